This is an optimization exercise on Yosys and OpenROAD, whose aim is small area, not a production implementation. Where RTL was checked, it was by simulation tests only, not by an equivalence proof against the original. The runs stand in the order in which they began. Some may have run side by side, so a run need not build on the results above it, and the first need not be the original design. Some runs may be left out. An edit can pass the tests and still lose a function that they never use. The RTL of runs 1 to 4 was laid out without a check of its function. Power is estimated from default activity; no workload was simulated.

==> flow/design.v <==
module baud_rate_generator #(
    parameter CLK_FREQ = 100_000_000,    
    parameter BAUD_SELECTOR = 2'b00          
) (
    input  wire        clk,             
    input  wire        reset,           
    output wire        tick_16x         
);
    localparam DIV_9600   = (CLK_FREQ / (9600   * 16)) - 1;
    localparam DIV_19200  = (CLK_FREQ / (19200  * 16)) - 1;
    localparam DIV_57600  = (CLK_FREQ / (57600  * 16)) - 1;
    localparam DIV_115200 = (CLK_FREQ / (115200 * 16)) - 1;
    reg [$clog2(DIV_9600)-1:0] counter_reg;   
    reg [$clog2(DIV_9600)-1:0] divisor_reg;   
    reg [1:0]                  baud_selector_d; 
    always @(*) begin
        case (BAUD_SELECTOR)
            2'b00:  divisor_reg = DIV_9600;
            2'b01:  divisor_reg = DIV_19200;
            2'b10:  divisor_reg = DIV_57600;
            2'b11:  divisor_reg = DIV_115200;
            default: divisor_reg = DIV_9600;  
        endcase
    end
    always @(posedge clk or posedge reset) begin
        if (reset) begin
            counter_reg     <= 0;
            baud_selector_d <= 2'b0;
        end else begin
            if (BAUD_SELECTOR != baud_selector_d) begin
                baud_selector_d <= BAUD_SELECTOR;
                counter_reg     <= 0; 
            end
            else if (counter_reg == divisor_reg) begin
                counter_reg <= 0;
            end else begin
                counter_reg <= counter_reg + 1;
            end
        end
    end
    assign tick_16x = (counter_reg == divisor_reg);
endmodule
module register #(
    parameter WIDTH = 8  
) (
    input wire clk,
    input wire reset, 
    input wire load_en,
    input wire [WIDTH-1:0] data_in, 
    output reg [WIDTH-1:0] data_out 
);
always @(posedge clk or posedge reset) begin
    if (reset) data_out <= {WIDTH{1'b0}};       
    else if (load_en)  data_out <= data_in;     
end
endmodule
module uart_rx #(
) (
    input  wire                   clk,
    input  wire                   reset,
    input  wire                   serial_in,
    input  wire                   tick_16x,
    output reg                    data_ready_pulse,
    output wire                   error_frame,
    output wire [7:0]   data_out
);
    reg serial_in_r1, serial_in_r2;
    always @(posedge clk or posedge reset) begin
        if (reset) begin
            serial_in_r1 <= 1'b1;
            serial_in_r2 <= 1'b1;
        end else begin
            serial_in_r1 <= serial_in;
            serial_in_r2 <= serial_in_r1;
        end
    end
    wire falling_edge = ~serial_in_r1 & serial_in_r2;
    localparam [2:0] S_IDLE      = 3'd0;  
    localparam [2:0] S_START_BIT = 3'd1;  
    localparam [2:0] S_DATA_BITS = 3'd2;  
    localparam [2:0] S_STOP_BIT  = 3'd3;  
    localparam [2:0] S_DONE      = 3'd4;  
    reg [2:0]                   state_reg, next_state;
    reg [7:0]                   bit_index_reg, next_bit_index;
    reg [3:0]                   tick_count_reg, next_tick_count;
    reg [7:0]                   data_buffer_reg, next_data_buffer;
    reg [7:0]                   data_out_reg, next_data_out;
    reg                         error_frame_reg, next_error_frame;
    always @(posedge clk or posedge reset) begin
        if (reset) begin
            state_reg       <= S_IDLE;
            bit_index_reg   <= 0;
            tick_count_reg  <= 0;
            data_buffer_reg <= 0;
            data_out_reg    <= 0;
            error_frame_reg <= 1'b0;
        end else begin
            state_reg       <= next_state;
            bit_index_reg   <= next_bit_index;
            tick_count_reg  <= next_tick_count;
            data_buffer_reg <= next_data_buffer;
            data_out_reg    <= next_data_out;
            error_frame_reg <= next_error_frame;
        end
    end
    always @(*) begin
        next_state       = state_reg;
        next_bit_index   = bit_index_reg;
        next_tick_count  = tick_count_reg;
        next_data_buffer = data_buffer_reg;
        next_data_out    = data_out_reg;
        next_error_frame = error_frame_reg;
        data_ready_pulse        = 1'b0;  
        case (state_reg)
            S_IDLE: begin
                if (falling_edge) begin
                    next_state       = S_START_BIT;
                    next_tick_count  = 0;
                    next_error_frame = 1'b0;  
                end
            end
            S_START_BIT: begin
                if (tick_16x) begin
                    if (tick_count_reg == 7) begin  
                        next_tick_count = 0;
                        if (serial_in_r2 == 1'b0) begin  
                            next_state      = S_DATA_BITS;
                            next_tick_count = 0;
                            next_bit_index  = 0;
                        end else begin  
                            next_state = S_IDLE;
                        end
                    end else begin
                        next_tick_count = tick_count_reg + 1;
                    end
                end
            end
            S_DATA_BITS: begin
                if (tick_16x) begin
                    if (tick_count_reg == 15) begin  
                        next_tick_count  = 0;
                        next_data_buffer = {serial_in_r2, data_buffer_reg[7:1]};
                        if (bit_index_reg == 7) begin  
                            next_state = S_STOP_BIT;
                        end else begin
                            next_bit_index = bit_index_reg + 1;
                        end
                    end else begin
                        next_tick_count = tick_count_reg + 1;
                    end
                end
            end
            S_STOP_BIT: begin
                if (tick_16x) begin
                    if (tick_count_reg == 15) begin  
                        if (serial_in_r2 == 1'b1) begin  
                            next_data_out = data_buffer_reg;  
                            next_error_frame = 1'b0;
                        end else begin
                            next_error_frame = 1'b1;         
                        end
                        next_state = S_DONE;  
                    end else begin
                        next_tick_count = tick_count_reg + 1;
                    end
                end
            end
            S_DONE: begin
                data_ready_pulse  = 1'b1;  
                next_state = S_IDLE;  
            end
            default: begin
                next_state = S_IDLE;
            end
        endcase
    end
    assign data_out    = data_out_reg;
    assign error_frame = error_frame_reg;
endmodule
module uart_tx (
    input  wire        clk,             
    input  wire        reset,           
    input  wire        tick_16x,        
    input  wire [7:0]  data_in,         
    input  wire        start,           
    output reg         serial_out,      
    output wire        busy             
);
    localparam S_IDLE      = 2'd0;  
    localparam S_START_BIT = 2'd1;  
    localparam S_DATA_BITS = 2'd2;  
    localparam S_STOP_BIT  = 2'd3;  
    reg [1:0] state_reg;
    reg [3:0] tick_counter_reg; 
    reg [2:0] bit_index_reg;    
    reg [7:0] data_buffer_reg;  
    always @(posedge clk or posedge reset) begin
        if (reset) begin
            state_reg        <= S_IDLE;
            tick_counter_reg <= 4'd0;
            bit_index_reg    <= 3'd0;
            serial_out       <= 1'b1;  
        end else begin
            case (state_reg)
                S_IDLE: begin 
                    serial_out <= 1'b1;
                    if (start) begin
                        data_buffer_reg  <= data_in;  
                        tick_counter_reg <= 4'd0;
                        serial_out       <= 1'b0;   
                        state_reg        <= S_START_BIT;
                    end
                end
                S_START_BIT: begin
                    if (tick_16x) begin
                        if (tick_counter_reg == 15) begin  
                            tick_counter_reg <= 4'd0;
                            bit_index_reg    <= 3'd0;
                            serial_out       <= data_buffer_reg[0];  
                            state_reg        <= S_DATA_BITS;
                        end else begin
                            tick_counter_reg <= tick_counter_reg + 1;
                        end
                    end
                end
                S_DATA_BITS: begin
                    if (tick_16x) begin
                        if (tick_counter_reg == 15) begin  
                            tick_counter_reg <= 4'd0;
                            if (bit_index_reg == 7) begin  
                                serial_out <= 1'b1; 
                                state_reg  <= S_STOP_BIT;
                            end else begin  
                                bit_index_reg <= bit_index_reg + 1;
                                serial_out    <= data_buffer_reg[bit_index_reg + 1];
                            end
                        end else begin
                            tick_counter_reg <= tick_counter_reg + 1;
                        end
                    end
                end
                S_STOP_BIT: begin
                    if (tick_16x) begin
                        if (tick_counter_reg == 15) begin
                            state_reg <= S_IDLE;
                        end else begin
                            tick_counter_reg <= tick_counter_reg + 1;
                        end
                    end
                end
                default: begin
                    state_reg <= S_IDLE;
                end
            endcase
        end
    end
    assign busy = (state_reg != S_IDLE);  
endmodule
module rx_controller (
    input  wire        clk,
    input  wire        reset,
    input  wire        data_ready_pulse,  
    input  wire [7:0]  data_in,           
    output wire [21:0] alu_data_out,        
    output wire        reg_load_pulse,      
    output wire [2:0]  current_ctrl_state,      
    output wire        display_cmd_pulse    
);
    localparam CMD_CONFIG  = 8'hCD;
    localparam CMD_DISPLAY = 8'hD1;
    localparam [2:0] S_IDLE    = 3'd0;
    localparam [2:0] S_WAIT_A  = 3'd1;
    localparam [2:0] S_WAIT_B  = 3'd2;
    localparam [2:0] S_WAIT_OP = 3'd3;
    localparam [2:0] S_DONE    = 3'd4; 
    reg [2:0] state_reg, next_state;
    reg [7:0] op_a_reg;
    reg [7:0] op_b_reg;
    reg [7:0] op_code_reg;
    reg [21:0] alu_data_out_reg;
    reg display_cmd_pulse_comb;
    always @(posedge clk or posedge reset) begin
        if (reset) begin
            state_reg        <= S_IDLE;
            op_a_reg         <= 8'd0;
            op_b_reg         <= 8'd0;
            op_code_reg      <= 8'd0;
            alu_data_out_reg <= 22'd0;
        end else begin
            state_reg <= next_state;
            if (data_ready_pulse) begin
                case (state_reg)
                    S_WAIT_A:  op_a_reg    <= data_in;
                    S_WAIT_B:  op_b_reg    <= data_in;
                    S_WAIT_OP: op_code_reg <= data_in; 
                endcase
            end
            if (next_state == S_DONE) begin
                 alu_data_out_reg <= {data_in[5:0], op_b_reg, op_a_reg};
            end
        end
    end
    always @(*) begin
        next_state             = state_reg;
        display_cmd_pulse_comb = 1'b0;
        case (state_reg)
            S_IDLE: begin
                if (data_ready_pulse) begin
                    if (data_in == CMD_CONFIG) begin
                        next_state = S_WAIT_A;
                    end 
                    else if (data_in == CMD_DISPLAY) begin
                        display_cmd_pulse_comb = 1'b1;
                        next_state = S_IDLE;  
                    end
                end
            end
            S_WAIT_A: begin
                if (data_ready_pulse) next_state = S_WAIT_B;
            end
            S_WAIT_B: begin
                if (data_ready_pulse) next_state = S_WAIT_OP;
            end
            S_WAIT_OP: begin
                if (data_ready_pulse) next_state = S_DONE;
            end
            S_DONE: begin
                next_state = S_IDLE;
            end
            default: begin
                next_state = S_IDLE;
            end
        endcase
    end
    assign alu_data_out      = alu_data_out_reg;
    assign reg_load_pulse    = (state_reg == S_DONE);
    assign display_cmd_pulse = display_cmd_pulse_comb;
    assign current_ctrl_state = state_reg;
endmodule
module tx_controller (
    input  wire        clk,
    input  wire        reset,
    input  wire        display_cmd_pulse,    
    input  wire [7:0]  alu_result,
    input  wire        alu_zero_flag,
    input  wire        alu_overflow_flag,
    input  wire        tx_busy,              
    output wire [7:0]  tx_data_out,        
    output wire        tx_start_pulse,        
    output wire [2:0]  tx_current_state
);
    localparam [2:0] S_IDLE              = 3'd0;  
    localparam [2:0] S_CAPTURE_DATA      = 3'd1;  
    localparam [2:0] S_SEND_RESULT       = 3'd2;  
    localparam [2:0] S_WAIT_RESULT_SENT  = 3'd3;  
    localparam [2:0] S_SEND_FLAGS        = 3'd4;  
    localparam [2:0] S_WAIT_FLAGS_SENT   = 3'd5;  
    reg [2:0] state_reg, next_state;
    reg [7:0] result_reg;
    reg [7:0] flags_reg;
    always @(posedge clk or posedge reset) begin
        if (reset) begin
            state_reg  <= S_IDLE;
            result_reg <= 8'd0;
            flags_reg  <= 8'd0;
        end else begin
            state_reg <= next_state;
            if (next_state == S_CAPTURE_DATA) begin
                result_reg <= alu_result;
                flags_reg  <= {6'b0, alu_overflow_flag, alu_zero_flag};
            end
        end
    end
    always @(*) begin
        next_state = state_reg;
        case (state_reg)
            S_IDLE: begin
                if (display_cmd_pulse && !tx_busy) begin
                    next_state = S_CAPTURE_DATA;
                end
            end
            S_CAPTURE_DATA: begin
                next_state = S_SEND_RESULT;
            end
            S_SEND_RESULT: begin
                next_state = S_WAIT_RESULT_SENT;
            end
            S_WAIT_RESULT_SENT: begin
                if (!tx_busy) begin
                    next_state = S_SEND_FLAGS;
                end
            end
            S_SEND_FLAGS: begin
                next_state = S_WAIT_FLAGS_SENT;
            end
            S_WAIT_FLAGS_SENT: begin
                if (!tx_busy) begin
                    next_state = S_IDLE;
                end
            end
            default: begin
                next_state = S_IDLE;
            end
        endcase
    end
    assign tx_start_pulse = (state_reg == S_SEND_RESULT) || (state_reg == S_SEND_FLAGS);
    assign tx_data_out = (state_reg == S_SEND_RESULT) ? result_reg : flags_reg;
    assign tx_current_state = state_reg;
endmodule
module simple_alu #(
    parameter DATA_WIDTH = 8
) (
    input  wire [DATA_WIDTH-1:0] A,
    input  wire [DATA_WIDTH-1:0] B,
    input  wire [5:0] Op,
    output reg signed [DATA_WIDTH-1:0] Result, 
    output reg Overflow,
    output reg Zero
);
localparam OP_ADD = 6'b100000;
localparam OP_SUB = 6'b100010;
localparam OP_AND = 6'b100100;
localparam OP_OR  = 6'b100101;
localparam OP_XOR = 6'b100110;
localparam OP_SRA = 6'b000011;
localparam OP_SRL = 6'b000010;
localparam OP_NOR = 6'b100111;
reg [DATA_WIDTH:0] sum_result;
wire a_sign, b_sign, res_sign;      
assign a_sign = A[DATA_WIDTH-1];
assign b_sign = B[DATA_WIDTH-1];
assign res_sign = Result[DATA_WIDTH-1];
always @(*) begin
    Result = {DATA_WIDTH{1'b0}};   
    Overflow = 1'b0;
    Zero = 1'b0;
    case (Op)
        OP_ADD: begin
            sum_result = {1'b0, A} + {1'b0, B};
            Result = sum_result[DATA_WIDTH-1:0];
            Overflow = (a_sign == 1'b0 && b_sign == 1'b0 && res_sign == 1'b1) || 
                       (a_sign == 1'b1 && b_sign == 1'b1 && res_sign == 1'b0);
        end
        OP_SUB: begin
            sum_result = {1'b0, A} - {1'b0, B};
            Result = sum_result[DATA_WIDTH-1:0];
            Overflow = (a_sign == 1'b0 && b_sign == 1'b1 && res_sign == 1'b1) || 
                       (a_sign == 1'b1 && b_sign == 1'b0 && res_sign == 1'b0);
        end
        OP_AND: Result = A & B;
        OP_OR:  Result = A | B;
        OP_XOR: Result = A ^ B;
        OP_NOR: Result = ~(A | B);
        OP_SRL: Result = A >> 1;  
        OP_SRA: Result = $signed(A) >>> 1;  
        default: Result = {DATA_WIDTH{1'b0}};  
    endcase
    if (Result == {DATA_WIDTH{1'b0}}) Zero = 1'b1;
    else Zero = 1'b0;
end
endmodule
module uart_controller #(
    parameter BAUD_SELECTOR = 2'b00
)
 (
    input  wire        clk,
    input  wire        reset,
    input  wire        serial_in,
    output wire        serial_out,
    input  wire [7:0]  alu_result,
    input  wire        alu_zero_flag,
    input  wire        alu_overflow_flag,
    output wire [21:0] alu_data_out,
    output wire        reg_load_pulse,
    output wire [2:0]  rx_current_state,
    output wire [2:0]  tx_current_state
);
    wire tick_16x;
    wire       rx_data_ready_pulse;
    wire [7:0] rx_data_out;
    wire       rx_error_frame;
    wire       tx_start_pulse;
    wire [7:0] tx_data_out;
    wire       tx_busy;
    wire display_cmd_pulse;
    baud_rate_generator #(
        .CLK_FREQ(1_843_200),   
        .BAUD_SELECTOR(BAUD_SELECTOR)
    ) i_baud_gen (
        .clk(clk),
        .reset(reset),
        .tick_16x(tick_16x)
    );
    uart_rx i_uart_rx (
        .clk(clk),
        .reset(reset),
        .serial_in(serial_in),
        .tick_16x(tick_16x),
        .data_ready_pulse(rx_data_ready_pulse),
        .error_frame(rx_error_frame),
        .data_out(rx_data_out)
    );
    rx_controller i_rx_controller (
        .clk(clk),
        .reset(reset),
        .data_ready_pulse(rx_data_ready_pulse),
        .data_in(rx_data_out),
        .alu_data_out(alu_data_out),
        .reg_load_pulse(reg_load_pulse),
        .display_cmd_pulse(display_cmd_pulse),
        .current_ctrl_state(rx_current_state)
    );
    tx_controller i_tx_controller (
        .clk(clk),
        .reset(reset),
        .display_cmd_pulse(display_cmd_pulse),
        .alu_result(alu_result),
        .alu_zero_flag(alu_zero_flag),
        .alu_overflow_flag(alu_overflow_flag),
        .tx_busy(tx_busy),
        .tx_data_out(tx_data_out),
        .tx_start_pulse(tx_start_pulse),
        .tx_current_state(tx_current_state)
    );
    uart_tx i_uart_tx (
        .clk(clk),
        .reset(reset),
        .tick_16x(tick_16x),
        .data_in(tx_data_out),
        .start(tx_start_pulse),
        .serial_out(serial_out),
        .busy(tx_busy)
    );
endmodule
module uart_top (
    input  wire        CLK100MHZ,      
    input  wire        RST,     
    input  wire        RX_IN,          
    output wire        TX_OUT,         
    output wire [7:0]  LED             
);
wire [21:0] reg_alu_data_in;
wire        reg_alu_load_pulse;
wire [21:0] alu_config_bus;
wire [7:0] alu_in_a;
wire [7:0] alu_in_b;
wire [5:0] alu_in_op;
wire [7:0] alu_result_out;
wire       alu_zero_out;
wire       alu_overflow_out;
wire [2:0] rx_current_state;
wire [2:0] tx_current_state;
assign alu_in_op = alu_config_bus[21:16];
assign alu_in_b  = alu_config_bus[15:8];
assign alu_in_a  = alu_config_bus[7:0];
uart_controller #(
    .BAUD_SELECTOR(2'b00)
)i_uart_ctrl 
(
    .clk(CLK100MHZ),
    .reset(RST),
    .serial_in(RX_IN),
    .serial_out(TX_OUT),
    .alu_result(alu_result_out),
    .alu_zero_flag(alu_zero_out),
    .alu_overflow_flag(alu_overflow_out),
    .alu_data_out(reg_alu_data_in),
    .reg_load_pulse(reg_alu_load_pulse),
    .rx_current_state(rx_current_state),
    .tx_current_state(tx_current_state)
);
register #(
    .WIDTH(22)
) i_alu_register (
    .clk(CLK100MHZ),
    .reset(RST),
    .load_en(reg_alu_load_pulse),
    .data_in(reg_alu_data_in),
    .data_out(alu_config_bus)
);
simple_alu #(
    .DATA_WIDTH(8)
) i_simple_alu (
    .A(alu_in_a),
    .B(alu_in_b),
    .Op(alu_in_op),
    .Result(alu_result_out),
    .Overflow(alu_overflow_out),
    .Zero(alu_zero_out)
);
assign LED[2:0] = rx_current_state;
assign LED[3]   = 1'b1;
assign LED[6:4] = tx_current_state;
assign LED[7]   = 1'b1;
endmodule
==> flow/run.sh <==
#!/bin/bash
# synth_recipe.tcl (not shown) runs the flow's synth.tcl, then flattens the netlist and writes it again
# the make line also repeats each setting of config.mk as NAME=value (left out here)
make -C /OpenROAD-flow-scripts/flow DESIGN_CONFIG=/design/flow/config.mk WORK_HOME=/design/flow/orfs CLKGATE_MAP_FILE= SYNTH_SCRIPT=/design/flow/synth_recipe.tcl finish
==> flow/config.mk <==
export PLATFORM = sky130hd
export DESIGN_NAME = uart_top
export DESIGN_NICKNAME = uart_top
export VERILOG_FILES = /design/flow/design.v
export SDC_FILE = /design/flow/constraint.sdc
export NUM_CORES = 4
export LEC_CHECK = 0
export CAP_MARGIN = 20
export CORE_MARGIN = 2
export CORE_UTILIZATION = 40
export SLEW_MARGIN = 20
==> flow/constraint.sdc <==
create_clock -name core_clock -period 10.0 [get_ports {CLK100MHZ}]
set_input_delay 2.0000 -clock core_clock [delete_from_list [all_inputs] [get_ports {CLK100MHZ}]]
set_output_delay 2.0000 -clock core_clock [all_outputs]
set_load 0.01 [all_outputs]
==> results of run 1 <==
-- per-layer routing --
| layer | global-route usage (%) | up-vias | share of wire, % |
|---|---|---|---|
| li1 | - | 2219 | - |
| met1 | 21.14 | 2311 | 46 |
| met2 | 26.42 | 67 | 49 |
| met3 | 4.617 | 21 | 3.2 |
| met4 | 6.374 | 0 | 2.0 |
| met5 | 0 | - | 0 |
-- area by class of cell --
class	instances	share of cell area (%)
Clock buffer	19	5.807
Clock inverter	13	2.919
Inverter	26	1.315
Multi-Input combinational cell	432	42.44
Sequential cell	131	42.59
Tap cell	220	3.529
Timing Repair Buffer	11	1.396
-- worst paths after layout --
| check | to | slack [ns] | depth (start not counted) |
|---|---|---|---|
| worst max-delay path | i_uart_ctrl.i_tx_controller.flags_reg[0] | 6.02 | 11 |
| worst min-delay path | i_uart_ctrl.i_uart_rx.serial_in_r2 | 0.37 | 0 |
| worst max register to register | i_uart_ctrl.i_tx_controller.flags_reg[0] | 6.02 | 11 |
| worst min register to register | i_uart_ctrl.i_uart_rx.serial_in_r2 | 0.37 | 0 |
| max in group asynchronous | i_uart_ctrl.i_rx_controller.op_a_reg[2] | 6.88 | 3 |
| min in group asynchronous | i_uart_ctrl.i_tx_controller.result_reg[4] | 2.03 | 2 |
-- stage by stage --
stage / worst slack [ns] / instances / power [µW]
global route: 5.811 / 852 / 1416
detailed placement: 6.036 / 820 / 658.2
CTS: 6.118 / 852 / 1373
global placement: 6.090 / 820 / 654.7
floorplan: 4.734 / 611 / 645.2
finish: 6.015 / 852 / 1358
-- report_power, final --
group	leakage (µW)	switching (µW)	internal, µW
registers	0.00179	20.7	549
logic	0.00145	43.6	34.4
clock network	0.000329	230	480
-- worst max-delay path, cell delays in order, from the launching register on --
cell and delay (ns):
sky130_fd_sc_hd__dfrtp_1 0.44, sky130_fd_sc_hd__or4b_1 0.76, sky130_fd_sc_hd__nor2_8 0.21, sky130_fd_sc_hd__mux2_2 0.39, sky130_fd_sc_hd__fa_1 0.50, sky130_fd_sc_hd__or2_2 0.10
sky130_fd_sc_hd__a21oi_1 0.05, sky130_fd_sc_hd__a2111oi_0 0.75, sky130_fd_sc_hd__nand2_1 0.13, sky130_fd_sc_hd__nor4_1 0.24, sky130_fd_sc_hd__o2111a_1 0.23, sky130_fd_sc_hd__a22o_1 0.12
-- placed cells by master, fill, tap and decap left out, types with 15 or more instances in the layout --
cell,n
sky130_fd_sc_hd__a21oi_1,15
sky130_fd_sc_hd__mux2_2,72
sky130_fd_sc_hd__ha_1,37
sky130_fd_sc_hd__dfrtp_1,120
sky130_fd_sc_hd__clkbuf_16,17
sky130_fd_sc_hd__o21ai_0,44
sky130_fd_sc_hd__nand2_1,57
sky130_fd_sc_hd__xnor2_1,16
sky130_fd_sc_hd__nor2_1,32
sky130_fd_sc_hd__inv_1,24
-- cell families (layout without fill, tap and decap cells) --
logic type,after synthesis,after routing,synth area share [%]
xor+xnor,20,20,2.679
simple gates,179,179,14.06
fa+ha+maj,38,38,7.084
compound gates,112,112,10.77
mux,81,81,13.64
buf+inv,48,69,2.991
flops,131,131,48.72
other cells,1,2,0.05500
==> run notes, run 1 <==
Synthesis
The post-synthesis cell area is 6818 µm². The number of flops mapped to enable cells by yosys is 8. In this run the biggest area consumer among cell types represents 44.04% of the synthesized area. A synthesized cell averages 11.18 µm². By count the netlist is led by sky130_fd_sc_hd__dfrtp_1, sky130_fd_sc_hd__mux2_2, sky130_fd_sc_hd__nand2_1, sky130_fd_sc_hd__o21ai_0, sky130_fd_sc_hd__ha_1. Synthesis produced a netlist whose cell count is 610. Summing the sequential cell areas from Yosys gives 48.72% of the chip area. The most frequently used cell type in the post-synthesis netlist is sky130_fd_sc_hd__dfrtp_1. The number of storage elements in the synthesis netlist is 131. The leading area contributor after synthesis is sky130_fd_sc_hd__dfrtp_1.

The most used flip-flop cell after synthesis is sky130_fd_sc_hd__dfrtp_1. The number of different library cells used by synthesis comes to 74. Ranked by total cell area, the synthesized netlist is headed by sky130_fd_sc_hd__dfrtp_1, sky130_fd_sc_hd__mux2_2, sky130_fd_sc_hd__ha_1, sky130_fd_sc_hd__edfxtp_1, sky130_fd_sc_hd__o21ai_0.

The share of async-settable or async-resettable flops after synthesis is 93.89%. The count of warnings emitted by yosys is 7.

Clock network
The CTS tree is done. In this run the post-CTS setup repair buffer count came out at 0. The clock tree root driver cell is sky130_fd_sc_hd__clkbuf_16.

The number of hold buffers added after CTS is 0. For this design, the sink count on the clock tree is 131. In this run the deepest clock path goes through 2 buffers.

The clock latency on the worst-skew pair is 0.42 ns. The count of cells resized by post-cts repair is 0. The post-CTS clock slew at the launch and capture registers of the worst setup and hold paths is 0.06 ns. The total number of H-tree levels is 4. The number of clock buffers added by TritonCTS is 17.

Min path
The startpoint of the tightest hold check path is i_uart_ctrl.i_uart_rx.serial_in_r1. The worst hold path class is flop to flop.

Timing
Setup violations remaining at the end of the flow were counted as 0. Measured against its own limit, the worst slew margin works out to 28.89%. The worst-case hold slack is 0.3665 ns.

The transition time of the tightest slew-check pin is 1.052 ns. The share of the clock period used by the worst path after layout is 39.85%. Setup repair after global routing left no endpoint under its margin.

The clock period could shrink to 3.985 ns. The timing-limited maximum frequency is 251.0 MHz. The final-report max-slew violation count came to 0.

The post-route setup TNS is 0 ns. The worst clock skew is 0.005924 ns. The hold violation count in the final report is 0.

Global routing
Across every metal layer, demand over resource in global routing totals 16.43%. The residual overflow from global routing is 0. The wire length of the first global-routing pass is 23.49 mm. The number of antenna violations at the first check in global routing is 0.

The via count of the first global-routing pass was 4734. The pin count of the biggest net entering global routing is 84.

Layout
The antenna diode instance count is 0. The fraction of final layout cells sized beyond drive strength 1 is 20.25%. The finished cells cover 7800 µm². In the final layout, flip-flops and latches occupy 3322 µm². The area added between synthesis and finish is 14.41%. Cells fill 46.87% of the core in the end. The fill cell total of the finished layout is 1476.

The total area of multi-input combinational cells is 3311 µm². After the last flow step, the layout net total stands at 660.

Floorplanning
The die covers 18110 µm². The height of the die is 134.6 µm. The number of cell rows is 47.

Pin placement for this block handled 12 I/O pins. The starting utilization of the core area is 40.97%. The floorplan step set the die width to 134.6 µm.

The area of the core is 16640 µm².

Routing
The first-pass iteration count of the detailed router is 4. In this run the remaining antenna-violating nets after routing total 0. The violation count after the first detailed-routing iteration is 236.

After detailed routing, the average wire length per cell comes to 15.75 µm. The residual DRC count is 0. The final routed wirelength across all metal layers is 13.42 mm.

The final route contains 4618 vias. Dividing the detail-routed via count by the number of cells gives 5.420.

Job
Max-cap violations in this run came to 0.

Placed design
Summed over all nets, the half-perimeter wirelength after detailed placement is 9.460 mm. Buffers placed on the I/O ports in this run total 9. The routability-driven placement congestion ratio is 0.8370. The post-place instance area is 7106 µm².

Setup path
The required time of the worst setup path is 10.36 ns. In this run the critical register-to-register path is launched from i_alu_register.data_out[19]. STA classifies the critical path startpoint as a flop. For the worst setup path, the data arrival time is 4.34 ns. The worst setup path category is flop to flop. The most critical setup path has its startpoint at i_alu_register.data_out[19]. In this run the worst path has a maximum fanout of 7. STA classifies the critical path endpoint as a flop.

Pwr
The leakage dissipation is 0.003564 µW. Power spread over the standard cell area amounts to 174.1 nW/µm². VDD sags by at most 0.0001251 V.

Outcome
The flow ran to the end and the layout has no timing, DRC or antenna violations.
==> run 2, diff against run 1 <==
==> flow/design.v (replaced) <==
module uart_top (
    input  wire       CLK100MHZ,
    input  wire       RST,
    input  wire       RX_IN,
    output wire       TX_OUT,
    output wire [7:0] LED
);
    wire clk = CLK100MHZ;
    reg [3:0] bc;
    wire tick = (bc == 4'd11);
    always @(posedge clk or posedge RST)
        if (RST) bc <= 4'd0;
        else     bc <= tick ? 4'd0 : bc + 4'd1;
    reg r1, r2;
    always @(posedge clk or posedge RST)
        if (RST) begin r1 <= 1'b1; r2 <= 1'b1; end
        else     begin r1 <= RX_IN; r2 <= r1; end
    wire fe = ~r1 & r2;
    localparam [3:0] P_IDLE = 4'd2, P_START = 4'd7, P_STOP = 4'd0, P_DONE = 4'd1;
    reg [3:0] p;
    reg [3:0] tc;
    wire ridle  = (p == P_IDLE);
    wire rdone  = (p == P_DONE);
    wire rstart = (p == P_START);
    wire rdata  = p[3];
    wire rstop  = (p == P_STOP);
    wire [2:0] rk = p[2:0];
    wire radv   = tick & (tc == 4'd15);
    always @(posedge clk or posedge RST)
        if (RST) p <= P_IDLE;
        else if (ridle)  p <= fe ? P_START : P_IDLE;
        else if (rdone)  p <= P_IDLE;
        else if (rstart & radv & r2) p <= P_IDLE;
        else if (radv)   p <= p + 4'd1;
    always @(posedge clk)
        if (ridle) tc <= 4'd8;
        else if (tick) tc <= tc + 4'd1;
    localparam [7:0] CMD_CONFIG = 8'hCD, CMD_DISPLAY = 8'hD1;
    reg mc, md;
    always @(posedge clk)
        if (rstart) begin mc <= 1'b1; md <= 1'b1; end
        else if (rdata & radv) begin
            mc <= mc & (r2 == CMD_CONFIG[rk]);
            md <= md & (r2 == CMD_DISPLAY[rk]);
        end
    reg cc, cd;
    wire good = rstop & radv & r2;
    wire bad  = rstop & radv & ~r2;
    always @(posedge clk or posedge RST)
        if (RST) begin cc <= 1'b0; cd <= 1'b0; end
        else if (good) begin cc <= mc; cd <= md; end
    reg [2:0] r;
    always @(posedge clk or posedge RST)
        if (RST) r <= 3'd0;
        else case (r)
            3'd0: if (rdone & cc) r <= 3'd1;
            3'd1, 3'd2, 3'd3: if (rdone) r <= r + 3'd1;
            default: r <= 3'd0;
        endcase
    wire display = (r == 3'd0) & rdone & cd;
    reg [2:0] s;
    localparam [3:0] Q_IDLE = 4'd1, Q_START = 4'd7;
    reg [3:0] q;
    reg [3:0] tc2;
    wire tidle = (q == Q_IDLE);
    wire tdata = q[3];
    wire [2:0] tk = q[2:0];
    wire tadv = tick & (tc2 == 4'd15);
    wire tload = (s == 3'd2) | (s == 3'd4);
    always @(posedge clk or posedge RST)
        if (RST) s <= 3'd0;
        else case (s)
            3'd0: if (display) s <= 3'd1;
            3'd1: s <= 3'd2;
            3'd2: s <= 3'd3;
            3'd3: if (tidle) s <= 3'd4;
            3'd4: s <= 3'd5;
            3'd5: if (tidle) s <= 3'd0;
            default: s <= 3'd0;
        endcase
    always @(posedge clk or posedge RST)
        if (RST) q <= Q_IDLE;
        else if (tload) q <= Q_START;
        else if (!tidle & tadv) q <= q + 4'd1;
    always @(posedge clk)
        if (tload) tc2 <= 4'd0;
        else if (tick) tc2 <= tc2 + 4'd1;
    reg [7:0] A, B;
    reg [5:0] op;
    wire rot = (s == 3'd3) & tdata & tadv;    
    wire shA = rdata & radv & (r == 3'd1);
    wire shB = rdata & radv & (r == 3'd2);
    wire shO = rdata & radv & (r == 3'd3) & (rk < 3'd6);
    always @(posedge clk) begin
        if (bad & (r == 3'd1)) A <= CMD_CONFIG;
        else if (shA | rot) A <= {shA ? r2 : A[0], A[7:1]};
        if (bad & (r == 3'd2)) B <= A;
        else if (shB | rot) B <= {shB ? r2 : B[0], B[7:1]};
    end
    always @(posedge clk or posedge RST)
        if (RST) op <= 6'd0;
        else if (bad & (r == 3'd3)) op <= B[5:0];
        else if (shO) op <= {r2, op[5:1]};
    wire is_add = (op == 6'b100000);
    wire is_sub = (op == 6'b100010);
    wire is_and = (op == 6'b100100);
    wire is_or  = (op == 6'b100101);
    wire is_xor = (op == 6'b100110);
    wire is_nor = (op == 6'b100111);
    wire is_srl = (op == 6'b000010);
    wire is_sra = (op == 6'b000011);
    wire a = A[0], b = B[0], a1 = A[1];
    wire last = (tk == 3'd7);
    reg c, z;
    wire bx = b ^ is_sub;
    wire cn = (is_add | is_sub) & ((a & bx) | (a & c) | (bx & c));
    reg res;
    always @(*) begin
        res = 1'b0;
        if (is_add | is_sub) res = a ^ bx ^ c;
        if (is_and) res = a & b;
        if (is_or)  res = a | b;
        if (is_xor) res = a ^ b;
        if (is_nor) res = ~(a | b);
        if (is_srl) res = last ? 1'b0 : a1;
        if (is_sra) res = last ? a : a1;
    end
    always @(posedge clk) begin
        if (s == 3'd2) begin c <= is_sub; z <= 1'b1; end
        else if (rot) begin
            c <= last ? (c ^ cn) : cn;
            z <= z & ~res;
        end
    end
    wire flag_bit = (tk == 3'd0) ? z : (tk == 3'd1) ? c : 1'b0;
    assign TX_OUT = (q == Q_START) ? 1'b0 : tdata ? (s[1] ? res : flag_bit) : 1'b1;
    assign LED = {1'b1, s, 1'b1, r};
endmodule
==> run 2 against run 1 <==
Cell count shrank 51%. Clock skew up 0.0045 ns. Flip-flop and latch count shrank 75. Synthesized cell count decreased by 50%. Maximum frequency decreased by 19%. Critical path depth down 1. Register-to-register slack improved by 1.4 ns. Routed wire length is 54% lower. Non-clock buffer count decreased by 1. Die area shrank 53%. Cell area down 57%. Largest cell class is now multi-input gates.
==> run notes, run 2 <==
Setup path
On the critical path, the stage with the largest delay is an instance of sky130_fd_sc_hd__clkdlybuf4s50_1. The worst path arrival time is 2.92 ns (-1.42 ns). The worst setup path category is flop to primary output. The worst setup path is launched from a flop.

The cell repeated most along the worst path is sky130_fd_sc_hd__nor2_1. The signal on the critical path passes through nand2b_1, nor2_1, nand3_1, xnor2_1, fa_1, nor2_1, o221a_2, o2111ai_1, o221ai_1, clkdlybuf4s50_1. The highest net fanout along the worst path came to 6 (-1). The worst setup path is captured at a primary output. Among cell families on the critical path, the largest total delay comes from buffers and inverters. The count of buffering cells on the critical path with inverters included is 1 (+1). The required time of the worst setup path came to 8.00 ns (-2.36 ns).

The delay of the slowest cell on the worst path came to 0.57 ns (-0.19 ns).

Floorplanning
The I/O pin total is 12 (unchanged). The die footprint came to 8481 µm² (-53%). The starting utilization of the core area came to 40.81% (-0.16 points).

The die boundary width came to 92.10 µm (-32%). The number of cell rows is 32 (-32%). The area of the core is 7607 µm² (-54%). The height of the die is 92.10 µm (-32%).

Layout
The final layout net count is 333 (-50%). The library cell used most frequently in the layout, excluding fill and tap cells, is sky130_fd_sc_hd__dfrtp_1. In the layout the commonest cells are sky130_fd_sc_hd__dfrtp_1, sky130_fd_sc_hd__nor2_1, sky130_fd_sc_hd__nand3_1, sky130_fd_sc_hd__dfxtp_1.

The sequential cell area in the final layout is 1356 µm² (-59%). The antenna diode instance count is 0 (unchanged). The summed area of non-filler cells in the final layout came to 3342 µm² (-57%). The fraction of final layout cells sized beyond drive strength 1 came to 9.904% (-10 points). The area added between synthesis and finish is 7.658%. The fill cell total of the finished layout is 743 (-50%). The total area of multi-input combinational cells is 1620 µm² (-51%).

Routing
The residual DRC count is 0 (unchanged). The remaining antenna violation count is 0 (unchanged). The violation count after the first detailed-routing iteration was 138 (-42%). The via density per instance is 5.441 (+0.38%). The vias after detailed routing is 2258 (-51%). The wire length per cell after detailed routing is 14.76 µm (-6.2%). The final routed wirelength across all metal layers is 6.127 mm (-54%). The first-pass iteration count of the detailed router was 4 (unchanged).

Clock network
The CTS tree is done. The clock latency on the worst-skew pair is 0.31 ns (-0.11 ns). In this run the clock root is driven by a sky130_fd_sc_hd__clkbuf_8. The TritonCTS buffer count is 5 (-12). The number of clock sinks was 56 (-57%). The count of cells resized by post-cts repair is 0 (unchanged). The number of hold buffers added after CTS is 0 (unchanged). The setup fix buffers added after clock tree synthesis was 0 (unchanged). The maximum number of buffers from clock root to sink is 2 (unchanged). The total number of H-tree levels is 2 (-2). The post-CTS clock slew at the launch and capture registers of the worst setup and hold paths came to 0.10 ns (+0.04 ns).

Global routing
The via count of the first global-routing pass came to 2119 (-55%). The total routing resource utilization after global routing was 15.07% (-1.4 points). The residual overflow from global routing was 0 (unchanged).

The wire length of the first global-routing pass is 10.30 mm (-56%). The number of antenna violations at the first check in global routing is 0 (unchanged). The pin count of the biggest net entering global routing was 29 (-65%).

Job
The number of max-capacitance violations reported is 0 (unchanged).

Timing
The hold violation count in the final report is 0 (unchanged). The worst clock skew is 0.01039 ns (+0.004463 ns). The share of the clock period used by the worst path after layout is 49.20% (+9.3 points). The number of failing setup endpoints in the final timing report is 0 (unchanged).

The minimum period implied by the final worst setup slack is 4.920 ns (+0.9349 ns). The post-route setup TNS is 0 ns (unchanged). The worst slew slack as a fraction of its limit is 50.67% (+22 points). The final-report max-slew violation count is 0 (unchanged). The transition time of the tightest slew-check pin was 0.7339 ns (-0.3184 ns). The timing-limited maximum frequency is 203.3 MHz (-19%). Setup repair after global routing left no endpoint under its margin.

Synthesis
The post-synthesis instance total came to 308 (-50%). The number of flops mapped to enable cells by yosys is 9 (+1). Ranked by instance count, the synthesized netlist is headed by sky130_fd_sc_hd__dfrtp_1, sky130_fd_sc_hd__nand3_1, sky130_fd_sc_hd__nor2_1, sky130_fd_sc_hd__dfxtp_1. The area share of the largest cell type after synthesis is 19.35% (-25 points). The post-synthesis cell area is 3104 µm² (-54%). After synthesis, the cell types taking the most area are sky130_fd_sc_hd__dfrtp_1, sky130_fd_sc_hd__dfxtp_1, sky130_fd_sc_hd__edfxtp_1, sky130_fd_sc_hd__ha_1, sky130_fd_sc_hd__mux2_4. The sequential fraction of the synthesis area is 43.69% (-5.0 points). The most frequently used cell type in the post-synthesis netlist is sky130_fd_sc_hd__dfrtp_1. The per-instance average area after synthesis is 10.08 µm² (-9.8%). The number of storage elements in the synthesis netlist came to 56 (-57%). The share of async-settable or async-resettable flops after synthesis is 50.00% (-44 points). The leading area contributor after synthesis is sky130_fd_sc_hd__dfrtp_1. The count of warnings emitted by yosys was 1 (-6). The most used flip-flop cell after synthesis is sky130_fd_sc_hd__dfrtp_1. The number of distinct standard cells referenced by the synthesized netlist is 62 (-16%).

Placed design
The post-place instance area is 3258 µm² (-54%). The port buffer count is 9 (unchanged). The post-detailed-placement half-perimeter wirelength is 4.427 mm (-53%). The routability-driven placement congestion ratio is 0.8055 (-3.8%).

Min path
The path class of the tightest hold or removal check is flop to flop.

Outcome
The flow ran to the end and the layout has no timing, DRC or antenna violations.
## run 2: cell types whose count changed in the layout (fill, tap and decap cells not counted), sizes merged, moves of 11 or more
cell	before	now
nand3	10	21
dfrtp	120	24
nor2	35	21
mux2	72	12
clkbuf	19	6
nand2	57	17
ha	37	17
o21ai	46	15
inv	27	16
dfxtp	0	19
## run 2: kinds of logic (layout without fill, tap and decap cells)
kind of cell	after synthesis	in the layout	share of synthesized area, %
compound gates	63	63	13.14
xor+xnor	12	12	3.386
fa+ha+maj	18	18	7.497
buf+inv	29	33	4.232
flops	56	56	43.69
mux	21	21	8.223
other cells	1	2	0.1208
simple gates	108	108	19.71
## run 2: metal layers
layer / up-vias / GRT usage [%] / wire, µm / share of wire [%]
li1: 1115 / - / - / -
met1: 1101 / 20.82 / 3013 / 49
met2: 38 / 23.96 / 2941 / 48
met3: 4 / 2.547 / 136 / 2.2
met4: 0 / 5.224 / 37 / 0.60
met5: - / 0 / 0 / 0
## run 2: worst paths after layout
kind / from / slack (ns) / depth (start not counted) / to
worst max-delay path: op[2] / 5.08 / 10 / TX_OUT
worst min register to register: r1 / 0.37 / 0 / r2
min in group asynchronous: RST / 2.07 / 3 / op[2]
max in group asynchronous: RST / 7.61 / 3 / p[1]
worst max register to register: bc[0] / 7.38 / 5 / B[6]
worst min-delay path: r1 / 0.37 / 0 / r2
## run 2: cell type report
type / instances / area share (%)
clock buffer: 6 / 2.171
timing repair buffer: 10 / 2.920
tap: 102 / 3.819
clock inverter: 2 / 0.3370
sequential: 56 / 40.58
inverter: 15 / 1.685
multi-input combinational: 224 / 48.48
## run 2: metrics by stage
step / hold WS [ns] / util [%] / setup slack (ns) / instances
after floorplan: 0.3540 / - / 6.080 / 309
after global placement: 0.3576 / 42.83 / 5.495 / 407
after detailed placement: 0.3590 / 42.83 / 5.451 / 407
after CTS: 0.3735 / 43.93 / 5.081 / 415
after global routing: 0.3814 / 43.93 / 4.910 / 415
final: 0.3718 / 43.93 / 5.080 / 415
Power of run 2 is not shown: the default activity estimate is doubtful for this run.
==> run 3, diff against run 2 <==
--- a/flow/config.mk
+++ b/flow/config.mk
@@ -5,7 +5,11 @@
 export SDC_FILE = /design/flow/constraint.sdc
 export NUM_CORES = 4
 export LEC_CHECK = 0
+export ABC_AREA = 1
 export CAP_MARGIN = 20
 export CORE_MARGIN = 2
 export CORE_UTILIZATION = 40
+export CTS_BUF_LIST = sky130_fd_sc_hd__clkbuf_8
+export CTS_CLUSTER_DIAMETER = 500
+export CTS_CLUSTER_SIZE = 100
 export SLEW_MARGIN = 20
==> run 3 against run 2 <==
Worst setup slack worse by 0.019 ns. Cell area up 0.56%. Register-to-register slack better by 0.41 ns. Utilization about the same. Still clean on timing, DRC and antenna. Flip-flop and latch count unchanged. Critical path type unchanged. Area after synthesis up 0.60%. Hold slack worse by 0.0015 ns.
==> run notes, run 3 <==
Outcome
The flow ran to the end and the layout has no timing, DRC or antenna violations.

Timing
The worst clock skew is 0.008941 ns (-0.001447 ns). The timing-limited maximum frequency is 202.5 MHz (-0.38%). The minimum period implied by the final worst setup slack came to 4.938 ns (+0.01867 ns).

The number of failing setup endpoints in the final timing report is 0 (unchanged). Setup repair after global routing left no endpoint under its margin. The post-route setup TNS is 0 ns (unchanged). The final-report max-slew violation count is 0 (unchanged).

The hold violation count in the final report is 0 (unchanged). The share of the clock period used by the worst path after layout is 49.38% (+0.19 points).

Clock network
The setup fix buffers added after clock tree synthesis is 0 (unchanged). The maximum number of buffers from clock root to sink was 2 (unchanged). The clock tree root driver cell is sky130_fd_sc_hd__clkbuf_8. The number of hold buffers added after CTS is 0 (unchanged).

The post-CTS clock slew at the launch and capture registers of the worst setup and hold paths came to 0.10 ns (about the same). The count of cells resized by post-cts repair is 0 (unchanged). TritonCTS built the clock tree.

The TritonCTS buffer count came to 5 (unchanged). The clock latency on the worst-skew pair was 0.31 ns (about the same). The total number of H-tree levels came to 2 (unchanged). The number of clock sinks is 56 (unchanged).

Floorplanning
The number of cell rows came to 32 (unchanged). The height of the die is 92.36 µm (+0.29%). The die footprint is 8530 µm² (+0.58%). The die boundary width is 92.36 µm (+0.29%). The area of the core is 7647 µm² (+0.53%). The I/O pin total came to 12 (unchanged).

The starting utilization of the core area is 40.84% (about the same).

Synthesis
In the post-synthesis netlist, the cell with the most instances is sky130_fd_sc_hd__nand2_1. By count the netlist is led by sky130_fd_sc_hd__nand2_1, sky130_fd_sc_hd__inv_1, sky130_fd_sc_hd__nand3_1, sky130_fd_sc_hd__nor2_1, sky130_fd_sc_hd__o21ai_0. The number of storage elements in the synthesis netlist was 56 (unchanged).

The share of async-settable or async-resettable flops after synthesis is 50.00% (unchanged). The area share of the largest cell type after synthesis is 19.23% (-0.12 points). The post-synthesis cell area came to 3123 µm² (+0.60%).

The most used flip-flop cell after synthesis is sky130_fd_sc_hd__dfrtp_1. The sequential fraction of the synthesis area is 43.43% (-0.26 points). By area the synthesized netlist is led by sky130_fd_sc_hd__dfrtp_1, sky130_fd_sc_hd__dfxtp_1, sky130_fd_sc_hd__nand2_1, sky130_fd_sc_hd__edfxtp_1, sky130_fd_sc_hd__nand3_1. The number of distinct standard cells referenced by the synthesized netlist is 35 (-44%). The number of flops mapped to enable cells by yosys came to 9 (unchanged). The post-synthesis instance total came to 388 (+26%).

The count of warnings emitted by yosys is 1 (unchanged). The per-instance average area after synthesis is 8.049 µm² (-20%). The leading area contributor after synthesis is sky130_fd_sc_hd__dfrtp_1.

Global routing
The residual overflow from global routing is 0 (unchanged). The number of antenna violations at the first check in global routing is 0 (unchanged). The total routing resource utilization after global routing is 15.42% (+0.36 points). The pin count of the biggest net entering global routing is 29 (unchanged). The via count of the first global-routing pass came to 2384 (+13%). The wire length of the first global-routing pass is 10.66 mm (+3.5%).

Setup path
The launching point of the worst reg2reg path is bc[0]. The worst setup path category is flop to primary output. The highest net fanout along the worst path is 3 (-3).

The depth of the worst register-to-register path is 7 (+2). The worst setup path is captured at a primary output. The startpoint of the worst setup timing path is op[3].

STA classifies the critical path startpoint as a flop. The required time of the worst setup path was 8.00 ns (about the same). The end of the worst register-to-register path is B[1]. The setup slack of the most critical reg-to-reg path is 7.79 ns (+0.41 ns). The worst path arrival time came to 2.94 ns (+0.02 ns).

Following the worst setup path forward leads to its endpoint at TX_OUT.

Job
The number of max-capacitance violations reported is 0 (unchanged).

Placed design
The port buffer count was 9 (unchanged). The routability-driven placement congestion ratio is 0.8193 (+1.7%). The post-detailed-placement half-perimeter wirelength is 4.525 mm (+2.2%).

Layout
The sequential cell area in the final layout came to 1356 µm² (unchanged). The final layout net count is 419 (+26%). The post-route core utilization is 43.95% (about the same). The antenna diode instance count is 0 (unchanged). The area added between synthesis and finish came to 7.612% (about the same). The fill cell total of the finished layout is 800 (+7.7%). The fraction of final layout cells sized beyond drive strength 1 is 8.020% (-1.9 points).

Leaving out fill and tap cells, the most frequent cells in the layout are sky130_fd_sc_hd__nand2_1, sky130_fd_sc_hd__inv_1, sky130_fd_sc_hd__nand3_1, sky130_fd_sc_hd__nor2_1, sky130_fd_sc_hd__o21ai_0. The leading cell type in the layout, fill and taps excluded is sky130_fd_sc_hd__nand2_1. The total area of multi-input combinational cells is 1499 µm² (-7.5%).

Min path
The worst hold path class is flop to flop. The number of cells on the worst hold path is 0 (unchanged).

Routing
The wire length per cell after detailed routing is 11.93 µm (-19%). The violation count after the first detailed-routing iteration is 142 (+2.9%). The final routed wirelength across all metal layers was 5.979 mm (-2.4%).

The residual DRC count was 0 (unchanged). The remaining antenna violation count is 0 (unchanged). The via density per instance came to 4.964 (-8.8%).

The vias after detailed routing is 2487 (+10%). The first-pass iteration count of the detailed router is 4 (unchanged).
run 3: cell type report:
type	count	area share, %
clock inverter	3	0.3723
clock buffer	5	2.048
tap	102	3.797
timing repair buffer	10	2.904
inverter	53	5.920
sequential	56	40.36
multi-input combinational	272	44.60
run 3: kinds of logic (layout without fill, tap and decap cells):
group	after synthesis	count (layout)	share of synthesized area [%]
and+or+nand+nor	199	199	30.25
buffers and inverters	61	71	8.694
DFF	56	56	43.43
AOI/OAI and AO/OA	48	48	8.654
adders and majority gates	18	18	7.452
xor gates and xnor gates	5	5	1.402
other	1	2	0.1201
run 3: worst max-delay path, stage by stage (launching register included):
cell and delay, ns:
sky130_fd_sc_hd__dfrtp_1 0.41, sky130_fd_sc_hd__nor2_1 0.16, sky130_fd_sc_hd__nand4_1 0.15, sky130_fd_sc_hd__nor2_1 0.18, sky130_fd_sc_hd__xor2_1 0.19, sky130_fd_sc_hd__fa_1 0.43, sky130_fd_sc_hd__nor2_1 0.10, sky130_fd_sc_hd__nor2_1 0.05
sky130_fd_sc_hd__nor2_1 0.14, sky130_fd_sc_hd__nand4_1 0.11, sky130_fd_sc_hd__a21oi_1 0.15, sky130_fd_sc_hd__clkdlybuf4s50_1 0.56
run 3: metal layers:
layer	wire length (µm)	share of wire, %	global-route usage (%)	vias to the layer above
li1	-	-	-	1276
met1	2983	50	20.65	1166
met2	2747	46	25.24	40
met3	177	3.0	2.441	5
met4	71	1.2	5.721	0
met5	0	0	0	-
run 3: per-stage QoR:
| stage | worst slack, ns | area, µm² | hold WS (ns) | cells |
|---|---|---|---|---|
| 5_1_grt | 4.762 | 3361 | 0.3751 | 501 |
| 3_3_place_gp | 5.412 | 3279 | 0.3632 | 493 |
| 2_1_floorplan | 6.059 | 3127 | 0.3540 | 389 |
| 3_5_place_dp | 5.405 | 3279 | 0.3582 | 493 |
| 6_report | 5.062 | 3361 | 0.3703 | 501 |
| 4_1_cts | 5.023 | 3361 | 0.3687 | 501 |
run 3: worst min-delay path by stage:
stage               from  slack (ns)  end
floorplan             r1        0.35   r2
CTS                   r1        0.37   r2
global route          r1        0.38   r2
detailed placement    r1        0.36   r2
global placement      r1        0.36   r2
finish                r1        0.37   r2
Power of run 3 is not shown: the default activity estimate is doubtful for this run.
==> run 4, diff against run 3 <==
--- a/flow/config.mk
+++ b/flow/config.mk
@@ -9,7 +9,4 @@
 export CAP_MARGIN = 20
 export CORE_MARGIN = 2
 export CORE_UTILIZATION = 40
-export CTS_BUF_LIST = sky130_fd_sc_hd__clkbuf_8
-export CTS_CLUSTER_DIAMETER = 500
-export CTS_CLUSTER_SIZE = 100
 export SLEW_MARGIN = 20
==> run 4 against run 3 <==
Die area unchanged. Clock skew is essentially flat. Synthesized cell count did not move. Cell count stayed put. Maximum frequency is essentially flat. Via count rose by 0.12%. Non-clock buffer count is the same. Flip-flop and latch count stayed put.
==> run notes, run 4 <==
Outcome
The flow ran to the end and the layout has no timing, DRC or antenna violations.

Synthesis
Yosys instantiated no cell more often than sky130_fd_sc_hd__nand2_1. The number of storage elements in the synthesis netlist came to 56 (unchanged). The post-synthesis instance total was 388 (unchanged). The area share of the largest cell type after synthesis was 19.23% (unchanged). The most used flip-flop cell after synthesis is sky130_fd_sc_hd__dfrtp_1.

The number of distinct standard cells referenced by the synthesized netlist was 35 (unchanged). The share of async-settable or async-resettable flops after synthesis is 50.00% (unchanged). By count the netlist is led by sky130_fd_sc_hd__nand2_1, sky130_fd_sc_hd__inv_1, sky130_fd_sc_hd__nand3_1, sky130_fd_sc_hd__nor2_1, sky130_fd_sc_hd__o21ai_0. The post-synthesis cell area was 3123 µm² (unchanged). The count of warnings emitted by yosys was 1 (unchanged). The leading area contributor after synthesis is sky130_fd_sc_hd__dfrtp_1.

By area the synthesized netlist is led by sky130_fd_sc_hd__dfrtp_1, sky130_fd_sc_hd__dfxtp_1, sky130_fd_sc_hd__nand2_1, sky130_fd_sc_hd__edfxtp_1, sky130_fd_sc_hd__nand3_1. The number of flops mapped to enable cells by yosys is 9 (unchanged). The sequential fraction of the synthesis area is 43.43% (unchanged).

The per-instance average area after synthesis is 8.049 µm² (unchanged).

Routing
The violation count after the first detailed-routing iteration is 146 (+2.8%). The residual DRC count is 0 (unchanged). The via density per instance is 4.970 (+0.12%). The remaining antenna violation count is 0 (unchanged).

The first-pass iteration count of the detailed router is 4 (unchanged). The wire length per cell after detailed routing is 11.93 µm (about the same). The vias after detailed routing came to 2490 (+0.12%). The final routed wirelength across all metal layers was 5.978 mm (about the same).

Timing
The hold violation count in the final report is 0 (unchanged). The minimum period implied by the final worst setup slack is 4.940 ns (+0.001660 ns). The post-route setup TNS is 0 ns (unchanged). The number of failing setup endpoints in the final timing report is 0 (unchanged). The timing-limited maximum frequency is 202.4 MHz (about the same). The worst clock skew was 0.008702 ns (-0.0002391 ns). The share of the clock period used by the worst path after layout was 49.40% (about the same).

Setup repair after global routing left no endpoint under its margin. The final-report max-slew violation count is 0 (unchanged).

Min path
In this run the most critical hold path is launched from r1. For hold timing, the worst endpoint is r2. In this run the worst hold path is classified as flop to flop. The number of cells on the worst hold path came to 0 (unchanged).

Floorplanning
The area of the core was 7647 µm² (unchanged). The number of cell rows is 32 (unchanged). The height of the die was 92.36 µm (unchanged).

The I/O pin total is 12 (unchanged). The die boundary width is 92.36 µm (unchanged). The starting utilization of the core area is 40.84% (unchanged). The die footprint is 8530 µm² (unchanged).

Clock network
The post-CTS clock slew at the launch and capture registers of the worst setup and hold paths was 0.10 ns (about the same). The number of clock sinks is 56 (unchanged). The TritonCTS buffer count came to 5 (unchanged). The number of hold buffers added after CTS is 0 (unchanged). In this run the clock root is driven by a sky130_fd_sc_hd__clkbuf_8.

The setup fix buffers added after clock tree synthesis is 0 (unchanged). The maximum number of buffers from clock root to sink is 2 (unchanged). The clock latency on the worst-skew pair is 0.31 ns (about the same). The count of cells resized by post-cts repair was 0 (unchanged). The CTS tree is done. The total number of H-tree levels is 2 (unchanged).

Setup path
The setup slack of the most critical reg-to-reg path was 7.78 ns (about the same). The worst setup path category is flop to primary output. The cell with the biggest individual delay on the critical path is sky130_fd_sc_hd__clkdlybuf4s50_1. The depth of the worst register-to-register path is 7 (unchanged). The required time of the worst setup path is 8.00 ns (about the same).

The worst setup path is captured at a primary output. The highest net fanout along the worst path came to 3 (unchanged). The count of buffering cells on the critical path with inverters included was 1 (unchanged).

Traced cell by cell, the critical path runs through nor2_1, nand4_1, nor2_1, xor2_1, fa_1, nor2_1, nor2_1, nor2_1, nand4_1, a21oi_1, clkdlybuf4s50_1. The launching point of the worst reg2reg path is bc[0]. The worst path arrival time is 2.94 ns (about the same). The nature of the critical path startpoint is a flop.

The delay of the slowest cell on the worst path is 0.56 ns (about the same). In this run the critical register-to-register path is captured at B[1]. The cell that appears most often on the critical path is sky130_fd_sc_hd__nor2_1.

The category of cells accounting for the largest share of critical-path delay is simple AND/OR/NAND/NOR gates.

Global routing
The total routing resource utilization after global routing is 15.42% (unchanged). The via count of the first global-routing pass is 2384 (unchanged). The pin count of the biggest net entering global routing is 29 (unchanged).

The residual overflow from global routing is 0 (unchanged). The number of antenna violations at the first check in global routing is 0 (unchanged). The wire length of the first global-routing pass is 10.66 mm (unchanged).

Placed design
The post-place instance area is 3279 µm² (unchanged). The port buffer count is 9 (unchanged). The post-detailed-placement half-perimeter wirelength is 4.525 mm (unchanged).

The routability-driven placement congestion ratio was 0.8193 (unchanged).

Layout
The fill cell total of the finished layout is 800 (unchanged). The final layout net count came to 419 (unchanged). The fraction of final layout cells sized beyond drive strength 1 is 8.020% (unchanged). The antenna diode instance count is 0 (unchanged). The library cell used most frequently in the layout, excluding fill and tap cells, is sky130_fd_sc_hd__nand2_1. In the layout the commonest cells are sky130_fd_sc_hd__nand2_1, sky130_fd_sc_hd__inv_1, sky130_fd_sc_hd__nand3_1, sky130_fd_sc_hd__nor2_1, sky130_fd_sc_hd__o21ai_0.

The area added between synthesis and finish came to 7.612% (unchanged). The summed area of non-filler cells in the final layout is 3361 µm² (unchanged).

Job
The number of max-capacitance violations reported was 0 (unchanged).
[run 4: cell counts after synthesis]
No cell type changed its count.
[run 4: worst max-delay path by stage]
stage,end,slack (ns),start,cells past startpoint
2_1_floorplan,TX_OUT,6.06,op[3],10
4_1_cts,TX_OUT,5.02,op[3],11
3_3_place_gp,TX_OUT,5.41,op[3],11
6_report,TX_OUT,5.06,op[3],11
3_5_place_dp,TX_OUT,5.40,op[3],11
5_1_grt,TX_OUT,4.76,op[3],11
[run 4: worst register-to-register path, delay by kind of cell, from the launching register on]
family / cells / cell delay (ns)
flops: 1 / 0.38
fa+ha+maj: 1 / 0.24
buf+inv: 1 / 0.15
simple gates: 5 / 1.11
[run 4: cell families after synthesis]
group | synth area share, %
AO/OA/AOI/OAI | 8.654
XOR/XNOR | 1.402
adder cells (fa/ha/maj) | 7.452
buffers and inverters | 8.694
flip-flops | 43.43
other | 0.1201
AND/OR/NAND/NOR | 30.25
[run 4: per-stage QoR]
step / setup slack, ns / hold slack, ns / std cells / utilization, %
3_5_place_dp: 5.405 / 0.3582 / 493 / 42.88
5_1_grt: 4.762 / 0.3747 / 501 / 43.95
4_1_cts: 5.023 / 0.3683 / 501 / 43.95
2_1_floorplan: 6.059 / 0.3540 / 389 / -
6_report: 5.060 / 0.3704 / 501 / 43.95
3_3_place_gp: 5.412 / 0.3632 / 493 / 42.88
[run 4: final cells by class]
class                   instances  area, µm²  area share, %
clock inverters                 1      5.005         0.1489
repair buffers                 10      97.59          2.904
well taps                     102      127.6          3.797
clock buffers                   7      76.32          2.271
flip-flops and latches         56       1356          40.36
inverters                      53      198.9          5.920
multi-input cells             272       1499          44.60
[run 4: per-layer routing]
layer | track usage (%) | part of all wire [%] | up-vias
met5 | 0 | 0 | -
met4 | 5.721 | 1.4 | 0
met3 | 2.441 | 2.6 | 7
met2 | 25.24 | 46 | 37
met1 | 20.65 | 50 | 1169
li1 | - | - | 1277
Power of run 4 is not shown: the default activity estimate is doubtful for this run.
==> run 5, diff against run 4 <==
==> flow/design.v (replaced) <==
module u_baud (input wire clk, input wire rst, output wire tick);
    reg [3:0] bc;
    assign tick = &bc;
    always @(posedge clk or posedge rst)
        if (rst) bc <= 4'd4;
        else     bc <= tick ? 4'd4 : bc + 4'd1;
endmodule
module u_rx (
    input  wire clk, input wire rst, input wire rx_in, input wire tick,
    output wire bitv,         
    output wire dadv,         
    output wire [2:0] k,      
    output wire sadv,         
    output wire done,         
    output reg  cc, output reg cd    
);
    reg r1, r2;
    always @(posedge clk or posedge rst)
        if (rst) begin r1 <= 1'b1; r2 <= 1'b1; end
        else     begin r1 <= rx_in; r2 <= r1; end
    wire fe = ~r1 & r2;
    assign bitv = r2;
    localparam [3:0] P_IDLE = 4'd2, P_START = 4'd7, P_STOP = 4'd0, P_DONE = 4'd1;
    reg [3:0] p, tc;
    wire idle  = (p == P_IDLE);
    wire start = (p == P_START);
    wire adv   = tick & (&tc);
    assign done = (p == P_DONE);
    assign dadv = p[3] & adv;
    assign sadv = (p == P_STOP) & adv;
    assign k    = p[2:0];
    always @(posedge clk or posedge rst)
        if (rst) p <= P_IDLE;
        else if (idle)  p <= fe ? P_START : P_IDLE;
        else if (done | (start & adv & r2)) p <= P_IDLE;
        else if (adv)   p <= p + 4'd1;
    always @(posedge clk)
        if (idle) tc <= 4'd8;
        else if (tick) tc <= tc + 4'd1;
    localparam [7:0] CMD_CONFIG = 8'hCD, CMD_DISPLAY = 8'hD1;
    reg mc, md;
    always @(posedge clk)
        if (start) begin mc <= 1'b1; md <= 1'b1; end
        else if (dadv) begin
            mc <= mc & (r2 == CMD_CONFIG[k]);
            md <= md & (r2 == CMD_DISPLAY[k]);
        end
    always @(posedge clk or posedge rst)
        if (rst) begin cc <= 1'b0; cd <= 1'b0; end
        else if (sadv & r2) begin cc <= mc; cd <= md; end
endmodule
module u_rxctrl (input wire clk, input wire rst, input wire done, input wire cc, output reg [2:0] r);
    always @(posedge clk or posedge rst)
        if (rst) r <= 3'd0;
        else case (r)
            3'd0: if (done & cc) r <= 3'd1;
            3'd1: if (done) r <= 3'd2;
            3'd2: if (done) r <= 3'd3;
            3'd3: if (done) r <= 3'd4;
            default: r <= 3'd0;
        endcase
endmodule
module u_tx (
    input wire clk, input wire rst, input wire tick, input wire display,
    output reg [2:0] s,
    output wire data,         
    output wire startb,       
    output wire [2:0] k,      
    output wire adv           
);
    localparam [3:0] Q_IDLE = 4'd1, Q_START = 4'd7;
    reg [3:0] q, tc;
    wire idle = (q == Q_IDLE);
    wire load = (s == 3'd2) | (s == 3'd4);
    assign data = q[3];
    assign startb = (q == Q_START);
    assign k = q[2:0];
    assign adv = tick & (&tc);
    always @(posedge clk or posedge rst)
        if (rst) s <= 3'd0;
        else case (s)
            3'd0: if (display) s <= 3'd1;
            3'd1: s <= 3'd2;
            3'd2: s <= 3'd3;
            3'd3: if (idle) s <= 3'd4;
            3'd4: s <= 3'd5;
            3'd5: if (idle) s <= 3'd0;
            default: s <= 3'd0;
        endcase
    always @(posedge clk or posedge rst)
        if (rst) q <= Q_IDLE;
        else if (load) q <= Q_START;
        else if (!idle & adv) q <= q + 4'd1;
    always @(posedge clk)
        if (load) tc <= 4'd0;
        else if (tick) tc <= tc + 4'd1;
endmodule
module u_regs (
    input wire clk, input wire rst,
    input wire bitv, input wire dadv, input wire [2:0] k, input wire sadv,
    input wire [2:0] r, input wire rot,
    output reg [7:0] A, output reg [7:0] B, output reg [5:0] op
);
    localparam [7:0] CMD_CONFIG = 8'hCD;
    reg f, fo;
    wire shA  = dadv & (r == 3'd1);
    wire shB  = dadv & (r == 3'd2);
    wire shO  = dadv & (r == 3'd3);
    wire fixA = dadv & f & (r == 3'd2);
    wire cpyB = dadv & f & (r == 3'd3);
    wire cpyO = dadv & fo;
    always @(posedge clk)
        if (sadv) f <= ~bitv;
    always @(posedge clk or posedge rst)
        if (rst) fo <= 1'b0;
        else if (sadv) fo <= ~bitv & (r == 3'd3);
    always @(posedge clk) begin
        if (shA | rot | fixA | cpyB)
            A <= {shA ? bitv : fixA ? CMD_CONFIG[k] : A[0], A[7:1]};
        if (shB | rot | cpyB | cpyO)
            B <= {shB ? bitv : cpyB ? A[0] : B[0], B[7:1]};
    end
    always @(posedge clk or posedge rst)
        if (rst) op <= 6'd0;
        else if ((shO | cpyO) & (k < 3'd6)) op <= {shO ? bitv : B[0], op[5:1]};
endmodule
module u_alu (
    input wire clk, input wire init, input wire step, input wire last,
    input wire a, input wire b, input wire a1, input wire [5:0] op,
    output wire res, output reg c, output reg z
);
    wire is_add = (op == 6'b100000);
    wire is_sub = (op == 6'b100010);
    wire is_and = (op == 6'b100100);
    wire is_or  = (op == 6'b100101);
    wire is_xor = (op == 6'b100110);
    wire is_nor = (op == 6'b100111);
    wire is_srl = (op == 6'b000010);
    wire is_sra = (op == 6'b000011);
    wire bx = b ^ is_sub;
    wire cn = (is_add | is_sub) & ((a & bx) | (a & c) | (bx & c));
    reg r_;
    always @(*) begin
        r_ = 1'b0;
        if (is_add | is_sub) r_ = a ^ bx ^ c;
        if (is_and) r_ = a & b;
        if (is_or)  r_ = a | b;
        if (is_xor) r_ = a ^ b;
        if (is_nor) r_ = ~(a | b);
        if (is_srl) r_ = last ? 1'b0 : a1;
        if (is_sra) r_ = last ? a : a1;
    end
    assign res = r_;
    always @(posedge clk)
        if (init) begin c <= is_sub; z <= 1'b1; end
        else if (step) begin
            c <= last ? (c ^ cn) : cn;
            z <= z & ~r_;
        end
endmodule
module uart_top (
    input  wire       CLK100MHZ,
    input  wire       RST,
    input  wire       RX_IN,
    output wire       TX_OUT,
    output wire [7:0] LED
);
    wire clk = CLK100MHZ;
    wire tick;
    u_baud i_baud (.clk(clk), .rst(RST), .tick(tick));
    wire bitv, dadv, sadv, done, cc, cd;
    wire [2:0] rk;
    u_rx i_rx (.clk(clk), .rst(RST), .rx_in(RX_IN), .tick(tick), .bitv(bitv), .dadv(dadv),
               .k(rk), .sadv(sadv), .done(done), .cc(cc), .cd(cd));
    wire [2:0] r;
    u_rxctrl i_rxctrl (.clk(clk), .rst(RST), .done(done), .cc(cc), .r(r));
    wire display = (r == 3'd0) & done & cd;
    wire [2:0] s, tk;
    wire tdata, tstart, tadv;
    u_tx i_tx (.clk(clk), .rst(RST), .tick(tick), .display(display), .s(s), .data(tdata),
               .startb(tstart), .k(tk), .adv(tadv));
    wire rot = (s == 3'd3) & tdata & tadv;
    wire [7:0] A, B;
    wire [5:0] op;
    u_regs i_regs (.clk(clk), .rst(RST), .bitv(bitv), .dadv(dadv), .k(rk), .sadv(sadv),
                   .r(r), .rot(rot), .A(A), .B(B), .op(op));
    wire res, c, z;
    u_alu i_alu (.clk(clk), .init(s == 3'd2), .step(rot), .last(tk == 3'd7),
                 .a(A[0]), .b(B[0]), .a1(A[1]), .op(op), .res(res), .c(c), .z(z));
    wire flag_bit = (tk == 3'd0) ? z : (tk == 3'd1) ? c : 1'b0;
    assign TX_OUT = tstart ? 1'b0 : tdata ? (s[1] ? res : flag_bit) : 1'b1;
    assign LED = {1'b1, s, 1'b1, r};
endmodule
--- a/flow/config.mk
+++ b/flow/config.mk
@@ -5,7 +5,6 @@
 export SDC_FILE = /design/flow/constraint.sdc
 export NUM_CORES = 4
 export LEC_CHECK = 0
-export ABC_AREA = 1
 export CAP_MARGIN = 20
 export CORE_MARGIN = 2
 export CORE_UTILIZATION = 40
==> run 5 against run 4 <==
Critical path depth decreased by 2. Non-clock buffer count unchanged. Flip-flop and latch count increased by 2. Register-to-register slack got worse by 0.20 ns. Still clean. Hold slack got worse by 0.0033 ns. Routed wire length decreased by 11%. Largest cell class is now sequential cells. Count of clock-buffer cells in the layout increased by 4.
==> run notes, run 5 <==
Outcome
The run finished with no timing, DRC or antenna violations.

Setup path
The worst setup path is launched from a flop. The highest net fanout along the worst path is 5 (+2). The delay of the slowest cell on the worst path is 0.55 ns (about the same). The required time of the worst setup path was 8.00 ns (about the same). The cell with the biggest individual delay on the critical path is sky130_fd_sc_hd__clkdlybuf4s50_1. The critical path goes through nor4_1, nand3_1, xnor2_1, fa_1, a21oi_1, a311o_1, o2111ai_1, o21ai_0, clkdlybuf4s50_1. The worst path arrival time is 3.16 ns (+0.22 ns). The critical path capture point type is a primary output. By startpoint and endpoint, the worst setup path is classified as flop to primary output.

Timing
Measured against its own limit, the worst slew margin works out to 51.37%. The post-route setup TNS is 0 ns (unchanged). Setup repair after global routing left no endpoint under its margin.

The transition time of the tightest slew-check pin is 0.7239 ns. The number of failing setup endpoints in the final timing report is 0 (unchanged). The share of the clock period used by the worst path after layout is 51.56% (+2.2 points). The worst clock skew came to 0.005485 ns (-0.003217 ns). The hold violation count in the final report is 0 (unchanged). The minimum period implied by the final worst setup slack is 5.156 ns (+0.2161 ns). The final-report max-slew violation count is 0 (unchanged). The timing-limited maximum frequency was 193.9 MHz (-4.2%).

Routing
The residual DRC count is 0 (unchanged). The wire length per cell after detailed routing is 13.79 µm (+16%). The final routed wirelength across all metal layers came to 5.310 mm (-11%). The remaining antenna violation count is 0 (unchanged). The via density per instance is 5.078 (+2.2%). The vias after detailed routing is 1955 (-21%). The first-pass iteration count of the detailed router came to 4 (unchanged). The violation count after the first detailed-routing iteration was 74 (-49%).

Synthesis
The most frequently used cell type in the post-synthesis netlist is sky130_fd_sc_hd__nor2_1. The adder-cell share of the synthesized area is 6.698% (-0.75 points). The sequential fraction of the synthesis area is 51.22% (+7.8 points).

The biggest area contributor in the post-synthesis netlist is sky130_fd_sc_hd__dfrtp_1. The number of distinct standard cells referenced by the synthesized netlist is 50 (+43%). The number of flops mapped to enable cells by yosys is 18 (+9).

The multiplexer share of the synthesized area is 5.539% (+5.5 points). After synthesis, the largest family of logic cells by area is simple AND/OR/NAND/NOR gates. The per-instance average area after synthesis is 10.75 µm² (+34%). By area the synthesized netlist is led by sky130_fd_sc_hd__dfrtp_1, sky130_fd_sc_hd__edfxtp_1, sky130_fd_sc_hd__dfxtp_1, sky130_fd_sc_hd__ha_1, sky130_fd_sc_hd__dfstp_2.

The post-synthesis cell area is 2914 µm² (-6.7%). The number of storage elements in the synthesis netlist is 58 (+3.6%). The share of async-settable or async-resettable flops after synthesis is 50.00% (unchanged).

The area share of the largest cell type after synthesis is 20.61% (+1.4 points). The most used flip-flop cell after synthesis is sky130_fd_sc_hd__dfrtp_1. The count of warnings emitted by yosys is 6 (+5). The xor and xnor area share after synthesis is 3.907% (+2.5 points). The share of the synthesized area in compound gates (AO/OA/AOI/OAI) came to 11.46% (+2.8 points). The post-synthesis instance total was 271 (-30%). The post-synthesis share of cell area spent on and, or, nand and nor gates came to 17.09% (-13 points). Ranked by instance count, the synthesized netlist is headed by sky130_fd_sc_hd__nor2_1, sky130_fd_sc_hd__dfrtp_1, sky130_fd_sc_hd__edfxtp_1, sky130_fd_sc_hd__nand2_1.

Placed design
The port buffer count was 9 (unchanged). The routability-driven placement congestion ratio is 0.8183 (-0.12%). The post-detailed-placement half-perimeter wirelength is 3.667 mm (-19%).

Clock network
The count of cells resized by post-cts repair was 0 (unchanged). The maximum number of buffers from clock root to sink was 2 (unchanged). The setup fix buffers added after clock tree synthesis is 0 (unchanged). The number of clock sinks is 58 (+3.6%). The total number of H-tree levels was 3 (+1). The TritonCTS buffer count came to 9 (+4). The CTS tree is done. The cell sitting at the root of the clock tree is a sky130_fd_sc_hd__clkbuf_8. The number of hold buffers added after CTS is 0 (unchanged).

The clock latency on the worst-skew pair is 0.34 ns (+0.03 ns). The post-CTS clock slew at the launch and capture registers of the worst setup and hold paths is 0.07 ns (-0.03 ns).

Global routing
The global routing met3 resource utilization is 5.910% (+3.5 points). The fraction of met1 tracks used by global routing is 20.36% (-0.29 points). The via count of the first global-routing pass was 1911 (-20%).

The wire length of the first global-routing pass came to 9.170 mm (-14%). The total routing resource utilization after global routing is 15.43% (about the same). The residual overflow from global routing is 0 (unchanged). The pin count of the biggest net entering global routing is 26 (-10%). The layer flagged by global routing as most heavily used is met2. The met2 capacity usage during global routing is 23.03% (-2.2 points). The number of antenna violations at the first check in global routing is 0 (unchanged).

Min path
The worst hold path class is flop to flop.

Floorplanning
The number of cell rows was 31 (-3.1%). The starting utilization of the core area is 40.83% (about the same). The die footprint is 7983 µm² (-6.4%). The die boundary width is 89.35 µm (-3.3%). The height of the die is 89.35 µm (-3.3%). The I/O pin total is 12 (unchanged). The area of the core was 7137 µm² (-6.7%).

Layout
The area added between synthesis and finish is 13.31%. The final layout net count is 299 (-29%). The fill cell total of the finished layout is 676 (-16%). The total area of multi-input combinational cells is 1315 µm² (-12%). Leaving out fill and tap cells, the most frequent cells in the layout are sky130_fd_sc_hd__nor2_1, sky130_fd_sc_hd__dfrtp_1, sky130_fd_sc_hd__edfxtp_1, sky130_fd_sc_hd__nand2_1.

The sequential cell area in the final layout is 1493 µm² (+10%). The antenna diode instance count came to 0 (unchanged). The fraction of final layout cells sized beyond drive strength 1 is 12.59% (+4.6 points). The library cell used most frequently in the layout, excluding fill and tap cells, is sky130_fd_sc_hd__nor2_1.

Job
The number of max-capacitance violations reported is 0 (unchanged).
[run 5: through the flow]
step / area (µm²) / util (%) / hold WS [ns] / worst slack (ns) / std cells
floorplan: 2918 / - / 0.3506 / 5.792 / 272
global placement: 3077 / 43.11 / 0.3566 / 5.207 / 369
detailed placement: 3077 / 43.11 / 0.3576 / 5.176 / 369
CTS: 3297 / 46.20 / 0.3682 / 4.795 / 385
global route: 3302 / 46.27 / 0.3720 / 4.474 / 385
finish: 3302 / 46.27 / 0.3671 / 4.844 / 385
[run 5: routing by layer]
layer  routed length [µm]  vias to the layer above
li1                     -                      983
met1                 2677                      945
met2                 2381                       22
met3                  191                        5
met4                   59                        0
met5                    0                        -
[run 5: final timing paths]
path / depth (start not counted) / from / to / slack (ns)
worst min-delay path: 0 / i_rx.r1 / i_rx.r2 / 0.37
worst max-delay path: 9 / i_regs.op[0] / TX_OUT / 4.84
worst max register to register: 4 / i_baud.bc[0] / i_regs.A[1] / 7.58
max in group asynchronous: 3 / RST / i_rx.p[1] / 7.53
min in group asynchronous: 2 / RST / i_baud.bc[1] / 1.85
worst min register to register: 0 / i_rx.r1 / i_rx.r2 / 0.37
[run 5: layout make-up]
| cell class | count | share of cell area [%] |
|---|---|---|
| clock buffer | 11 | 4.926 |
| multi-input combinational | 188 | 39.83 |
| inverter | 14 | 1.592 |
| sequential | 58 | 45.21 |
| timing repair buffer | 10 | 2.956 |
| clock inverter | 5 | 1.743 |
| tap | 99 | 3.751 |
[run 5: cells by family (layout without fill, tap and decap cells)]
kind of cell	Yosys count	after routing
and+or+nand+nor	94	94
DFF	58	58
AOI/OAI and AO/OA	49	49
buffers and inverters	26	40
adders and majority gates	15	15
muxes	15	15
xor gates and xnor gates	13	13
other	1	2
[run 5: worst max-delay path: cells and delay by family, from the launching register on]
family,cells,cell delay (ns)
flip-flops,1,0.42
AO/OA/AOI/OAI,4,0.61
XOR/XNOR,1,0.22
adder cells (fa/ha/maj),1,0.44
buffers and inverters,1,0.55
AND/OR/NAND/NOR,2,0.57
Power of run 5 is not shown: the default activity estimate is doubtful for this run.

## separate check: timing with driven ports
The results above use ideal ports. As a check the final layouts listed here were re-extracted and re-timed, cells and wires unchanged. Step 1 assumes that a clkbuf_16 drives the clock port and a buf_2 every other input. Step 2 adds t to the input delays and takes it off the output delays; t is the mean of the earliest and latest rising clock arrival at the registers after step 1. Input paths then give back, and output paths get back, about the clock's delay inside the block. a / b / c = no drivers / after step 1 / after step 2; a / b = the first two.
run	t, ns	setup WS [ns]	worst data-port slew with drivers (ns)
run 1	0.457	6.015 / 6.015 / 6.015	0.04
run 2	0.330	5.080 / 5.052 / 5.381	0.03
run 3	0.333	5.062 / 5.030 / 5.363	0.03
run 4	0.335	5.060 / 5.028 / 5.363	0.03
run 5	0.365	4.844 / 4.815 / 5.180	0.03
After both steps every run listed still meets setup and hold.
